Source: an optimization exercise on an open RTL-to-GDS flow (aim: small area). Production flows keep margins and buffers that such runs may drop. At most, simulation tests tie the RTL to the original design; equivalence was not proved. Runs are listed by start time; runs that overlapped did not see each other's results, and the first one shown may already differ from the original design. Some runs may be left out. An edit can pass the tests and still lose a function that they never use. Only the layout flow was run in run 2; the RTL was not checked for function there. Power and IR drop assume default switching activity.

===== flow/constraint.sdc =====
create_clock -name core_clock -period 10.0 [get_ports {clk}]
set_input_delay 2.0000 -clock core_clock [delete_from_list [all_inputs] [get_ports {clk}]]
set_output_delay 2.0000 -clock core_clock [all_outputs]
set_load 0.01 [all_outputs]

===== flow/config.mk =====
export PLATFORM = sky130hd
export DESIGN_NAME = top
export DESIGN_NICKNAME = top
export VERILOG_FILES = /design/flow/design.v
export SDC_FILE = /design/flow/constraint.sdc
export NUM_CORES = 4
export LEC_CHECK = 0
export CAP_MARGIN = 20
export CORE_MARGIN = 2
export CORE_UTILIZATION = 40
export SLEW_MARGIN = 20

===== flow/run.sh =====
#!/bin/bash
# synth_recipe.tcl (not shown) runs the flow's synth.tcl, then flattens the netlist and writes it again
# the make line also repeats each setting of config.mk as NAME=value (left out here)
make -C /OpenROAD-flow-scripts/flow DESIGN_CONFIG=/design/flow/config.mk WORK_HOME=/design/flow/orfs CLKGATE_MAP_FILE= SYNTH_SCRIPT=/design/flow/synth_recipe.tcl finish

===== flow/design.v =====
module led8x8drv
(
    input clk,
    input rst,
    input [63:0] data,
    output [7:0] LEDrow, 
    output [7:0] LEDcol
);
reg [63:0] array;
reg [7:0] colBuff;
reg [7:0] rowBuff;
reg [13:0] clockCounter;
reg [2:0] byteCounter;
always @(posedge clk) begin
    if (rst) begin
        array <= 0;
        colBuff <= 0;
        rowBuff <= 0;
        clockCounter <= 0;
        byteCounter <= 0;
    end
    else begin
    clockCounter <= clockCounter + 1;
    if (clockCounter[13] == 1) begin
        clockCounter <= 0;
        if (byteCounter == 0) begin
            array <= data;
        end
        case (byteCounter[2:0])
            0: begin
                colBuff <= array[7:0];
                rowBuff <= 8'b00000001;
            end
            1: begin
                colBuff <= array[15:8];
                rowBuff <= 8'b00000010;
            end
            2: begin
                colBuff <= array[23:16];
                rowBuff <= 8'b00000100;
            end
            3: begin
                colBuff <= array[31:24];
                rowBuff <= 8'b00001000;
            end
            4: begin
                colBuff <= array[39:32];
                rowBuff <= 8'b00010000;
            end
            5: begin
                colBuff <= array[47:40];
                rowBuff <= 8'b00100000;
            end
            6: begin
                colBuff <= array[55:48];
                rowBuff <= 8'b01000000;
            end
            7: begin
                colBuff <= array[63:56];
                rowBuff <= 8'b10000000;
            end
        endcase
        byteCounter <= byteCounter + 1;
    end
    end
end
assign LEDcol = colBuff;
assign LEDrow = rowBuff;
endmodule
module prand64
(
    input clk,
    input rst,
    input pReset,
    input runRand,
    input [63:0] seed,
    output [63:0] randNum
);
reg [63:0] randValue;
reg r_XNOR;
always @(posedge clk) begin
    if (rst) begin
        randValue <= 64'h0123456789ABCDEF;
        r_XNOR <= 0;
    end
    else if (pReset == 1'b1) begin
        randValue <= seed;
    end
    else begin 
        if (runRand == 1'b1) begin
            r_XNOR <= randValue[63] ^~ randValue[62] ^~ randValue[60] ^~ randValue[59];
            randValue <= {randValue[62:0], r_XNOR};
        end
    end
end
assign randNum = randValue;
endmodule
module buttonDebounce
(
    input clk,
    input rst,
    input button_in, 
    output button_out,
    output button_rise
);
reg [14:0] slow_clock_counter;
reg slow_clk;
reg first_stage;
reg second_stage;
reg button_out_reg1;
reg button_out_reg2;
reg button_out_reg3;
wire slow_en = slow_clock_counter[14] & ~slow_clk;
always @(posedge clk) begin
    if (rst) begin
        slow_clock_counter <= 0;
        slow_clk <= 0;
        button_out_reg2 <= 0;
        button_out_reg3 <= 0;
    end
    else begin
        slow_clock_counter <= slow_clock_counter+1;
        slow_clk <= slow_clock_counter[14];
        button_out_reg2 <= button_out_reg1;
        button_out_reg3 <= button_out_reg2;
    end
end
always @(posedge clk) begin
    if (rst) begin
        button_out_reg1 <= 0;
        second_stage <= 0;
        first_stage <= 0;
    end
    else if (slow_en) begin
        button_out_reg1 <= second_stage && first_stage;
        second_stage <= first_stage;
        first_stage <= button_in;
    end
end
assign button_out = button_out_reg2;
assign button_rise = button_out_reg1 & ~button_out_reg2;
endmodule
module top
(
    input clk,
    input rst,
    input [7:0] switch,
    input [3:0] button,
    output [7:0] LEDrow, 
    output [7:0] LEDcol
);
reg [63:0] data_pattern;
wire [7:0] ledRow_w;
wire [7:0] ledCol_w;
wire [63:0] randNum_w;
wire [63:0] seed_w;
wire bt0_w;
wire bt1_w;
wire bt1_rise_w;
wire bt0_rise_unused;
reg [31:0] countCounter;
localparam FAST_COUNT_WAIT = 500000;
reg [1:0] count_speed;
reg [31:0] countValue_sw;
reg [31:0] countValue;
led8x8drv matrix (.clk(clk), .rst(rst), .data(data_pattern), .LEDrow(ledRow_w), .LEDcol(ledCol_w));
prand64 randomizer (.clk(clk), .rst(rst), .pReset(bt0_w), .runRand(1'b1), .seed(seed_w), .randNum(randNum_w));
buttonDebounce bt0 (.clk(clk), .rst(rst), .button_in(button[0]), .button_out(bt0_w), .button_rise(bt0_rise_unused));
buttonDebounce bt1 (.clk(clk), .rst(rst), .button_in(button[1]), .button_out(bt1_w), .button_rise(bt1_rise_w));
always @(posedge clk) begin
    if (rst) begin
        countValue <= FAST_COUNT_WAIT;
        countCounter <= 0;
        data_pattern <= 0;
    end
    else begin
        countValue <= countValue_sw;
        countCounter <= countCounter+1;
        if (countCounter > countValue) begin
            countCounter <= 0;
            data_pattern <= randNum_w;
        end
    end
end
always @(posedge clk) begin
    if (rst) begin
        count_speed <= 1;
        countValue_sw <= FAST_COUNT_WAIT;
    end
    else if (bt1_rise_w) begin
        count_speed <= count_speed+1;
        case (count_speed)
            0: countValue_sw <= FAST_COUNT_WAIT;
            1: countValue_sw <= 5*FAST_COUNT_WAIT;
            2: countValue_sw <= 25*FAST_COUNT_WAIT;
            3: countValue_sw <= 100*FAST_COUNT_WAIT;
        endcase
    end
end
assign LEDrow[7:0] = ~ledRow_w;
assign seed_w[63:0] = {8{switch[7:0]}};
genvar i;
for (i=0; i<8; i=i+1) begin : g_col
    assign LEDcol[i] = ledCol_w[7-i];
end
endmodule

==> results of run 1 <==
flip-flops by register name, indices dropped and copies added, names as in the netlist, 10 cells and up:
| name | cells |
|---|---|
| randomizer.randValue | 64 |
| data_pattern | 64 |
| countValue | 10 |
| bt1.slow_clock_counter | 15 |
| matrix.array | 64 |
| countValue_sw | 10 |
| countCounter | 32 |
| matrix.clockCounter | 14 |
| bt0.slow_clock_counter | 15 |
worst max-delay path, delay by kind of cell:
family	cells	cell delay, ps
buffers and inverters	2	1380
AO/OA/AOI/OAI	2	480
cell type report:
type	count	area share, %
clock inverter	5	0.577
clock buffer	50	7.34
inverter	64	1.76
tap	390	3.57
timing repair buffer	35	2.43
multi-input combinational	849	37.6
sequential	319	46.8
worst max-delay path by stage:
stage | from | depth (start not counted) | slack (ps) | endpoint
after floorplan | rst | 6 | 6940 | data_pattern[24]$_SDFFE_PP0N_
after global placement | rst | 4 | 5850 | countCounter[9]$_SDFF_PP0_
after detailed placement | rst | 4 | 5910 | randomizer.randValue[24]$_SDFF_PP1_
after CTS | rst | 4 | 6440 | randomizer.randValue[24]$_SDFF_PP1_
after global routing | rst | 4 | 6230 | randomizer.randValue[32]$_SDFF_PP1_
final | rst | 4 | 6390 | randomizer.randValue[24]$_SDFF_PP1_
Yosys cell counts (2+ instances only):
library cell	instances
dfxtp_1	319
nand2_1	180
a21oi_1	134
nor2_1	104
inv_1	64
a22o_1	60
clkbuf_1	46
o21ai_0	46
nand2b_1	40
ha_1	33
xor2_1	33
nand3_1	32
xnor2_1	23
nor2b_1	17
nand4_1	15
mux2_2	14
nor3_1	13
a211oi_1	10
a22oi_1	10
buf_1	10
or3_1	10
and3_1	7
mux2i_1	7
or2_2	7
a222oi_1	6
buf_6	6
and2_1	5
buf_2	5
a22o_2	4
and4_1	4
a31oi_1	3
a211o_1	2
a2bb2oi_1	2
nor4_1	2
o21bai_1	2
layer usage:
metal  wire, um  vias up  global-route usage [%]
met5          0        -                       0
met4        405        0                    3.89
met3       1150       29                    2.83
met2      10800      146                    25.3
met1      13000     3966                    24.1
li1           -     4401                       -
per-stage QoR:
| step | util, % | hold slack [ps] | instance area (sq um) |
|---|---|---|---|
| final | 46.1 | 437 | 13700 |
| after global routing | 46.1 | 464 | 13700 |
| after global placement | 42.4 | 429 | 12600 |
| after CTS | 46.1 | 443 | 13700 |
| after detailed placement | 42.4 | 434 | 12600 |
| after floorplan | - | 418 | 12100 |
cell families (layout without fill, tap and decap cells):
| logic type | after synthesis | in the layout | share of synthesized area (%) |
|---|---|---|---|
| compound gates | 288 | 288 | 15.3 |
| other cells | 1 | 5 | 0.0311 |
| xor+xnor | 56 | 56 | 4.07 |
| mux | 21 | 21 | 1.89 |
| fa+ha+maj | 33 | 33 | 3.42 |
| flops | 319 | 319 | 52.9 |
| simple gates | 446 | 446 | 17.4 |
| buf+inv | 136 | 154 | 4.97 |
power groups by stage:
stage               clock network [W]  registers [W]  logic [W]
global route                  0.00131        0.00133  0.0000720
detailed placement                  0        0.00135  0.0000645
finish                        0.00122        0.00133  0.0000641
global placement                    0        0.00135  0.0000636
floorplan                           0        0.00135  0.0000500
CTS                           0.00125        0.00132  0.0000649
==> summary.txt, run 1 <==
Syn avg cell area: 9.28 sq um
Hold_sp: matrix.clockCounter[12]$_SDFF_PP0_
Worst rel slew slack: 34.8%
Post-synth EDFFs: 0
Antenna violations before repair: 0
Final hold vios: 0
Placed cell count: 1657
DR pass1 iterations: 7
Synth Instances: 1300
Synth area leaders: dfxtp_1 53%, nand2_1 5.6%, a21oi_1 5.6%
Chip height: 178 um
R2r setup slk: 7130 ps
Detailed router's first-iteration violation count: 584
Crit path time final: 3610 ps
Comb pwr share: 2.5%
GRT Residual Overflow: 0
Int Pwr: 0.00207 W
Num CTS Buffers: 34
Flop pwr share: 50.8%
Power per cell area: 191 mW/mm^2
CTS tree: yes
Vias: 8542
Pre-CTS WS: 5910 ps
Setup TNS: 0 ps
Buffers on Ports: 27
Antenna Cells: 0
Die area: 0.0316 sq mm
CTS-repair resized insts: 0
Worst VDD drop: 100 uV
Commonest non-fill, non-tap cell in the layout: dfxtp_1
Net Switching: 0.000535 W
Sequential element share of the synthesized area: 52.9%
Worst endpoint data arrival time: 4020 ps
RSZ-0062 raised after global routing: no
Cts hold-fix bufs: 0
Clk buf depth: 3
Multi-input logic area: 0.00513 sq mm
Hold endpoint: matrix.clockCounter[13]$_SDFF_PP0_
Top achievable clock speed: 0.277 GHz
Final Wtd Congestion: 0.737
Setup ws final: 6390 ps
CTS root buf: clkbuf_16
First-pass GRT wire length: 42.2 mm
Setup crit end kind: flop
DP HPWL: 15.3 mm
CP max stage cell: buf_4
Total track usage: 16.5%
Run status: no timing/DRC/antenna violations
Final Setup Violations: 0
H-tree depth: 2
Worst r2r src: matrix.byteCounter[0]$_SDFFE_PP0P_
Layout cells sized above 1: 7.34%
Worst skew pair latency: 500 ps
Fin cells: 1712
Share of the synthesized area in the top cell type: 52.9%
R2r endpoint: matrix.colBuff[5]$_SDFFE_PP0P_
Number of global-route vias before repair: 8138
Reg area: 0.00639 sq mm
Clock network fraction of design power: 46.8%
Most frequent cells in the layout: 318 x dfxtp_1, 179 x nand2_1, 134 x a21oi_1
Type of the worst setup path: in -> reg
Hold depth: 2
Starting Density: 40.7%
Max-Cap Viols: 0
Unique cell type count in the Yosys netlist: 60
Clock transition at path regs: 60 ps
Synth Cell Area: 0.0121 sq mm
Power Total: 0.00261 W
Fillers: 2902
Postcts setup bufs: 0
Switching share of power: 20.5%
Sink Count: 319
Worst-margin pin slew: 979 ps
Width of the die: 178 um
Crit path cell chain: buf_6, buf_4, a21oi_1, o21ai_0
Max FO, Critical Path: 102
Tcrit/Tclk final: 36.1%
Hold Crit Class: reg -> reg
Fin. max-slew vios: 0
Drt drc: 0
Via/cell ratio: 4.99
Routed WL per cell: 14.8 um
FF+latch count, synth: 319
Yosys warns: 4
I/O Pins: 30
Area growth from synthesis to layout: 13.2%
Critical Path Max Stage Delay: 850 ps
Post-Route WL: 25.3 mm
Num rows: 63
Final net count: 1350
Core ar.: 0.0296 sq mm
Clock Skew: 17.0 ps
Critical Path RT: 10410 ps
Pin count of the biggest net entering global routing: 103
Largest area contributor in the netlist: dfxtp_1
Top FF cell, synth: dfxtp_1
CP Launch Type: primary input
Leakage power: 5.07 nW
Worst r2r path cells: 6
ANT nets after route: 0
FFs w/ async S/R, synth: 0%
==> inputs of run 2 (changes only) <==
==> flow/design.v (replaced) <==
module top
(
    input clk,
    input rst,
    input [7:0] switch,
    input [3:0] button,
    output [7:0] LEDrow,
    output [7:0] LEDcol
);
function automatic pol(input integer i);
    pol = (i % 2) == 0;
endfunction
function automatic pl(input integer i);
    pl = pol(i) ^ ((i / 8) % 2);
endfunction
genvar i, j;
wire rstn = ~rst;
localparam [14:0] D_RST = 15'h7f7e;
reg  [14:0] dn;
wire [14:0] dv, dn_d;
for (i = 0; i < 15; i = i + 1) begin : g_dv
    assign dv[i] = dn[i] ^ pol(i);
end
wire dlow1 = &dv[13:0];
wire tick  = dlow1 & dv[14];
wire dfb   = ~(dv[14] ^ dv[13]) ^ dlow1;
for (i = 0; i < 15; i = i + 1) begin : g_dn
    wire prev = (i == 0) ? dfb : dn[(i == 0) ? 0 : i - 1];
    if (D_RST[i] ^ pol(i)) begin : g1
        c_nand2 u (.a(rstn), .b(prev), .y(dn_d[i]));
    end else begin : g0
        c_nor2 u (.a(rst), .b(prev), .y(dn_d[i]));
    end
    always @(posedge clk) dn[i] <= dn_d[i];
end
wire t1 = tick & rstn;
wire t0 = ~tick & rstn;
reg  [1:0] bf, bs, br1, br2;
wire [1:0] bf_d, bs_d, br1_d;
for (i = 0; i < 2; i = i + 1) begin : g_btn
    c_a22o uf (.a1(t1), .a2(button[i]), .b1(t0), .b2(bf[i]), .y(bf_d[i]));
    c_a22o us (.a1(t1), .a2(bf[i]), .b1(t0), .b2(bs[i]), .y(bs_d[i]));
    c_a32o ur (.a1(t1), .a2(bs[i]), .a3(bf[i]), .b1(t0), .b2(br1[i]), .y(br1_d[i]));
    always @(posedge clk) begin
        bf[i] <= bf_d[i];
        bs[i] <= bs_d[i];
        br1[i] <= br1_d[i];
        br2[i] <= br1[i] & rstn;
    end
end
wire load = br2[0];
reg rise_d;                  
always @(posedge clk) rise_d <= br1[1] & ~br2[1] & rstn;
localparam [63:0] RV_RST = 64'h0123456789ABCDEF;
reg  [63:0] n;
wire [63:0] n_d;
reg rx;
wire [7:0] swn = ~switch;
wire [7:0] swr, swnr;        
for (i = 0; i < 8; i = i + 1) begin : g_sw
    c_nor2 ua (.a(swn[i]), .b(rst), .y(swr[i]));
    c_nor2 ub (.a(switch[i]), .b(rst), .y(swnr[i]));
end
wire ld_a = ~load | rst;
wire ld_b =  load | rst;
wire ld_c =  load & rstn;
wire ld_d = ~load & rstn;
for (i = 0; i < 64; i = i + 1) begin : g_n
    wire y = (i == 0) ? rx : n[(i == 0) ? 0 : i - 1];
    localparam integer PP = (i == 0) ? 0 : pl(i - 1);
    localparam integer R  = RV_RST[i] ^ pl(i);
    if (pl(i) != PP) begin : ginv
        if (R == 0) begin : g0
            c_o22ai u (.a1(ld_a), .a2(pl(i) ? switch[i % 8] : swn[i % 8]),
                       .b1(ld_b), .b2(y), .y(n_d[i]));
        end else begin : g1
            c_o22ai u (.a1(ld_d), .a2(pl(i) ? swr[i % 8] : swnr[i % 8]),
                       .b1(ld_b), .b2(y), .y(n_d[i]));
        end
    end else begin : gbuf
        if (R == 0) begin : g0
            c_a22o u (.a1(ld_c), .a2(pl(i) ? swn[i % 8] : switch[i % 8]),
                      .b1(ld_d), .b2(y), .y(n_d[i]));
        end else begin : g1
            c_o22a u (.a1(ld_a), .a2(pl(i) ? swn[i % 8] : switch[i % 8]),
                      .b1(ld_b), .b2(y), .y(n_d[i]));
        end
    end
    always @(posedge clk) n[i] <= n_d[i];
end
wire rfb = ~((n[63] ^ pl(63)) ^ (n[62] ^ pl(62)) ^ (n[60] ^ pl(60)) ^ (n[59] ^ pl(59)));
wire rx_d;
c_a22o u_rx (.a1(ld_d), .a2(rfb), .b1(ld_c), .b2(rx), .y(rx_d));
always @(posedge clk) rx <= rx_d;
reg [1:0] idx;
reg  [25:0] cn;
wire [25:0] cv, cn_d;
reg g;
for (i = 0; i < 26; i = i + 1) begin : g_cv
    assign cv[i] = cn[i] ^ pol(i);
end
wire cfb = ~(cv[25] ^ cv[5] ^ cv[1] ^ cv[0]);
wire eq0 = cv == 26'h3d6eac1;    
wire eq1 = cv == 26'h1e6003a;    
wire eq2 = cv == 26'h260859b;    
wire eq3 = cv == 26'h25f4042;    
wire fire = (idx == 2'd0) ? (eq0 | g) :
            (idx == 2'd1) ? eq1 :
            (idx == 2'd2) ? eq2 : eq3;
wire crl  = rst | fire;
wire crln = ~crl;
for (i = 0; i < 26; i = i + 1) begin : g_cn
    wire prev = (i == 0) ? cfb : cn[(i == 0) ? 0 : i - 1];
    if (pol(i)) begin : g1
        c_nand2 u (.a(crln), .b(prev), .y(cn_d[i]));
    end else begin : g0
        c_nor2 u (.a(crl), .b(prev), .y(cn_d[i]));
    end
    always @(posedge clk) cn[i] <= cn_d[i];
end
always @(posedge clk) begin
    if (rst) begin
        idx <= 0; g <= 0;
    end else begin
        if (rise_d) idx <= idx + 1'b1;
        g <= ~fire & (g | eq0);
    end
end
reg  [63:0] dq;
wire [63:0] dq_d;
wire f_a = ~fire | rst;
wire f_b =  fire | rst;
wire f_c =  fire & rstn;
wire f_d = ~fire & rstn;
for (i = 0; i < 64; i = i + 1) begin : g_dq
    if (pl(i)) begin : g1
        c_o22a u (.a1(f_a), .a2(n[i]), .b1(f_b), .b2(dq[i]), .y(dq_d[i]));
    end else begin : g0
        c_a22o u (.a1(f_c), .a2(n[i]), .b1(f_d), .b2(dq[i]), .y(dq_d[i]));
    end
    always @(posedge clk) dq[i] <= dq_d[i];
end
reg  [13:0] rn;
wire [13:0] rcv, rn_d;
for (i = 0; i < 14; i = i + 1) begin : g_rcv
    assign rcv[i] = rn[i] ^ pol(i);
end
wire rfb2 = ~(rcv[13] ^ rcv[4] ^ rcv[2] ^ rcv[0]);
wire step = rcv == 14'h2d25;
wire rrl  = rst | step;
wire rrln = ~rrl;
for (i = 0; i < 14; i = i + 1) begin : g_rn
    wire prev = (i == 0) ? rfb2 : rn[(i == 0) ? 0 : i - 1];
    if (pol(i)) begin : g1
        c_nand2 u (.a(rrln), .b(prev), .y(rn_d[i]));
    end else begin : g0
        c_nor2 u (.a(rrl), .b(prev), .y(rn_d[i]));
    end
    always @(posedge clk) rn[i] <= rn_d[i];
end
reg [2:0] k;
reg started;
always @(posedge clk) begin
    if (rst) begin
        k <= 0; started <= 0;
    end else if (step) begin
        k <= k + 1'b1; started <= 1;
    end
end
for (i = 0; i < 8; i = i + 1) begin : g_row
    assign LEDrow[i] = ~(started & (k == ((i + 1) % 8)));
end
reg  [63:0] aq;
wire [63:0] aq_d;
wire fl  = step & (k == 3'd0);
wire fln = ~fl;
for (i = 0; i < 64; i = i + 1) begin : g_aq
    c_o22ai u (.a1(fl), .a2(aq[(i + 56) % 64]), .b1(fln), .b2(dq[i]), .y(aq_d[i]));
    always @(posedge clk) aq[i] <= aq_d[i];
end
wire [3:0] sm;               
for (i = 0; i < 4; i = i + 1) begin : g_sm
    assign sm[i] = step & rstn & started & (k[1:0] == i);
end
wire hold = ~step & rstn;
wire cz = rstn & (started | ~step);
reg  [7:0] cq;
wire [7:0] cq_d;
for (i = 0; i < 8; i = i + 1) begin : g_col
    wire u0y, u1y;
    c_a222oi u0 (.a1(sm[1]), .a2(aq[8*1 + 7 - i]), .b1(sm[2]), .b2(aq[8*3 + 7 - i]),
                 .c1(sm[3]), .c2(aq[8*5 + 7 - i]), .y(u0y));
    c_a22o   u1 (.a1(sm[0]), .a2(aq[8*7 + 7 - i]), .b1(hold), .b2(cq[i]), .y(u1y));
    if (pol(7 - i)) begin : g1
        c_nand3b u2 (.a_n(u1y), .b(u0y), .c(cz), .y(cq_d[i]));
        assign LEDcol[i] = ~cq[i];
    end else begin : g0
        c_nand2b u2 (.a_n(u1y), .b(u0y), .y(cq_d[i]));
        assign LEDcol[i] = cq[i];
    end
    always @(posedge clk) cq[i] <= cq_d[i];
end
endmodule
module c_nor2 (input a, input b, output y);
assign y = ~(a | b);
endmodule
module c_nand2 (input a, input b, output y);
assign y = ~(a & b);
endmodule
module c_nand3 (input a, input b, input c, output y);
assign y = ~(a & b & c);
endmodule
module c_nand2b (input a_n, input b, output y);
assign y = ~(~a_n & b);
endmodule
module c_nand3b (input a_n, input b, input c, output y);
assign y = ~(~a_n & b & c);
endmodule
module c_o22ai (input a1, input a2, input b1, input b2, output y);
assign y = ~((a1 | a2) & (b1 | b2));
endmodule
module c_a22oi (input a1, input a2, input b1, input b2, output y);
assign y = ~((a1 & a2) | (b1 & b2));
endmodule
module c_a22o (input a1, input a2, input b1, input b2, output y);
assign y = (a1 & a2) | (b1 & b2);
endmodule
module c_a32o (input a1, input a2, input a3, input b1, input b2, output y);
assign y = (a1 & a2 & a3) | (b1 & b2);
endmodule
module c_o22a (input a1, input a2, input b1, input b2, output y);
assign y = (a1 | a2) & (b1 | b2);
endmodule
module c_a222oi (input a1, input a2, input b1, input b2, input c1, input c2, output y);
assign y = ~((a1 & a2) | (b1 & b2) | (c1 & c2));
endmodule
--- a/flow/config.mk
+++ b/flow/config.mk
@@ -5,7 +5,10 @@
 export SDC_FILE = /design/flow/constraint.sdc
 export NUM_CORES = 4
 export LEC_CHECK = 0
+export ABC_AREA = 0
+export ABC_CLOCK_PERIOD_IN_PS = 10000
 export CAP_MARGIN = 20
 export CORE_MARGIN = 2
 export CORE_UTILIZATION = 40
 export SLEW_MARGIN = 20
+export SYNTH_HIERARCHICAL = 1
==> summary.txt, run 2 <==
Width of the die: 147 um (was 178 um)
CP Launch Type: primary input (unchanged)
DR pass1 iterations: 5 (was 7)
Post-synth EDFFs: 0 (unchanged)
Setup TNS: 0 ps (unchanged)
Sink Count: 272 (was 319)
Power Total: 0.00218 W (was 0.00261 W)
Post-synth top cells: 272 x dfxtp_1, 123 x o22ai_1, 55 x nor2_1, 48 x a22o_1, 38 x nand2_1 (was 319 x dfxtp_1, 180 x nand2_1, 134 x a21oi_1, 104 x nor2_1, 64 x inv_1)
Reg area: 0.00545 sq mm (was 0.00639 sq mm)
Post-Route WL: 19.2 mm (was 25.3 mm)
Detailed router's first-iteration violation count: 337 (was 584)
Post-synthesis compound-gate area fraction: 20.2% (was 15.3%)
Buffers on Ports: 27 (unchanged)
CTS root buf: clkbuf_16 (unchanged)
Hold Crit Class: reg -> reg (unchanged)
Pin count of the biggest net entering global routing: 66 (was 103)
Post-Synth Simple-Gate Area: 9.06% (was 17.4%)
DP HPWL: 11.6 mm (was 15.3 mm)
Chip height: 147 um (was 178 um)
Syn avg cell area: 11.8 sq um (was 9.28 sq um)
Setup ws final: 6000 ps (was 6390 ps)
Multi-input logic area: 0.00267 sq mm (was 0.00513 sq mm)
Starting Density: 40.7% (about the same)
Pre-CTS WS: 5400 ps (was 5910 ps)
Total track usage: 17.6% (was 16.5%)
Core ar.: 0.0202 sq mm (was 0.0296 sq mm)
Most frequent cells in the layout: 272 x dfxtp_1, 123 x o22ai_1, 55 x nor2_1 (was 318 x dfxtp_1, 179 x nand2_1, 134 x a21oi_1)
Layout cells sized above 1: 7.47% (was 7.34%)
Setup crit end kind: flop (unchanged)
Final Wtd Congestion: 0.832 (was 0.737)
FFs w/ async S/R, synth: 0% (unchanged)
Largest regs: aq: 64 flops, dq: 64 flops, n: 64 flops (was data_pattern: 64 flops, matrix.array: 64 flops, randomizer.randValue: 64 flops)
Via/cell ratio: 5.49 (was 4.99)
Die area: 0.0217 sq mm (was 0.0316 sq mm)
Largest family of logic cells by synthesized area: compound AO/OA/AOI/OAI gates (was simple AND/OR/NAND/NOR gates)
FF+latch count, synth: 272 (was 319)
Unique cell type count in the Yosys netlist: 42 (was 60)
H-tree depth: 1 (was 2)
CTS tree: yes (unchanged)
Max-Cap Viols: 0 (unchanged)
Yosys warns: 7 (was 4)
Synth area leaders: dfxtp_1 66%, o22ai_1 9.4%, a22o_1 5.1% (was dfxtp_1 53%, nand2_1 5.6%, a21oi_1 5.6%)
Num rows: 52 (was 63)
Routed WL per cell: 18.4 um (was 14.8 um)
Worst Hold Slack: 382 ps (was 437 ps)
Synth Instances: 700 (was 1300)
Sequential element share of the synthesized area: 66.2% (was 52.9%)
Area growth from synthesis to layout: 18.5% (was 13.2%)
RSZ-0062 raised after global routing: no (unchanged)
Crit path time final: 4000 ps (was 3610 ps)
GRT Residual Overflow: 0 (unchanged)
Critical Path RT: 10390 ps (was 10410 ps)
Number of global-route vias before repair: 5738 (was 8138)
Cts hold-fix bufs: 0 (unchanged)
Multiplexer share of the synthesized area: 0.243% (was 1.89%)
Hold_sp: rn[3]$_DFF_P_ (was matrix.clockCounter[12]$_SDFF_PP0_)
Final cell utilization of the core: 48.2% (was 46.1%)
First-pass GRT wire length: 30.8 mm (was 42.2 mm)
Post-Synth XOR/XNOR Area: 1.28% (was 4.07%)
Max FO, Critical Path: 37 (was 102)
Drt drc: 0 (unchanged)
Vias: 5744 (was 8542)
Clk buf depth: 3 (unchanged)
ANT nets after route: 0 (unchanged)
Fillers: 1791 (was 2902)
Worst-margin pin slew: 1050 ps (was 979 ps)
Type of the worst setup path: in -> reg (unchanged)
Run status: no timing/DRC/antenna violations (unchanged)
Synth Cell Area: 0.00823 sq mm (was 0.0121 sq mm)
Leakage power: 3.75 nW (was 5.07 nW)
Worst VDD drop: 119 uV (was 100 uV)
Commonest non-fill, non-tap cell in the layout: dfxtp_1 (unchanged)
Worst r2r src: rn[9]$_DFF_P_ (was matrix.byteCounter[0]$_SDFFE_PP0P_)
CTS-repair resized insts: 0 (unchanged)
Worst rel slew slack: 30.0% (was 34.8%)
Post-Synth Adder-Cell Area: 1.37% (was 3.42%)
Final hold vios: 0 (unchanged)
Top achievable clock speed: 0.250 GHz (was 0.277 GHz)
Worst endpoint data arrival time: 4390 ps (was 4020 ps)
Antenna violations before repair: 1 (was 0)
Num CTS Buffers: 27 (was 34)
Postcts setup bufs: 0 (unchanged)
Tcrit/Tclk final: 40.0% (was 36.1%)
Clock transition at path regs: 60 ps (about the same)
Clock Skew: 20.9 ps (was 17.0 ps)
Count leader, synth: dfxtp_1 (unchanged)
I/O Pins: 30 (unchanged)
Worst skew pair latency: 530 ps (was 500 ps)
Final net count: 781 (was 1350)
Power per cell area: 224 mW/mm^2 (was 191 mW/mm^2)
Largest area contributor in the netlist: dfxtp_1 (unchanged)
Share of the synthesized area in the top cell type: 66.2% (was 52.9%)
Critical path origin: rst (unchanged)
R2r setup slk: 6950 ps (was 7130 ps)
Final Setup Violations: 0 (unchanged)
Fin. max-slew vios: 0 (unchanged)
Top FF cell, synth: dfxtp_1 (unchanged)
==> run 2: cell types whose count changed in the layout (fill, tap and decap cells not counted), moves of 14 or more <==
cell      delta
nand2_1    -141
a21oi_1    -130
o22ai_1    +123
nor2_1      -48
dfxtp_1     -46
o21ai_0     -45
inv_1       -42
o22a_1      +36
nand2b_1    -34
xor2_1      -30
nand3_1     -29
ha_1        -24
mux2_2      -14
xnor2_1     -14
==> run 2: final cells by class <==
class / count / area share [%]
Sequential cell: 272 / 55.8
Multi-Input combinational cell: 398 / 27.3
Tap cell: 270 / 3.46
Inverter: 24 / 0.924
Clock inverter: 6 / 0.642
Antenna cell: 1 / 0.0257
Clock buffer: 41 / 8.39
Timing Repair Buffer: 35 / 3.39
==> run 2: where the power goes <==
part           switching [W]  internal (W)  total [W]
Clock               0.000396      0.000587   0.000982
Combinational      0.0000366     0.0000275  0.0000641
Sequential         0.0000220       0.00111    0.00114
==> run 2: cells by family (layout without fill, tap and decap cells) <==
logic type / count (synthesis) / in the layout
multiplexers: 2 / 2
AND/OR/NAND/NOR: 148 / 148
flip-flops: 272 / 272
other: 0 / 1
XOR/XNOR: 12 / 12
adder cells (fa/ha/maj): 9 / 9
buffers and inverters: 30 / 106
AO/OA/AOI/OAI: 227 / 227
==> run 2: final timing paths <==
kind         cells after the start            end
min                              1  rn[4]$_DFF_P_
max                              7  cq[5]$_DFF_P_
min reg2reg                      1  rn[4]$_DFF_P_
max reg2reg                      7  aq[2]$_DFF_P_
==> run 2: metal layers <==
layer	routed length (um)	track usage, %	share of wire, %	vias to the layer above
met1	9230	25.0	48	2797
li1	-	-	-	2764
met4	438	5.24	2.3	0
met5	0	0	0	-
met3	860	2.56	4.5	37
met2	8710	28.0	45	146
==> run 2: modules after synthesis (local to each module, per instance) <==
module,times used,flops+latches,cells inside,area (sq um)
c_o22ai,121,0,1,6.26
c_a32o,2,0,1,10.0
c_a22o,48,0,1,8.76
c_nand3b,4,0,1,7.51
c_o22a,36,0,1,8.76
c_nand2,27,0,1,3.75
c_a222oi,8,0,1,10.0
c_nand2b,4,0,1,6.26
top,1,272,409,6330
c_nor2,41,0,1,3.75
==> run 2: per-stage QoR <==
step                area [sq um]  std cells
floorplan                   8230        700
global placement            8870        999
detailed placement          8870        999
CTS                         9750       1046
global route                9750       1047
finish                      9750       1047
==> run 2: worst max-delay path, stage by stage <==
cell             delay (ps)
clkdlybuf4s50_1         460
buf_4                   380
inv_1                   340
nand2_1                 310
inv_1                   380
a22o_1                  320
nand3b_1                150
==> inputs of run 3 (changes only) <==
--- a/flow/design.v
+++ b/flow/design.v
@@ -100,13 +100,12 @@
     assign cv[i] = cn[i] ^ pol(i);
 end
 wire cfb = ~(cv[25] ^ cv[5] ^ cv[1] ^ cv[0]);
-wire eq0 = cv == 26'h3d6eac1;    
-wire eq1 = cv == 26'h1e6003a;    
-wire eq2 = cv == 26'h260859b;    
-wire eq3 = cv == 26'h25f4042;    
-wire fire = (idx == 2'd0) ? (eq0 | g) :
-            (idx == 2'd1) ? eq1 :
-            (idx == 2'd2) ? eq2 : eq3;
+wire eq0 = (cv & 26'h3fdfaa0) == (26'h3d6eac1 & 26'h3fdfaa0);    
+wire eq1 = (cv & 26'h3f7fcb8) == (26'h1e6003a & 26'h3f7fcb8);    
+wire eq2 = (cv & 26'h3fddfea) == (26'h260859b & 26'h3fddfea);    
+wire eq3 = (cv & 26'h3fffbf7) == (26'h25f4042 & 26'h3fffbf7);    
+wire fire = (~idx[1] & ~idx[0] & (eq0 | g)) | (~idx[1] & idx[0] & eq1) |
+            ( idx[1] &  idx[0] & eq2)       | ( idx[1] & ~idx[0] & eq3);
 wire crl  = rst | fire;
 wire crln = ~crl;
 for (i = 0; i < 26; i = i + 1) begin : g_cn
@@ -122,7 +121,7 @@
     if (rst) begin
         idx <= 0; g <= 0;
     end else begin
-        if (rise_d) idx <= idx + 1'b1;
+        if (rise_d) idx <= {idx[0], ~idx[1]};
         g <= ~fire & (g | eq0);
     end
 end
@@ -146,7 +145,7 @@
     assign rcv[i] = rn[i] ^ pol(i);
 end
 wire rfb2 = ~(rcv[13] ^ rcv[4] ^ rcv[2] ^ rcv[0]);
-wire step = rcv == 14'h2d25;
+wire step = (rcv & 14'h3ff5) == (14'h2d25 & 14'h3ff5);    
 wire rrl  = rst | step;
 wire rrln = ~rrl;
 for (i = 0; i < 14; i = i + 1) begin : g_rn
@@ -161,11 +160,10 @@
 reg [2:0] k;
 reg started;
 always @(posedge clk) begin
-    if (rst) begin
-        k <= 0; started <= 0;
-    end else if (step) begin
-        k <= k + 1'b1; started <= 1;
-    end
+    k[0] <= rstn & (k[0] ^ step);
+    k[1] <= rstn & (k[1] ^ (step & k[0]));
+    k[2] <= rstn & (k[2] ^ (step & k[0] & k[1]));
+    started <= rstn & (started | step);
 end
 for (i = 0; i < 8; i = i + 1) begin : g_row
     assign LEDrow[i] = ~(started & (k == ((i + 1) % 8)));
@@ -179,8 +177,9 @@
     always @(posedge clk) aq[i] <= aq_d[i];
 end
 wire [3:0] sm;               
+wire sr = step & rstn & started;
 for (i = 0; i < 4; i = i + 1) begin : g_sm
-    assign sm[i] = step & rstn & started & (k[1:0] == i);
+    assign sm[i] = sr & (k[1:0] == i);
 end
 wire hold = ~step & rstn;
 wire cz = rstn & (started | ~step);
==> flow/flow/run.sh (new file) <==
#!/bin/bash
# The standard flow (standard.sh, unchanged synthesis), with two
# layout choices changed:
#  * ports are buffered with buf_1 instead of the default buffer cell;
#  * clock tree: clkbuf_4 buffers, sink clusters of at most 10 flops within
#    50 um, and no dummy load cells.
# standard.sh's full output (make and every tool) goes to standard.log here;
# ORFS keeps each step's own log under orfs/logs/.
set -euo pipefail
bash standard.sh \
  BUFFER_PORTS_ARGS="-buffer_cell sky130_fd_sc_hd__buf_1" \
  CTS_ARGS="-sink_clustering_enable -repair_clock_nets -dont_use_dummy_load -buf_list sky130_fd_sc_hd__clkbuf_4 -sink_clustering_size 10 -sink_clustering_max_diameter 50" \
  finish > standard.log 2>&1
==> flow/standard.sh (new file) <==
#!/bin/bash
# synth_recipe.tcl (not shown) runs the flow's synth.tcl, then flattens the netlist and writes it again
# the make line also repeats each setting of config.mk as NAME=value (left out here)
make -C /OpenROAD-flow-scripts/flow DESIGN_CONFIG=/design/flow/config.mk WORK_HOME=/design/flow/orfs CLKGATE_MAP_FILE= SYNTH_SCRIPT=/design/flow/synth_recipe.tcl "${@:-finish}"
removed: flow/run.sh
==> summary.txt, run 3 <==
CP top delay family: simple AND/OR/NAND/NOR gates (was buffers and inverters)
CTS-repair resized insts: 0 (unchanged)
Sink Count: 272 (unchanged)
Die area: 0.0215 sq mm (was 0.0217 sq mm)
GRT Residual Overflow: 0 (unchanged)
Crit path cell chain: clkbuf_2, buf_4, inv_1, nand3_1, nor2_1, a222oi_1, nand3b_1 (was clkdlybuf4s50_1, buf_4, inv_1, nand2_1, inv_1, a22o_1, nand3b_1)
Fin. max-slew vios: 0 (unchanged)
Top FF cell, synth: dfxtp_1 (unchanged)
Clk buf depth: 3 (unchanged)
Critical Path RT: 10490 ps (was 10390 ps)
Layout cells sized above 1: 7.87% (was 7.47%)
Num rows: 52 (unchanged)
Syn avg cell area: 11.8 sq um (about the same)
Synth Instances: 686 (was 700)
Final Wtd Congestion: 0.801 (was 0.832)
Setup TNS: 0 ps (unchanged)
Vias: 5773 (was 5744)
DR pass1 iterations: 7 (was 5)
Worst r2r src: rn[9]$_DFF_P_ (unchanged)
Core ar.: 0.0201 sq mm (was 0.0202 sq mm)
Pin count of the biggest net entering global routing: 66 (unchanged)
Postcts setup bufs: 0 (unchanged)
Num CTS Buffers: 34 (was 27)
CP Launch Type: primary input (unchanged)
Worst endpoint data arrival time: 4310 ps (was 4390 ps)
Share of the synthesized area in the top cell type: 67.0% (was 66.2%)
Post-synth top cells: 272 x dfxtp_1, 121 x o22ai_1, 53 x nor2_1, 48 x a22o_1 (was 272 x dfxtp_1, 123 x o22ai_1, 55 x nor2_1, 48 x a22o_1, 38 x nand2_1)
Hold Crit Class: reg -> reg (unchanged)
Final hold vios: 0 (unchanged)
H-tree depth: 2 (was 1)
Routing usage on met3: 4.13% (was 2.56%)
FF+latch count, synth: 272 (unchanged)
Run status: no timing/DRC/antenna violations (unchanged)
Synth area leaders: dfxtp_1 67%, o22ai_1 9.3%, a22o_1 5.2% (was dfxtp_1 66%, o22ai_1 9.4%, a22o_1 5.1%)
Max-Cap Viols: 0 (unchanged)
Chip height: 147 um (about the same)
Met1 Track Usage GR: 24.4% (was 25.0%)
Cts hold-fix bufs: 0 (unchanged)
Hold depth: 1 (unchanged)
Unique cell type count in the Yosys netlist: 42 (unchanged)
Critical Path Max Stage Delay: 930 ps (was 460 ps)
Fillers: 1874 (was 1791)
Post-Route WL: 18.9 mm (was 19.2 mm)
Clock Skew: 85.3 ps (was 20.9 ps)
Worst-margin pin slew: 1140 ps (was 1050 ps)
Post-synth EDFFs: 0 (unchanged)
Clock transition at path regs: 100 ps (was 60 ps)
Count leader, synth: dfxtp_1 (unchanged)
Leakage power: 3.37 nW (was 3.75 nW)
Antenna violations before repair: 1 (unchanged)
Crit path time final: 3820 ps (was 4000 ps)
CTS root buf: clkbuf_4 (was clkbuf_16)
CP max stage cell: nor2_1 (was clkdlybuf4s50_1)
Worst r2r path cells: 7 (unchanged)
Sequential element share of the synthesized area: 67.0% (was 66.2%)
Width of the die: 147 um (about the same)
Top achievable clock speed: 0.262 GHz (was 0.250 GHz)
FFs w/ async S/R, synth: 0% (unchanged)
Commonest non-fill, non-tap cell in the layout: dfxtp_1 (unchanged)
Final net count: 768 (was 781)
Hold endpoint: rn[12]$_DFF_P_ (was rn[4]$_DFF_P_)
ANT nets after route: 0 (unchanged)
Worst Hold Slack: 352 ps (was 382 ps)
Largest regs: aq: 64 flops, dq: 64 flops, n: 64 flops (unchanged)
I/O Pins: 30 (unchanged)
Largest area contributor in the netlist: dfxtp_1 (unchanged)
R2r setup slk: 6980 ps (was 6950 ps)
Most frequent cells in the layout: 272 x dfxtp_1, 121 x o22ai_1, 52 x nor2_1 (was 272 x dfxtp_1, 123 x o22ai_1, 55 x nor2_1)
R2r endpoint: aq[58]$_DFF_P_ (was aq[2]$_DFF_P_)
Worst skew pair latency: 620 ps (was 530 ps)
Yosys warns: 7 (unchanged)
Worst rel slew slack: 23.6% (was 30.0%)
CTS tree: yes (unchanged)
Area growth from synthesis to layout: 9.13% (was 18.5%)
Power per cell area: 188 mW/mm^2 (was 224 mW/mm^2)
RSZ-0062 raised after global routing: no (unchanged)
First-pass GRT wire length: 30.5 mm (was 30.8 mm)
Worst VDD drop: 68.1 uV (was 119 uV)
Crit path buf inv count: 3 (was 4)
Starting Density: 40.4% (was 40.7%)
Number of global-route vias before repair: 5717 (was 5738)
DP HPWL: 11.5 mm (was 11.6 mm)
Setup crit end kind: flop (unchanged)
Routed WL per cell: 18.5 um (was 18.4 um)
Type of the worst setup path: in -> reg (unchanged)
Buffers on Ports: 27 (unchanged)
Most Crowded Layer GR: met2 (unchanged)
Via/cell ratio: 5.65 (was 5.49)
Synth Cell Area: 0.00813 sq mm (was 0.00823 sq mm)
Total track usage: 17.7% (was 17.6%)
Detailed router's first-iteration violation count: 408 (was 337)
Hold_sp: rn[11]$_DFF_P_ (was rn[3]$_DFF_P_)
Met2 usage: 27.8% (was 28.0%)
Tcrit/Tclk final: 38.2% (was 40.0%)
Final Setup Violations: 0 (unchanged)
Max FO, Critical Path: 34 (was 37)
Drt drc: 0 (unchanged)
-- run 3: changes by cell type in the layout (fill, tap and decap cells not counted), moves of 3 or more --
cell and change:
inv_1 -3, ha_1 -7, clkbuf_4 +34, nor3_1 +3
nand3_1 +3, nand2_1 -3, buf_1 +26, nor2_1 -3
clkdlybuf4s50_1 -27, clkbuf_8 -9, clkbuf_1 -5, clkbuf_16 -27
-- run 3: worst reg2reg max path: cells and delay by family (launching register included) --
family          cells  cell delay, ps
simple gates        4             520
buf+inv             2            1510
compound gates      1             540
flops               1             340
-- run 3: logic make-up after synthesis --
| group | Yosys count | synth area share [%] |
|---|---|---|
| flops | 272 | 67.0 |
| fa+ha+maj | 2 | 0.308 |
| compound gates | 223 | 20.4 |
| mux | 2 | 0.246 |
| simple gates | 150 | 9.44 |
| xor+xnor | 11 | 1.19 |
| buf+inv | 26 | 1.39 |
-- run 3: worst max-delay path by stage --
stage | startpoint | end | slack, ps | cells after the start
after floorplan | rst | rx$_DFF_P_ | 6320 | 3
after global placement | rst | cq[5]$_DFF_P_ | 5590 | 7
after detailed placement | rst | cq[7]$_DFF_P_ | 5550 | 7
after CTS | rst | cq[5]$_DFF_P_ | 6170 | 7
after global routing | rst | n[10]$_DFF_P_ | 6110 | 7
final | rst | cq[3]$_DFF_P_ | 6180 | 7
-- run 3: where the power goes --
group / switching (W) / internal, W / total [W] / leakage, nW
logic: 0.0000371 / 0.0000229 / 0.0000600 / 0.971
registers: 0.0000209 / 0.00111 / 0.00113 / 2.24
clock network: 0.000320 / 0.000158 / 0.000478 / 0.156
-- run 3: Yosys stat by module (local to each module, per instance) --
module    cells inside  times used  area [sq um]  flops+latches
c_nor2               1          41          3.75              0
top                395           1          6220            272
c_nand3b             1           4          7.51              0
c_a22o               1          48          8.76              0
c_a32o               1           2          10.0              0
c_nand2              1          27          3.75              0
c_o22ai              1         121          6.26              0
c_nand2b             1           4          6.26              0
c_a222oi             1           8          10.0              0
c_o22a               1          36          8.76              0
-- run 3: per-stage QoR --
stage	instances	worst slack (ps)	power (W)	util, %	area (sq um)
finish	1021	6180	0.00167	44.1	8870
global route	1021	6110	0.00174	44.1	8870
CTS	1020	6170	0.00169	44.1	8860
detailed placement	986	5550	0.00122	42.8	8610
global placement	986	5590	0.00122	42.8	8610
floorplan	686	6320	0.00119	-	8130
-- run 3: layout make-up --
cell class / instances / area [sq um] / share of cell area (%)
Timing Repair Buffer: 36 / 170 / 1.92
Multi-Input combinational cell: 388 / 2580 / 29.1
Inverter: 20 / 76.3 / 0.861
Sequential cell: 272 / 5450 / 61.4
Clock buffer: 34 / 255 / 2.88
Antenna cell: 1 / 2.50 / 0.0282
Tap cell: 270 / 338 / 3.81
-- run 3: metal layers --
layer | routed length (um) | vias to the layer above
met3 | 1230 | 37
met5 | 0 | -
met2 | 8430 | 164
li1 | - | 2735
met4 | 387 | 0
met1 | 8820 | 2837
==> inputs of run 4 (changes only) <==
==> flow/run.sh (new file) <==
#!/bin/bash
# synth_recipe.tcl (not shown) runs the flow's synth.tcl, then flattens the netlist and writes it again
# the make line also repeats each setting of config.mk as NAME=value (left out here)
make -C /OpenROAD-flow-scripts/flow DESIGN_CONFIG=/design/flow/config.mk WORK_HOME=/design/flow/orfs CLKGATE_MAP_FILE= SYNTH_SCRIPT=/design/flow/synth_recipe.tcl finish
--- a/flow/config.mk
+++ b/flow/config.mk
@@ -10,5 +10,8 @@
 export CAP_MARGIN = 20
 export CORE_MARGIN = 2
 export CORE_UTILIZATION = 40
+export CTS_BUF_LIST = sky130_fd_sc_hd__clkbuf_4
+export CTS_CLUSTER_DIAMETER = 50
+export CTS_CLUSTER_SIZE = 10
 export SLEW_MARGIN = 20
 export SYNTH_HIERARCHICAL = 1
removed: flow/flow/run.sh
removed: flow/standard.sh
==> summary.txt, run 4 <==
Chip height: 147 um (unchanged)
Largest regs: aq: 64 flops, dq: 64 flops, n: 64 flops (unchanged)
Die area: 0.0215 sq mm (unchanged)
Pin count of the biggest net entering global routing: 66 (unchanged)
Commonest non-fill, non-tap cell in the layout: dfxtp_1 (unchanged)
Final Wtd Congestion: 0.818 (was 0.801)
Width of the die: 147 um (unchanged)
Routing usage on met3: 2.91% (was 4.13%)
R2r setup slk: 6920 ps (was 6980 ps)
Top achievable clock speed: 0.245 GHz (was 0.262 GHz)
Area growth from synthesis to layout: 11.2% (was 9.13%)
CTS tree: yes (unchanged)
Via/cell ratio: 5.65 (about the same)
Clock network fraction of design power: 28.2% (was 28.6%)
GRT Residual Overflow: 0 (unchanged)
Crit path time final: 4090 ps (was 3820 ps)
Post-Route WL: 18.5 mm (was 18.9 mm)
Final Setup Violations: 0 (unchanged)
Post-synth EDFFs: 0 (unchanged)
Worst-margin pin slew: 1220 ps (was 1140 ps)
FF+latch count, synth: 272 (unchanged)
FFs w/ async S/R, synth: 0% (unchanged)
Antenna violations before repair: 1 (unchanged)
Synth Cell Area: 0.00813 sq mm (unchanged)
Most frequent cells in the layout: 272 x dfxtp_1, 121 x o22ai_1, 52 x nor2_1 (unchanged)
CP Launch Type: primary input (unchanged)
Switching share of power: 22.8% (was 22.6%)
Starting Density: 40.4% (unchanged)
Number of global-route vias before repair: 5736 (was 5717)
Largest area contributor in the netlist: dfxtp_1 (unchanged)
Run status: no timing/DRC/antenna violations (unchanged)
Met1 Track Usage GR: 23.6% (was 24.4%)
Clock transition at path regs: 110 ps (was 100 ps)
CTS root buf: clkbuf_4 (unchanged)
Hold Crit Class: reg -> reg (unchanged)
Vias: 5775 (was 5773)
Net Switching: 0.000381 W (was 0.000378 W)
Worst VDD drop: 72.4 uV (was 68.1 uV)
Comb pwr share: 3.8% (was 3.6%)
Unique cell type count in the Yosys netlist: 42 (unchanged)
Cts hold-fix bufs: 0 (unchanged)
Max-Cap Viols: 0 (unchanged)
Synth Instances: 686 (unchanged)
Worst skew pair latency: 700 ps (was 620 ps)
Clock Skew: 66.4 ps (was 85.3 ps)
Core ar.: 0.0201 sq mm (unchanged)
H-tree depth: 1 (was 2)
Final net count: 765 (was 768)
Type of the worst setup path: in -> reg (unchanged)
Num rows: 52 (unchanged)
CTS-repair resized insts: 0 (unchanged)
Top FF cell, synth: dfxtp_1 (unchanged)
Yosys warns: 7 (unchanged)
Critical Path RT: 10560 ps (was 10490 ps)
Fillers: 1863 (was 1874)
Syn avg cell area: 11.8 sq um (unchanged)
Int Pwr: 0.00129 W (about the same)
Leakage power: 3.44 nW (was 3.37 nW)
DR pass1 iterations: 6 (was 7)
Total track usage: 17.3% (was 17.7%)
DP HPWL: 11.2 mm (was 11.5 mm)
Fin. max-slew vios: 0 (unchanged)
I/O Pins: 30 (unchanged)
Routed WL per cell: 18.1 um (was 18.5 um)
Power per cell area: 185 mW/mm^2 (was 188 mW/mm^2)
Tcrit/Tclk final: 40.9% (was 38.2%)
Post-synth top cells: 272 x dfxtp_1, 121 x o22ai_1, 53 x nor2_1, 48 x a22o_1 (unchanged)
Sequential element share of the synthesized area: 67.0% (unchanged)
Worst rel slew slack: 18.4% (was 23.6%)
Detailed router's first-iteration violation count: 400 (was 408)
Setup crit end kind: flop (unchanged)
Count leader, synth: dfxtp_1 (unchanged)
Post-route cell area: 0.00904 sq mm (was 0.00887 sq mm)
Clk buf depth: 3 (unchanged)
Final hold vios: 0 (unchanged)
Flop pwr share: 67.9% (was 67.8%)
Most Crowded Layer GR: met2 (unchanged)
Layout cells sized above 1: 7.71% (was 7.87%)
Sink Count: 272 (unchanged)
Share of the synthesized area in the top cell type: 67.0% (unchanged)
Worst endpoint data arrival time: 4650 ps (was 4310 ps)
Drt drc: 0 (unchanged)
Setup TNS: 0 ps (unchanged)
ANT nets after route: 0 (unchanged)
First-pass GRT wire length: 30.1 mm (was 30.5 mm)
RSZ-0062 raised after global routing: no (unchanged)
Postcts setup bufs: 0 (unchanged)
Met2 usage: 28.2% (was 27.8%)
Synth area leaders: dfxtp_1 67%, o22ai_1 9.3%, a22o_1 5.2% (unchanged)
Max FO, Critical Path: 34 (unchanged)
Num CTS Buffers: 31 (was 34)
Placed Area: 0.00877 sq mm (was 0.00861 sq mm)
Buffers on Ports: 27 (unchanged)
run 4: cell counts after synthesis:
No cell type changed its count.
run 4: cell type report:
cell class / count / area (sq um) / area share (%)
flip-flops and latches: 272 / 5450 / 60.2
well taps: 270 / 338 / 3.74
clock buffers: 32 / 240 / 2.66
inverters: 20 / 76.3 / 0.844
repair buffers: 36 / 338 / 3.74
multi-input cells: 388 / 2580 / 28.5
clock inverters: 4 / 20.0 / 0.221
diodes: 1 / 2.50 / 0.0277
run 4: path summary, 6_finish.rpt:
kind | start | end | cells past startpoint
setup / recovery | rst | cq[5]$_DFF_P_ | 7
hold / removal | rn[1]$_DFF_P_ | rn[2]$_DFF_P_ | 1
setup reg to reg | rn[9]$_DFF_P_ | aq[50]$_DFF_P_ | 7
hold reg to reg | rn[1]$_DFF_P_ | rn[2]$_DFF_P_ | 1
run 4: cells by family after synthesis:
family	after synthesis	share of synthesized area, %
and+or+nand+nor	150	9.44
AOI/OAI and AO/OA	223	20.4
buffers and inverters	26	1.39
adders and majority gates	2	0.308
muxes	2	0.246
DFF	272	67.0
xor gates and xnor gates	11	1.19
run 4: critical path: stages:
cell and delay (ps):
clkdlybuf4s50_1 390, buf_4 260, inv_1 390, nand3_1 230, nor2_1 980, a222oi_1 220, nand3b_1 160
run 4: routing by layer:
layer  routed length [um]  vias up  part of all wire, %
met5                    0        -                    0
met3                 1270       31                  6.9
met4                  417        0                  2.2
met2                 8390      160                   45
met1                 8460     2852                   46
li1                     -     2732                    -
run 4: metrics by stage:
step	setup WS [ps]	total power, W	std cells	hold slack (ps)	utilization [%]
after floorplan	6320	0.00119	686	343	-
after global placement	5200	0.00122	986	348	43.6
after detailed placement	5100	0.00122	986	357	43.6
after CTS	5820	0.00169	1022	386	44.9
after global routing	5820	0.00174	1023	387	45.0
final	5910	0.00167	1023	373	45.0
run 4: power groups by stage:
stage | Combinational [W] | Clock, W | Sequential, W
after detailed placement | 0.0000633 | 0 | 0.00116
after global routing | 0.0000703 | 0.000533 | 0.00114
after global placement | 0.0000619 | 0 | 0.00116
after CTS | 0.0000638 | 0.000498 | 0.00113
final | 0.0000641 | 0.000471 | 0.00113
after floorplan | 0.0000399 | 0 | 0.00115
run 4: Yosys stat by module, one instance, submodules excluded:
module    times used  flip-flops and latches  area, sq um  cells
c_a222oi           8                       0         10.0      1
c_nand3b           4                       0         7.51      1
c_a22o            48                       0         8.76      1
c_o22a            36                       0         8.76      1
top                1                     272         6220    395
c_nand2           27                       0         3.75      1
c_nand2b           4                       0         6.26      1
c_a32o             2                       0         10.0      1
c_nor2            41                       0         3.75      1
c_o22ai          121                       0         6.26      1
==> inputs of run 5 (changes only) <==
--- a/flow/design.v
+++ b/flow/design.v
@@ -173,28 +173,21 @@
 wire fl  = step & (k == 3'd0);
 wire fln = ~fl;
 for (i = 0; i < 64; i = i + 1) begin : g_aq
-    c_o22ai u (.a1(fl), .a2(aq[(i + 56) % 64]), .b1(fln), .b2(dq[i]), .y(aq_d[i]));
+    c_o22ai u (.a1(fl), .a2(aq[(i + 8) % 64]), .b1(fln), .b2(dq[i]), .y(aq_d[i]));
     always @(posedge clk) aq[i] <= aq_d[i];
 end
-wire [3:0] sm;               
-wire sr = step & rstn & started;
-for (i = 0; i < 4; i = i + 1) begin : g_sm
-    assign sm[i] = sr & (k[1:0] == i);
-end
-wire hold = ~step & rstn;
-wire cz = rstn & (started | ~step);
+wire cs  = step & started & rstn;    
+wire csn = ~cs;
+wire ch  = ~step & rstn;             
+wire chn = step | rst;
 reg  [7:0] cq;
 wire [7:0] cq_d;
 for (i = 0; i < 8; i = i + 1) begin : g_col
-    wire u0y, u1y;
-    c_a222oi u0 (.a1(sm[1]), .a2(aq[8*1 + 7 - i]), .b1(sm[2]), .b2(aq[8*3 + 7 - i]),
-                 .c1(sm[3]), .c2(aq[8*5 + 7 - i]), .y(u0y));
-    c_a22o   u1 (.a1(sm[0]), .a2(aq[8*7 + 7 - i]), .b1(hold), .b2(cq[i]), .y(u1y));
     if (pol(7 - i)) begin : g1
-        c_nand3b u2 (.a_n(u1y), .b(u0y), .c(cz), .y(cq_d[i]));
+        c_o22a u (.a1(csn), .a2(aq[8 + 7 - i]), .b1(chn), .b2(cq[i]), .y(cq_d[i]));
         assign LEDcol[i] = ~cq[i];
     end else begin : g0
-        c_nand2b u2 (.a_n(u1y), .b(u0y), .y(cq_d[i]));
+        c_a22o u (.a1(cs), .a2(aq[8 + 7 - i]), .b1(ch), .b2(cq[i]), .y(cq_d[i]));
         assign LEDcol[i] = cq[i];
     end
     always @(posedge clk) cq[i] <= cq_d[i];
==> summary.txt, run 5 <==
I/O Pins: 30 (unchanged)
Starting Density: 40.7% (was 40.4%)
Largest area contributor in the netlist: dfxtp_1 (unchanged)
Worst skew pair latency: 690 ps (was 700 ps)
Routed WL per cell: 17.1 um (was 18.1 um)
Area growth from synthesis to layout: 11.5% (was 11.2%)
Detailed router's first-iteration violation count: 303 (was 400)
Worst endpoint data arrival time: 1980 ps (was 4650 ps)
Most frequent cells in the layout: 272 x dfxtp_1, 121 x o22ai_1, 54 x nor2_1 (was 272 x dfxtp_1, 121 x o22ai_1, 52 x nor2_1)
Total track usage: 16.7% (was 17.3%)
Post-synth EDFFs: 0 (unchanged)
Final Wtd Congestion: 0.791 (was 0.818)
Yosys warns: 7 (unchanged)
Synth area leaders: dfxtp_1 69%, o22ai_1 9.6%, a22o_1 4.9% (was dfxtp_1 67%, o22ai_1 9.3%, a22o_1 5.2%)
Worst rel slew slack: 27.3% (was 18.4%)
Crit path time final: 3980 ps (was 4090 ps)
Setup TNS: 0 ps (unchanged)
Crit path cell chain: nor2b_1, nand3_1, clkdlybuf4s50_1 (was clkdlybuf4s50_1, buf_4, inv_1, nand3_1, nor2_1, a222oi_1, nand3b_1)
CP max stage cell: clkdlybuf4s50_1 (was nor2_1)
CP Launch Type: flop (was primary input)
Type of the worst setup path: reg -> out (was in -> reg)
Fillers: 1801 (was 1863)
Final hold vios: 0 (unchanged)
Sink Count: 272 (unchanged)
Layout cells sized above 1: 7.27% (was 7.71%)
Final net count: 743 (was 765)
Die area: 0.0209 sq mm (was 0.0215 sq mm)
Share of the synthesized area in the top cell type: 68.7% (was 67.0%)
Vias: 5461 (was 5775)
DP HPWL: 10.4 mm (was 11.2 mm)
GRT Residual Overflow: 0 (unchanged)
ANT nets after route: 0 (unchanged)
Max FO, Critical Path: 7 (was 34)
Leakage power: 3.33 nW (was 3.44 nW)
Fin. max-slew vios: 0 (unchanged)
Final Setup Violations: 0 (unchanged)
Worst-margin pin slew: 1090 ps (was 1220 ps)
Clock transition at path regs: 100 ps (was 110 ps)
Post-synth top cells: 272 x dfxtp_1, 121 x o22ai_1, 55 x nor2_1, 44 x a22o_1, 40 x o22a_1 (was 272 x dfxtp_1, 121 x o22ai_1, 53 x nor2_1, 48 x a22o_1)
Critical Path RT: 8000 ps (was 10560 ps)
Width of the die: 145 um (was 147 um)
RSZ-0062 raised after global routing: no (unchanged)
Pin count of the biggest net entering global routing: 66 (unchanged)
Max-Cap Viols: 0 (unchanged)
CP top delay family: buffers and inverters (was simple AND/OR/NAND/NOR gates)
Commonest non-fill, non-tap cell in the layout: dfxtp_1 (unchanged)
Power per cell area: 188 mW/mm^2 (was 185 mW/mm^2)
Buffers on Ports: 27 (unchanged)
Syn avg cell area: 11.9 sq um (was 11.8 sq um)
Clk buf depth: 3 (unchanged)
Synth Cell Area: 0.00792 sq mm (was 0.00813 sq mm)
Power Total: 0.00166 W (was 0.00167 W)
Core ar.: 0.0195 sq mm (was 0.0201 sq mm)
Cts hold-fix bufs: 0 (unchanged)
Top achievable clock speed: 0.251 GHz (was 0.245 GHz)
Clock Skew: 64.8 ps (was 66.4 ps)
Drt drc: 0 (unchanged)
CTS tree: yes (unchanged)
Critical Path Max Stage Delay: 490 ps (was 980 ps)
Num rows: 51 (was 52)
Largest regs: aq: 64 flops, dq: 64 flops, n: 64 flops (unchanged)
Post-Route WL: 17.0 mm (was 18.5 mm)
FF+latch count, synth: 272 (unchanged)
Fin cells: 995 (was 1023)
Unique cell type count in the Yosys netlist: 36 (was 42)
Sequential element share of the synthesized area: 68.7% (was 67.0%)
H-tree depth: 1 (unchanged)
Num CTS Buffers: 31 (unchanged)
Crit path buf inv count: 1 (was 3)
Postcts setup bufs: 0 (unchanged)
Top FF cell, synth: dfxtp_1 (unchanged)
Number of global-route vias before repair: 5426 (was 5736)
Chip height: 145 um (was 147 um)
Count leader, synth: dfxtp_1 (unchanged)
Worst VDD drop: 77.4 uV (was 72.4 uV)
Antenna violations before repair: 1 (unchanged)
FFs w/ async S/R, synth: 0% (unchanged)
Synth Instances: 665 (was 686)
CTS-repair resized insts: 0 (unchanged)
Tcrit/Tclk final: 39.8% (was 40.9%)
CTS root buf: clkbuf_4 (unchanged)
Run status: no timing/DRC/antenna violations (unchanged)
Final cell utilization of the core: 45.4% (was 45.0%)
Via/cell ratio: 5.49 (was 5.65)
DR pass1 iterations: 4 (was 6)
Placed cell count: 959 (was 986)
First-pass GRT wire length: 28.0 mm (was 30.1 mm)
Hold Crit Class: reg -> reg (unchanged)
Setup crit end kind: primary output (was flop)
[run 5: cell count changes after synthesis, moves of 3 or more]
cell and change:
nor4_1 +3, a222oi_1 -8, nand2b_1 -3, a22o_1 -4
nor3b_1 -3, o22a_1 +4, nand3b_1 -3
[run 5: per-layer routing]
layer / global-route usage (%) / share of wire (%)
met1: 23.1 / 48
met2: 27.3 / 46
met4: 4.50 / 1.6
met5: 0 / 0
met3: 2.86 / 5.1
[run 5: where the power goes]
| part | switching (W) | internal (W) |
|---|---|---|
| Clock | 0.000320 | 0.000149 |
| Combinational | 0.0000339 | 0.0000238 |
| Sequential | 0.0000209 | 0.00111 |
| Total | 0.000375 | 0.00128 |
[run 5: cells by family after synthesis]
family	after synthesis	synth area share, %
flip-flops	272	68.7
AO/OA/AOI/OAI	215	19.9
AND/OR/NAND/NOR	139	8.37
buffers and inverters	25	1.37
XOR/XNOR	11	1.22
adder cells (fa/ha/maj)	2	0.316
multiplexers	1	0.126
[run 5: through the flow]
step	hold WS [ps]	setup slack [ps]	cell area, sq um
floorplan	343	6070	7920
global placement	350	5210	8540
detailed placement	364	5180	8580
CTS	373	5920	8830
global route	398	5760	8830
finish	376	6020	8830
[run 5: per-module statistics from Yosys, one instance, submodules excluded]
module | cells | copies in the design
c_o22ai | 1 | 121
top | 390 | 1
c_nor2 | 1 | 41
c_a32o | 1 | 2
c_a22o | 1 | 44
c_nand2 | 1 | 27
c_o22a | 1 | 40
[run 5: final cells by class]
cell class | instances | area, sq um | area share [%]
clock inverter | 3 | 15.0 | 0.170
multi-input combinational | 368 | 2380 | 26.9
antenna | 1 | 2.50 | 0.0283
inverter | 20 | 75.1 | 0.850
clock buffer | 32 | 240 | 2.72
tap | 265 | 332 | 3.75
sequential | 272 | 5450 | 61.6
timing repair buffer | 34 | 348 | 3.94
[run 5: worst paths after layout]
check	start	endpoint	slack [ps]	cells after the start
worst max-delay path	started$_DFF_P_	LEDrow[2]	6020	3
worst min-delay path	rn[8]$_DFF_P_	rn[9]$_DFF_P_	380	1
worst max register to register	rn[9]$_DFF_P_	aq[58]$_DFF_P_	7010	8
worst min register to register	rn[8]$_DFF_P_	rn[9]$_DFF_P_	380	1
[run 5: worst reg2reg max path: stages (launching register included)]
cell,delay (ps)
dfxtp_1,330
and4bb_2,280
nand4_1,100
nor4_1,670
nand2_2,80
buf_4,380
inv_2,520
buf_12,280
o22ai_1,140
==> inputs of run 6 (changes only) <==
==> flow/flow/run.sh (new file) <==
#!/bin/bash
# The standard flow (standard.sh, unchanged synthesis), with two
# layout choices changed:
#  * ports are buffered with buf_1 instead of the default buffer cell;
#  * clock tree: clkbuf_4 buffers, sink clusters of at most 10 flops within
#    50 um, and no dummy load cells.
# standard.sh's full output (make and every tool) goes to standard.log here;
# ORFS keeps each step's own log under orfs/logs/.
set -euo pipefail
bash standard.sh \
  BUFFER_PORTS_ARGS="-buffer_cell sky130_fd_sc_hd__buf_1" \
  CTS_ARGS="-sink_clustering_enable -repair_clock_nets -dont_use_dummy_load -buf_list sky130_fd_sc_hd__clkbuf_4 -sink_clustering_size 10 -sink_clustering_max_diameter 50" \
  finish > standard.log 2>&1
==> flow/standard.sh (new file) <==
#!/bin/bash
# synth_recipe.tcl (not shown) runs the flow's synth.tcl, then flattens the netlist and writes it again
# the make line also repeats each setting of config.mk as NAME=value (left out here)
make -C /OpenROAD-flow-scripts/flow DESIGN_CONFIG=/design/flow/config.mk WORK_HOME=/design/flow/orfs CLKGATE_MAP_FILE= SYNTH_SCRIPT=/design/flow/synth_recipe.tcl "${@:-finish}"
==> flow/config.mk (replaced) <==
export PLATFORM = sky130hd
export DESIGN_NAME = top
export DESIGN_NICKNAME = top
export VERILOG_FILES = /design/flow/design.v
export SDC_FILE = /design/flow/constraint.sdc
export NUM_CORES = 4
export LEC_CHECK = 0
export ABC_AREA = 0
export ABC_CLOCK_PERIOD_IN_PS = 10000
export CAP_MARGIN = 0
export CORE_MARGIN = 2
export CORE_UTILIZATION = 40
export SLEW_MARGIN = 0
export SYNTH_HIERARCHICAL = 1
removed: flow/run.sh
==> summary.txt, run 6 <==
CP dominant cell by count: buf_4
Die area: 0.0209 sq mm (unchanged)
Max FO, Critical Path: 62 (was 7)
Syn avg cell area: 11.9 sq um (unchanged)
Buffers on Ports: 27 (unchanged)
Top FF cell, synth: dfxtp_1 (unchanged)
Fillers: 1819 (was 1801)
DR pass1 iterations: 5 (was 4)
CP max stage cell: inv_1 (was clkdlybuf4s50_1)
Sink Count: 272 (unchanged)
Chip height: 145 um (unchanged)
Max layer used: met4 (unchanged)
Final net count: 742 (was 743)
Worst endpoint data arrival time: 4310 ps (was 1980 ps)
Num CTS Buffers: 31 (unchanged)
Count leader, synth: dfxtp_1 (unchanged)
Setup TNS: 0 ps (unchanged)
Top achievable clock speed: 0.263 GHz (was 0.251 GHz)
Worst rel slew slack: 20.0% (was 27.3%)
Wl on met1: 8.39 mm (was 8.13 mm)
Critical Path Max Stage Delay: 700 ps (was 490 ps)
Unique cell type count in the Yosys netlist: 36 (unchanged)
Commonest non-fill, non-tap cell in the layout: dfxtp_1 (unchanged)
Number of global-route vias before repair: 5321 (was 5426)
Final Wtd Congestion: 0.805 (was 0.791)
Synth Instances: 665 (unchanged)
Cts hold-fix bufs: 0 (unchanged)
FF+latch count, synth: 272 (unchanged)
Largest area contributor in the netlist: dfxtp_1 (unchanged)
Via/cell ratio: 5.45 (was 5.49)
Final Setup Violations: 0 (unchanged)
Clock transition at path regs: 100 ps (about the same)
Starting Density: 40.7% (unchanged)
Most frequent cells in the layout: 272 x dfxtp_1, 121 x o22ai_1, 54 x nor2_1 (unchanged)
Clock Skew: 107 ps (was 64.8 ps)
Power per cell area: 191 mW/mm^2 (was 188 mW/mm^2)
GRT Residual Overflow: 0 (unchanged)
Area growth from synthesis to layout: 8.69% (was 11.5%)
Worst-margin pin slew: 1200 ps (was 1090 ps)
Max-Cap Viols: 0 (unchanged)
Total track usage: 16.4% (was 16.7%)
Worst VDD drop: 72.6 uV (was 77.4 uV)
CTS tree: yes (unchanged)
Worst skew pair latency: 670 ps (was 690 ps)
Sequential element share of the synthesized area: 68.7% (unchanged)
First-pass GRT wire length: 27.4 mm (was 28.0 mm)
Drt drc: 0 (unchanged)
CP Launch Type: primary input (was flop)
Power Total: 0.00164 W (was 0.00166 W)
Post-Route WL: 17.0 mm (about the same)
Tcrit/Tclk final: 38.0% (was 39.8%)
Largest regs: aq: 64 flops, dq: 64 flops, n: 64 flops (unchanged)
Post-synth top cells: 272 x dfxtp_1, 121 x o22ai_1, 55 x nor2_1, 44 x a22o_1, 40 x o22a_1 (unchanged)
Run status: no timing/DRC/antenna violations (unchanged)
Width of the die: 145 um (unchanged)
ANT nets after route: 0 (unchanged)
Hold Crit Class: reg -> reg (unchanged)
Met3 routed WL: 721 um (was 865 um)
Routed WL per cell: 17.2 um (was 17.1 um)
Final hold vios: 0 (unchanged)
Post-synth EDFFs: 0 (unchanged)
Type of the worst setup path: in -> reg (was reg -> out)
Share of the synthesized area in the top cell type: 68.7% (unchanged)
Antenna violations before repair: 0 (was 1)
Core ar.: 0.0195 sq mm (unchanged)
DP HPWL: 10.1 mm (was 10.4 mm)
Final cell utilization of the core: 44.2% (was 45.4%)
Crit path cell chain: clkbuf_2, buf_4, or2_2, buf_4, inv_1, o22ai_1 (was nor2b_1, nand3_1, clkdlybuf4s50_1)
Clk buf depth: 3 (unchanged)
CTS root buf: clkbuf_4 (unchanged)
FFs w/ async S/R, synth: 0% (unchanged)
Detailed router's first-iteration violation count: 305 (was 303)
Yosys warns: 7 (unchanged)
Fin. max-slew vios: 0 (unchanged)
Crit path time final: 3800 ps (was 3980 ps)
Reg area: 0.00545 sq mm (unchanged)
Critical Path RT: 10510 ps (was 8000 ps)
Num rows: 51 (unchanged)
Layout cells sized above 1: 6.77% (was 7.27%)
Metal2 WL: 7.71 mm (was 7.74 mm)
Synth area leaders: dfxtp_1 69%, o22ai_1 9.6%, a22o_1 4.9% (unchanged)
Leakage power: 3.24 nW (was 3.33 nW)
Multi-input logic area: 0.00238 sq mm (unchanged)
Vias: 5391 (was 5461)
H-tree depth: 1 (unchanged)
CTS-repair resized insts: 0 (unchanged)
Setup crit end kind: flop (was primary output)
I/O Pins: 30 (unchanged)
Pin count of the biggest net entering global routing: 66 (unchanged)
RSZ-0062 raised after global routing: no (unchanged)
Antenna Cells: 0 (was 1)
Synth Cell Area: 0.00792 sq mm (unchanged)
Postcts setup bufs: 0 (unchanged)
run 6: cell counts after synthesis:
No cell type changed its count.
run 6: cells by family after synthesis:
logic type	Yosys count	synth area share [%]
buffers and inverters	25	1.37
xor gates and xnor gates	11	1.22
DFF	272	68.7
AOI/OAI and AO/OA	215	19.9
and+or+nand+nor	139	8.37
adders and majority gates	2	0.316
muxes	1	0.126
run 6: area by class of cell:
| class | count | area share [%] |
|---|---|---|
| repair buffers | 33 | 1.71 |
| clock buffers | 31 | 2.70 |
| flip-flops and latches | 272 | 63.2 |
| well taps | 265 | 3.85 |
| inverters | 20 | 0.872 |
| multi-input cells | 368 | 27.6 |
run 6: path summary, 6_finish.rpt:
check	slack, ps	depth (start not counted)	end	from
worst max register to register	6660	7	aq[2]$_DFF_P_	rn[7]$_DFF_P_
worst min register to register	370	1	rn[2]$_DFF_P_	rn[1]$_DFF_P_
worst min-delay path	370	1	rn[2]$_DFF_P_	rn[1]$_DFF_P_
worst max-delay path	6200	6	n[52]$_DFF_P_	rst
run 6: power breakdown:
part,internal [W],leakage [nW],switching [W]
clock network,0.000142,0.143,0.000314
logic,0.0000203,0.851,0.0000334
registers,0.00111,2.24,0.0000210
total,0.00127,3.24,0.000368
run 6: per-stage QoR:
| stage | cell area (sq um) | setup slack [ps] | hold slack (ps) | std cells |
|---|---|---|---|---|
| floorplan | 7920 | 6070 | 343 | 665 |
| global placement | 8380 | 5600 | 351 | 958 |
| detailed placement | 8380 | 5570 | 350 | 958 |
| CTS | 8610 | 6310 | 380 | 989 |
| global route | 8610 | 6040 | 402 | 989 |
| finish | 8610 | 6200 | 375 | 989 |
run 6: layer usage:
metal,global-route usage [%],up-vias
li1,-,2611
met5,0,-
met4,4.04,0
met3,2.73,20
met2,27.0,126
met1,22.6,2634
run 6: modules after synthesis (local to each module, per instance):
module / cells / area, sq um / copies in the design
c_a22o: 1 / 8.76 / 44
c_a32o: 1 / 10.0 / 2
c_nand2: 1 / 3.75 / 27
c_nor2: 1 / 3.75 / 41
c_o22a: 1 / 8.76 / 40
c_o22ai: 1 / 6.26 / 121
top: 390 / 6150 / 1
run 6: critical path: cells and delay by family:
| family | cells | cell delay (ps) |
|---|---|---|
| AND/OR/NAND/NOR | 1 | 190 |
| buffers and inverters | 4 | 1640 |
| AO/OA/AOI/OAI | 1 | 400 |
==> inputs of run 7 (changes only) <==
--- a/flow/design.v
+++ b/flow/design.v
@@ -99,11 +99,11 @@
 for (i = 0; i < 26; i = i + 1) begin : g_cv
     assign cv[i] = cn[i] ^ pol(i);
 end
-wire cfb = ~(cv[25] ^ cv[5] ^ cv[1] ^ cv[0]);
-wire eq0 = (cv & 26'h3fdfaa0) == (26'h3d6eac1 & 26'h3fdfaa0);    
-wire eq1 = (cv & 26'h3f7fcb8) == (26'h1e6003a & 26'h3f7fcb8);    
-wire eq2 = (cv & 26'h3fddfea) == (26'h260859b & 26'h3fddfea);    
-wire eq3 = (cv & 26'h3fffbf7) == (26'h25f4042 & 26'h3fffbf7);    
+wire cfb = ~(cv[25] ^ cv[4]);
+wire eq0 = (cv & 26'h3ff7a81) == (26'h260ca75 & 26'h3ff7a81);    
+wire eq1 = (cv & 26'h3bffc59) == (26'h0133cb7 & 26'h3bffc59);    
+wire eq2 = (cv & 26'h3fffbf8) == (26'h0f6b563 & 26'h3fffbf8);    
+wire eq3 = (cv & 26'h3f7f7ff) == (26'h13cab14 & 26'h3f7f7ff);    
 wire fire = (~idx[1] & ~idx[0] & (eq0 | g)) | (~idx[1] & idx[0] & eq1) |
             ( idx[1] &  idx[0] & eq2)       | ( idx[1] & ~idx[0] & eq3);
 wire crl  = rst | fire;
@@ -144,8 +144,8 @@
 for (i = 0; i < 14; i = i + 1) begin : g_rcv
     assign rcv[i] = rn[i] ^ pol(i);
 end
-wire rfb2 = ~(rcv[13] ^ rcv[4] ^ rcv[2] ^ rcv[0]);
-wire step = (rcv & 14'h3ff5) == (14'h2d25 & 14'h3ff5);    
+wire rfb2 = ~(rcv[13] ^ rcv[0]);
+wire step = (rcv & 14'h3ff8) == (14'h0999 & 14'h3ff8);    
 wire rrl  = rst | step;
 wire rrln = ~rrl;
 for (i = 0; i < 14; i = i + 1) begin : g_rn
==> flow/flow/run.sh (replaced) <==
#!/bin/bash
# The standard flow (standard.sh, unchanged synthesis), with these
# layout choices changed:
#  * ports are buffered with buf_1 instead of the default buffer cell;
#  * clock tree: clkbuf_4 buffers, sink clusters of at most 11 flops within
#    50 um, and no dummy load cells;
#  * after global routing, gates off the critical paths are downsized
#    (ORFS's RECOVER_POWER step).
# standard.sh's full output (make and every tool) goes to standard.log here;
# ORFS keeps each step's own log under orfs/logs/.
set -euo pipefail
bash standard.sh \
  BUFFER_PORTS_ARGS="-buffer_cell sky130_fd_sc_hd__buf_1" \
  CTS_ARGS="-sink_clustering_enable -repair_clock_nets -dont_use_dummy_load -buf_list sky130_fd_sc_hd__clkbuf_4 -sink_clustering_size 11 -sink_clustering_max_diameter 50" \
  RECOVER_POWER=100 \
  finish > standard.log 2>&1
--- a/flow/config.mk
+++ b/flow/config.mk
@@ -9,6 +9,6 @@
 export ABC_CLOCK_PERIOD_IN_PS = 10000
 export CAP_MARGIN = 0
 export CORE_MARGIN = 2
-export CORE_UTILIZATION = 40
+export CORE_UTILIZATION = 65
 export SLEW_MARGIN = 0
 export SYNTH_HIERARCHICAL = 1
==> summary.txt, run 7 <==
Run status: failed layout checks (was no timing/DRC/antenna violations)
Layout check failures: max-capacitance violations, max-slew violations
Max FO, Critical Path: 65 (was 62)
Most frequent cells in the layout: 272 x dfxtp_1, 122 x o22ai_1, 53 x nor2_1 (was 272 x dfxtp_1, 121 x o22ai_1, 54 x nor2_1)
Chip height: 114 um (was 145 um)
Yosys warns: 7 (unchanged)
Num CTS Buffers: 28 (was 31)
Largest regs: aq: 64 flops, dq: 64 flops, n: 64 flops (unchanged)
RSZ-0062 raised after global routing: no (unchanged)
CTS tree: yes (unchanged)
FFs w/ async S/R, synth: 0% (unchanged)
Hold depth: 1 (unchanged)
Largest area contributor in the netlist: dfxtp_1 (unchanged)
Tcrit/Tclk final: 59.2% (was 38.0%)
Synth Instances: 658 (was 665)
R2r endpoint: aq[58]$_DFF_P_ (was aq[2]$_DFF_P_)
Fin. max-slew vios: 165 (was 0)
Sequential element share of the synthesized area: 68.9% (was 68.7%)
Die area: 0.0131 sq mm (was 0.0209 sq mm)
Worst VDD drop: 130 uV (was 72.6 uV)
Synth area leaders: dfxtp_1 69%, o22ai_1 9.7%, a22o_1 4.9% (was dfxtp_1 69%, o22ai_1 9.6%, a22o_1 4.9%)
Final Wtd Congestion: 0.844 (was 0.805)
Max-Cap Viols: 3 (was 0)
Vias: 5337 (was 5391)
Leakage power: 3.24 nW (about the same)
Power per cell area: 192 mW/mm^2 (was 191 mW/mm^2)
Clk buf depth: 3 (unchanged)
Via/cell ratio: 6.21 (was 5.45)
GRT Residual Overflow: 0 (unchanged)
Synth Cell Area: 0.00790 sq mm (was 0.00792 sq mm)
Post-synth EDFFs: 0 (unchanged)
ANT nets after route: 0 (unchanged)
Buffers on Ports: 27 (unchanged)
Hold endpoint: rn[2]$_DFF_P_ (unchanged)
Worst skew pair latency: 650 ps (was 670 ps)
Routed WL per cell: 18.6 um (was 17.2 um)
Antenna Cells: 0 (unchanged)
Final hold vios: 0 (unchanged)
Pin count of the biggest net entering global routing: 66 (unchanged)
Area growth from synthesis to layout: 6.24% (was 8.69%)
Drt drc: 0 (unchanged)
Top FF cell, synth: dfxtp_1 (unchanged)
Setup TNS: 0 ps (unchanged)
Number of global-route vias before repair: 5198 (was 5321)
Setup crit end kind: flop (unchanged)
Reg area: 0.00545 sq mm (unchanged)
Multi-input logic area: 0.00235 sq mm (was 0.00238 sq mm)
Final cell utilization of the core: 70.2% (was 44.2%)
Final Setup Violations: 0 (unchanged)
CTS root buf: clkbuf_4 (unchanged)
Starting Density: 66.1% (was 40.7%)
Sink Count: 272 (unchanged)
Antenna violations before repair: 0 (unchanged)
Cts hold-fix bufs: 0 (unchanged)
Unique cell type count in the Yosys netlist: 38 (was 36)
Total track usage: 24.8% (was 16.4%)
Type of the worst setup path: reg -> reg (was in -> reg)
Final net count: 731 (was 742)
Count leader, synth: dfxtp_1 (unchanged)
I/O Pins: 30 (unchanged)
DR pass1 iterations: 5 (unchanged)
Clock Skew: 51.9 ps (was 107 ps)
Worst-margin pin slew: 2910 ps (was 1200 ps)
R2r setup slk: 4080 ps (was 6660 ps)
Layout cells sized above 1: 5.05% (was 6.77%)
Hold Crit Class: reg -> reg (unchanged)
CP Launch Type: flop (was primary input)
Syn avg cell area: 12.0 sq um (was 11.9 sq um)
Commonest non-fill, non-tap cell in the layout: dfxtp_1 (unchanged)
Width of the die: 114 um (was 145 um)
DP HPWL: 9.95 mm (was 10.1 mm)
Core ar.: 0.0120 sq mm (was 0.0195 sq mm)
Postcts setup bufs: 0 (unchanged)
CTS-repair resized insts: 0 (unchanged)
Worst rel slew slack: -94.1% (was 20.0%)
Fillers: 929 (was 1819)
Num rows: 40 (was 51)
Hold_sp: rn[1]$_DFF_P_ (unchanged)
Worst r2r src: rn[3]$_DFF_P_ (was rn[7]$_DFF_P_)
First-pass GRT wire length: 26.1 mm (was 27.4 mm)
Post-Route WL: 16.0 mm (was 17.0 mm)
Share of the synthesized area in the top cell type: 68.9% (was 68.7%)
Critical Path RT: 10490 ps (was 10510 ps)
H-tree depth: 1 (unchanged)
Clock transition at path regs: 110 ps (was 100 ps)
Detailed router's first-iteration violation count: 353 (was 305)
Worst endpoint data arrival time: 6420 ps (was 4310 ps)
FF+latch count, synth: 272 (unchanged)
Post-synth top cells: 272 x dfxtp_1, 122 x o22ai_1, 54 x nor2_1, 44 x a22o_1, 40 x o22a_1 (was 272 x dfxtp_1, 121 x o22ai_1, 55 x nor2_1, 44 x a22o_1, 40 x o22a_1)
Worst r2r path cells: 8 (was 7)
Top achievable clock speed: 0.169 GHz (was 0.263 GHz)
Crit path time final: 5920 ps (was 3800 ps)
run 7: changes by cell type after synthesis, moves of 3 or more:
cell,previous run,this run
xnor2_1,8,4
nor3_1,3,0
nor4bb_1,0,4
or2_2,4,0
nor4_1,7,3
nand4_1,5,8
inv_2,0,4
and4b_1,0,4
inv_1,20,17
nand2_1,37,34
run 7: routing by layer:
layer  up-vias  part of all wire, %  GRT usage [%]
met5         -                    0              0
met4         0                  1.6           6.10
met3        27                  4.7           3.60
met2       145                   46           41.2
met1      2572                   47           34.6
li1       2593                    -              -
run 7: worst max path at each step:
stage                                 to  cells past startpoint          start  slack [ps]
after floorplan               rx$_DFF_P_                      4            rst        5360
after global placement        rx$_DFF_P_                      5            rst        5210
after detailed placement      rx$_DFF_P_                      5            rst        5170
after CTS                     rx$_DFF_P_                      5            rst        5840
after global routing      aq[57]$_DFF_P_                      8  rn[3]$_DFF_P_        3570
final                     aq[58]$_DFF_P_                      8  rn[3]$_DFF_P_        4080
run 7: cells by family after synthesis:
| group | count (synthesis) | synth area share, % |
|---|---|---|
| fa+ha+maj | 2 | 0.317 |
| flops | 272 | 68.9 |
| mux | 1 | 0.127 |
| simple gates | 135 | 8.68 |
| xor+xnor | 7 | 0.776 |
| buf+inv | 26 | 1.43 |
| compound gates | 215 | 19.8 |
run 7: per-module statistics from Yosys (local to each module, per instance):
| module | flip-flops and latches | times used |
|---|---|---|
| c_a22o | 0 | 44 |
| c_a32o | 0 | 2 |
| c_nand2 | 0 | 27 |
| c_nor2 | 0 | 41 |
| c_o22a | 0 | 40 |
| c_o22ai | 0 | 121 |
| top | 272 | 1 |
run 7: worst max-delay path: stages, from the launching register on:
cell	delay (ps)
dfxtp_1	330
or4b_1	160
nor4_1	50
nand4_1	130
inv_1	120
nand3b_2	90
clkbuf_1	2060
inv_1	2110
o22ai_1	700
run 7: stage by stage:
stage	total power [W]	worst slack [ps]	std cells	cell area, sq um	hold WS, ps
6_report	0.00161	4080	860	8390	381
4_1_cts	0.00162	5840	860	8410	385
3_3_place_gp	0.00120	5210	832	8200	350
5_1_grt	0.00167	3570	860	8390	394
3_5_place_dp	0.00120	5170	832	8200	357
2_1_floorplan	0.00118	5360	658	7900	343
run 7: power breakdown:
group / internal (W) / switching (W)
Clock: 0.000129 / 0.000305
Combinational: 0.0000179 / 0.0000323
Sequential: 0.00111 / 0.0000189
Total: 0.00126 / 0.000356
run 7: cell type report:
type,count,area share (%)
sequential,272,64.9
multi-input combinational,360,28.0
clock buffer,28,2.50
tap,147,2.19
timing repair buffer,32,1.49
inverter,21,0.939
==> inputs of run 8 (changes only) <==
--- a/flow/design.v
+++ b/flow/design.v
@@ -93,36 +93,50 @@
 c_a22o u_rx (.a1(ld_d), .a2(rfb), .b1(ld_c), .b2(rx), .y(rx_d));
 always @(posedge clk) rx <= rx_d;
 reg [1:0] idx;
-reg  [25:0] cn;
-wire [25:0] cv, cn_d;
-reg g;
-for (i = 0; i < 26; i = i + 1) begin : g_cv
-    assign cv[i] = cn[i] ^ pol(i);
-end
-wire cfb = ~(cv[25] ^ cv[4]);
-wire eq0 = (cv & 26'h3ff7a81) == (26'h260ca75 & 26'h3ff7a81);    
-wire eq1 = (cv & 26'h3bffc59) == (26'h0133cb7 & 26'h3bffc59);    
-wire eq2 = (cv & 26'h3fffbf8) == (26'h0f6b563 & 26'h3fffbf8);    
-wire eq3 = (cv & 26'h3f7f7ff) == (26'h13cab14 & 26'h3f7f7ff);    
-wire fire = (~idx[1] & ~idx[0] & (eq0 | g)) | (~idx[1] & idx[0] & eq1) |
-            ( idx[1] &  idx[0] & eq2)       | ( idx[1] & ~idx[0] & eq3);
-wire crl  = rst | fire;
-wire crln = ~crl;
-for (i = 0; i < 26; i = i + 1) begin : g_cn
-    wire prev = (i == 0) ? cfb : cn[(i == 0) ? 0 : i - 1];
+reg  [18:0] bn;              
+wire [18:0] bv, bn_d;
+reg  [6:0]  aq7;             
+wire [6:0]  aq7_d;
+reg bw, g;
+for (i = 0; i < 19; i = i + 1) begin : g_bv
+    assign bv[i] = bn[i] ^ pol(i);
+end
+wire bfb  = ~(bv[18] ^ bv[5]);
+wire bend = (bv & 19'h7dfff) == (19'h594b8 & 19'h7dfff);      
+wire afb  = ~(aq7[6] ^ aq7[3]);
+wire am1   = aq7[0];                                           
+wire am5   = aq7[4];                                           
+wire am25  = (aq7 & 7'h64) == (7'h6d & 7'h64);                 
+wire am100 = (aq7 & 7'h4f) == (7'h50 & 7'h4f);                 
+wire fire = (~bw & ((~idx[1] & idx[0] & am5) | (idx[1] & idx[0] & am25) |
+                    (idx[1] & ~idx[0] & am100))) |
+            (~idx[1] & ~idx[0] & g);
+wire arl  = rst | fire;      
+wire brl  = arl | bend;      
+wire brln = ~brl;
+for (i = 0; i < 19; i = i + 1) begin : g_bn
+    wire prev = (i == 0) ? bfb : bn[(i == 0) ? 0 : i - 1];
     if (pol(i)) begin : g1
-        c_nand2 u (.a(crln), .b(prev), .y(cn_d[i]));
-    end else begin : g0
-        c_nor2 u (.a(crl), .b(prev), .y(cn_d[i]));
-    end
-    always @(posedge clk) cn[i] <= cn_d[i];
+        c_nand2 u (.a(brln), .b(prev), .y(bn_d[i]));
+    end else begin : g0
+        c_nor2 u (.a(brl), .b(prev), .y(bn_d[i]));
+    end
+    always @(posedge clk) bn[i] <= bn_d[i];
+end
+wire a_s = bend & ~arl;      
+wire a_h = ~bend & ~arl;     
+for (i = 0; i < 7; i = i + 1) begin : g_a
+    c_a22o u (.a1(a_s), .a2((i == 0) ? afb : aq7[(i == 0) ? 0 : i - 1]),
+              .b1(a_h), .b2(aq7[i]), .y(aq7_d[i]));
+    always @(posedge clk) aq7[i] <= aq7_d[i];
 end
 always @(posedge clk) begin
+    bw <= brl;
     if (rst) begin
         idx <= 0; g <= 0;
     end else begin
         if (rise_d) idx <= {idx[0], ~idx[1]};
-        g <= ~fire & (g | eq0);
+        g <= ~fire & (g | (am1 & bw));
     end
 end
 reg  [63:0] dq;
==> flow/flow/run.sh (replaced) <==
#!/bin/bash
# The standard flow (standard.sh, unchanged synthesis), with these
# layout choices changed:
#  * ports are buffered with buf_1 instead of the default buffer cell;
#  * clock tree: clkbuf_4 buffers, sink clusters of at most 11 flops within
#    50 um, and no dummy load cells.
# standard.sh's full output (make and every tool) goes to standard.log here;
# ORFS keeps each step's own log under orfs/logs/.
set -euo pipefail
bash standard.sh \
  BUFFER_PORTS_ARGS="-buffer_cell sky130_fd_sc_hd__buf_1" \
  CTS_ARGS="-sink_clustering_enable -repair_clock_nets -dont_use_dummy_load -buf_list sky130_fd_sc_hd__clkbuf_4 -sink_clustering_size 11 -sink_clustering_max_diameter 50" \
  finish > standard.log 2>&1
--- a/flow/config.mk
+++ b/flow/config.mk
@@ -9,6 +9,6 @@
 export ABC_CLOCK_PERIOD_IN_PS = 10000
 export CAP_MARGIN = 0
 export CORE_MARGIN = 2
-export CORE_UTILIZATION = 65
+export CORE_UTILIZATION = 75
 export SLEW_MARGIN = 0
 export SYNTH_HIERARCHICAL = 1
==> summary.txt, run 8 <==
Run status: no timing/DRC/antenna violations (was failed layout checks)
H-tree depth: 1 (unchanged)
Worst Hold Slack: 389 ps (was 381 ps)
Crit path cell chain: clkbuf_2, buf_4, or2_2, buf_4, inv_1, a22o_1 (was or4b_1, nor4_1, nand4_1, inv_1, nand3b_2, clkbuf_1, inv_1, o22ai_1)
Type of the worst setup path: in -> reg (was reg -> reg)
Final net count: 722 (was 731)
Routed WL per cell: 19.0 um (was 18.6 um)
Sequential element share of the synthesized area: 69.4% (was 68.9%)
Post-route cell area: 0.00839 sq mm (about the same)
Number of global-route vias before repair: 5171 (was 5198)
Yosys warns: 7 (unchanged)
Tcrit/Tclk final: 38.7% (was 59.2%)
Power per cell area: 192 mW/mm^2 (about the same)
Syn avg cell area: 12.1 sq um (was 12.0 sq um)
Width of the die: 106 um (was 114 um)
Placed cell count: 812 (was 832)
CP dominant cell by count: buf_4 (was inv_1)
Most frequent cells in the layout: 273 x dfxtp_1, 121 x o22ai_1, 51 x a22o_1 (was 272 x dfxtp_1, 122 x o22ai_1, 53 x nor2_1)
Leakage power: 3.22 nW (was 3.24 nW)
DP HPWL: 9.66 mm (was 9.95 mm)
Setup TNS: 0 ps (unchanged)
Drt drc: 0 (unchanged)
Buffers on Ports: 27 (unchanged)
Fillers: 650 (was 929)
Largest area contributor in the netlist: dfxtp_1 (unchanged)
Max layer used: met4 (unchanged)
CTS root buf: clkbuf_4 (unchanged)
Largest regs: aq: 64 flops, dq: 64 flops, n: 64 flops (unchanged)
Critical Path RT: 10520 ps (was 10490 ps)
Vias: 5440 (was 5337)
Synth area leaders: dfxtp_1 69%, o22ai_1 9.6%, a22o_1 5.7% (was dfxtp_1 69%, o22ai_1 9.7%, a22o_1 4.9%)
Clock Skew: 25.2 ps (was 51.9 ps)
Top FF cell, synth: dfxtp_1 (unchanged)
Unique cell type count in the Yosys netlist: 37 (was 38)
Postcts setup bufs: 0 (unchanged)
CP Launch Type: primary input (was flop)
Via/cell ratio: 6.48 (was 6.21)
Post-synth EDFFs: 0 (unchanged)
Metal2 WL: 7.58 mm (was 7.41 mm)
Hold Crit Class: reg -> reg (unchanged)
Share of the synthesized area in the top cell type: 69.4% (was 68.9%)
Final hold vios: 0 (unchanged)
Antenna Cells: 0 (unchanged)
FFs w/ async S/R, synth: 0% (unchanged)
Count leader, synth: dfxtp_1 (unchanged)
FF+latch count, synth: 273 (was 272)
Fin cells: 840 (was 860)
Clock transition at path regs: 100 ps (was 110 ps)
Top achievable clock speed: 0.258 GHz (was 0.169 GHz)
ANT nets after route: 0 (unchanged)
Area growth from synthesis to layout: 6.51% (was 6.24%)
First-pass GRT wire length: 25.7 mm (was 26.1 mm)
Starting Density: 76.7% (was 66.1%)
Pin count of the biggest net entering global routing: 65 (was 66)
Placed Area: 0.00818 sq mm (was 0.00820 sq mm)
Max FO, Critical Path: 62 (was 65)
Num rows: 37 (was 40)
Final Setup Violations: 0 (unchanged)
Worst rel slew slack: 15.3% (was -94.1%)
GRT Residual Overflow: 0 (unchanged)
Clk buf depth: 3 (unchanged)
Met3 routed WL: 941 um (was 753 um)
Synth Cell Area: 0.00788 sq mm (was 0.00790 sq mm)
Post-Route WL: 15.9 mm (was 16.0 mm)
Antenna violations before repair: 0 (unchanged)
Post-synth top cells: 273 x dfxtp_1, 121 x o22ai_1, 51 x a22o_1, 44 x nor2_1, 40 x o22a_1 (was 272 x dfxtp_1, 122 x o22ai_1, 54 x nor2_1, 44 x a22o_1, 40 x o22a_1)
Final Wtd Congestion: 0.792 (was 0.844)
Cts hold-fix bufs: 0 (unchanged)
CP max stage cell: inv_1 (unchanged)
DR pass1 iterations: 5 (unchanged)
Worst endpoint data arrival time: 4390 ps (was 6420 ps)
Crit path time final: 3870 ps (was 5920 ps)
Core ar.: 0.0103 sq mm (was 0.0120 sq mm)
Sink Count: 273 (was 272)
Worst-margin pin slew: 1270 ps (was 2910 ps)
I/O Pins: 30 (unchanged)
Layout cells sized above 1: 6.25% (was 5.05%)
RSZ-0062 raised after global routing: no (unchanged)
Commonest non-fill, non-tap cell in the layout: dfxtp_1 (unchanged)
Worst skew pair latency: 630 ps (was 650 ps)
Num CTS Buffers: 28 (unchanged)
Die area: 0.0113 sq mm (was 0.0131 sq mm)
Power Total: 0.00161 W (about the same)
Synth Instances: 649 (was 658)
CTS tree: yes (unchanged)
Total track usage: 28.4% (was 24.8%)
Max-Cap Viols: 0 (was 3)
CTS-repair resized insts: 0 (unchanged)
Wl on met1: 7.07 mm (was 7.60 mm)
Worst VDD drop: 152 uV (was 130 uV)
Detailed router's first-iteration violation count: 413 (was 353)
Fin. max-slew vios: 0 (was 165)
Setup crit end kind: flop (unchanged)
Critical Path Max Stage Delay: 720 ps (was 2110 ps)
Chip height: 106 um (was 114 um)
run 8: cell count changes after synthesis, sizes merged, moves of 3 or more:
cell,before,now
nand4,8,5
nor4bb,4,1
nor2,54,44
a22o,44,51
nand2,34,31
xnor2,4,7
and4b,4,1
run 8: power breakdown:
part           internal [W]  switching, W  total (W)
clock              0.000129      0.000300   0.000429
sequential          0.00111     0.0000186    0.00113
combinational     0.0000184     0.0000324  0.0000508
run 8: modules after synthesis, one instance, submodules excluded:
module,area [sq um],cells inside
top,6080,374
c_a32o,10.0,1
c_a22o,8.76,1
c_o22a,8.76,1
c_o22ai,6.26,1
c_nand2,3.75,1
c_nor2,3.75,1
run 8: area by class of cell:
| class | instances | area (sq um) | area share, % |
|---|---|---|---|
| inverter | 21 | 78.8 | 0.939 |
| sequential | 273 | 5470 | 65.1 |
| multi-input combinational | 349 | 2320 | 27.6 |
| tap | 136 | 170 | 2.03 |
| timing repair buffer | 33 | 148 | 1.76 |
| clock buffer | 28 | 210 | 2.50 |
run 8: per-stage QoR:
stage          util, %  setup WS, ps
2_1_floorplan        -          3780
3_3_place_gp      79.6          5660
3_5_place_dp      79.6          5570
4_1_cts           81.7          6220
5_1_grt           81.7          6030
6_report          81.7          6130
run 8: cell families after synthesis:
logic type      share of synthesized area [%]
fa+ha+maj                               0.318
flops                                    69.4
buf+inv                                  1.48
compound gates                           20.7
mux                                     0.127
simple gates                             6.97
xor+xnor                                 1.00
run 8: per-layer routing:
metal | vias up | global-route usage, %
met5 | - | 0
met1 | 2657 | 40.0
met3 | 31 | 4.41
met2 | 193 | 45.6
met4 | 0 | 9.28
li1 | 2559 | -
run 8: final timing paths:
check                                endpoint  slack, ps  cells after the start     startpoint
worst max-delay path               rx$_DFF_P_       6130                      6            rst
worst min-delay path            bn[4]$_DFF_P_        390                      1  bn[3]$_DFF_P_
worst max register to register  aq[0]$_DFF_P_       6910                      5  rn[4]$_DFF_P_
worst min register to register  bn[4]$_DFF_P_        390                      1  bn[3]$_DFF_P_
run 8: worst max-delay path: cells and delay by family:
family,cells,cell delay [ps]
buffers and inverters,4,1690
AOI/OAI and AO/OA,1,440
and+or+nand+nor,1,200
==> inputs of run 9 (changes only) <==
--- a/flow/design.v
+++ b/flow/design.v
@@ -13,7 +13,7 @@
 function automatic pl(input integer i);
     pl = pol(i) ^ ((i / 8) % 2);
 endfunction
-genvar i, j;
+genvar i;
 wire rstn = ~rst;
 localparam [14:0] D_RST = 15'h7f7e;
 reg  [14:0] dn;
@@ -213,21 +213,9 @@
 module c_nand2 (input a, input b, output y);
 assign y = ~(a & b);
 endmodule
-module c_nand3 (input a, input b, input c, output y);
-assign y = ~(a & b & c);
-endmodule
-module c_nand2b (input a_n, input b, output y);
-assign y = ~(~a_n & b);
-endmodule
-module c_nand3b (input a_n, input b, input c, output y);
-assign y = ~(~a_n & b & c);
-endmodule
 module c_o22ai (input a1, input a2, input b1, input b2, output y);
 assign y = ~((a1 | a2) & (b1 | b2));
 endmodule
-module c_a22oi (input a1, input a2, input b1, input b2, output y);
-assign y = ~((a1 & a2) | (b1 & b2));
-endmodule
 module c_a22o (input a1, input a2, input b1, input b2, output y);
 assign y = (a1 & a2) | (b1 & b2);
 endmodule
@@ -237,6 +225,3 @@
 module c_o22a (input a1, input a2, input b1, input b2, output y);
 assign y = (a1 | a2) & (b1 | b2);
 endmodule
-module c_a222oi (input a1, input a2, input b1, input b2, input c1, input c2, output y);
-assign y = ~((a1 & a2) | (b1 & b2) | (c1 & c2));
-endmodule
==> summary.txt, run 9 <==
Worst rel slew slack: 15.3% (unchanged)
Critical Path RT: 10520 ps (about the same)
Setup crit end kind: flop (unchanged)
Crit path time final: 3870 ps (unchanged)
Hold Crit Class: reg -> reg (unchanged)
Net Switching: 0.000351 W (unchanged)
Clock transition at path regs: 100 ps (about the same)
R2r endpoint: aq[0]$_DFF_P_ (unchanged)
Largest regs: aq: 64 flops, dq: 64 flops, n: 64 flops (unchanged)
Final Setup Violations: 0 (unchanged)
Buffers on Ports: 27 (unchanged)
Most frequent cells in the layout: 273 x dfxtp_1, 121 x o22ai_1, 51 x a22o_1 (unchanged)
Antenna Cells: 0 (unchanged)
I/O Pins: 30 (unchanged)
Count leader, synth: dfxtp_1 (unchanged)
FF+latch count, synth: 273 (unchanged)
Area growth from synthesis to layout: 6.51% (unchanged)
DP HPWL: 9.66 mm (unchanged)
Comb pwr share: 3.2% (about the same)
Switching share of power: 21.8% (unchanged)
Sink Count: 273 (unchanged)
Hold depth: 1 (unchanged)
CTS tree: yes (unchanged)
Type of the worst setup path: in -> reg (unchanged)
H-tree depth: 1 (unchanged)
Top achievable clock speed: 0.258 GHz (unchanged)
Leakage power: 3.22 nW (unchanged)
Final net count: 722 (unchanged)
Share of the synthesized area in the top cell type: 69.4% (unchanged)
CP dominant cell by count: buf_4 (unchanged)
Worst VDD drop: 152 uV (unchanged)
Crit path cell chain: clkbuf_2, buf_4, or2_2, buf_4, inv_1, a22o_1 (unchanged)
Total track usage: 28.4% (unchanged)
Tcrit/Tclk final: 38.7% (unchanged)
Number of global-route vias before repair: 5171 (unchanged)
Run status: no timing/DRC/antenna violations (unchanged)
Clock network fraction of design power: 26.6% (about the same)
ANT nets after route: 0 (unchanged)
CTS root buf: clkbuf_4 (unchanged)
Worst skew pair latency: 630 ps (about the same)
Yosys warns: 7 (unchanged)
Num CTS Buffers: 28 (unchanged)
Worst r2r path cells: 5 (unchanged)
CTS-repair resized insts: 0 (unchanged)
Final cell utilization of the core: 81.7% (unchanged)
Antenna violations before repair: 0 (unchanged)
Unique cell type count in the Yosys netlist: 37 (unchanged)
Worst r2r src: rn[4]$_DFF_P_ (unchanged)
RSZ-0062 raised after global routing: no (unchanged)
Synth Instances: 649 (unchanged)
Hold_sp: bn[3]$_DFF_P_ (unchanged)
R2r setup slk: 6910 ps (about the same)
Worst endpoint data arrival time: 4390 ps (about the same)
Worst-margin pin slew: 1270 ps (unchanged)
Power Total: 0.00161 W (unchanged)
Commonest non-fill, non-tap cell in the layout: dfxtp_1 (unchanged)
Largest area contributor in the netlist: dfxtp_1 (unchanged)
Drt drc: 0 (unchanged)
Layout cells sized above 1: 6.25% (unchanged)
Die area: 0.0113 sq mm (unchanged)
Max-Cap Viols: 0 (unchanged)
Pre-CTS WS: 5570 ps (unchanged)
Fin. max-slew vios: 0 (unchanged)
Post-Route WL: 15.9 mm (unchanged)
Power per cell area: 192 mW/mm^2 (unchanged)
Hold endpoint: bn[4]$_DFF_P_ (unchanged)
Via/cell ratio: 6.48 (unchanged)
CP Launch Type: primary input (unchanged)
Final Wtd Congestion: 0.792 (unchanged)
Critical Path Max Stage Delay: 720 ps (about the same)
Clk buf depth: 3 (unchanged)
Vias: 5440 (unchanged)
CP max stage cell: inv_1 (unchanged)
Int Pwr: 0.00126 W (unchanged)
Setup TNS: 0 ps (unchanged)
Flop pwr share: 70.2% (about the same)
Postcts setup bufs: 0 (unchanged)
Cts hold-fix bufs: 0 (unchanged)
Starting Density: 76.7% (unchanged)
GRT Residual Overflow: 0 (unchanged)
Clock Skew: 25.2 ps (unchanged)
FFs w/ async S/R, synth: 0% (unchanged)
Top FF cell, synth: dfxtp_1 (unchanged)
Post-synth EDFFs: 0 (unchanged)
Pin count of the biggest net entering global routing: 65 (unchanged)
Post-synth top cells: 273 x dfxtp_1, 121 x o22ai_1, 51 x a22o_1, 44 x nor2_1, 40 x o22a_1 (unchanged)
Width of the die: 106 um (unchanged)
Num rows: 37 (unchanged)
Sequential element share of the synthesized area: 69.4% (unchanged)
Chip height: 106 um (unchanged)
First-pass GRT wire length: 25.7 mm (unchanged)
Core ar.: 0.0103 sq mm (unchanged)
Setup ws final: 6130 ps (unchanged)
Detailed router's first-iteration violation count: 413 (unchanged)
Routed WL per cell: 19.0 um (unchanged)
Final hold vios: 0 (unchanged)
Synth area leaders: dfxtp_1 69%, o22ai_1 9.6%, a22o_1 5.7% (unchanged)
Syn avg cell area: 12.1 sq um (unchanged)
DR pass1 iterations: 5 (unchanged)
Synth Cell Area: 0.00788 sq mm (unchanged)
Max FO, Critical Path: 62 (unchanged)
run 9: power groups by stage:
| stage | Combinational [W] | Clock [W] | Sequential, W |
|---|---|---|---|
| finish | 0.0000508 | 0.000429 | 0.00113 |
| global route | 0.0000552 | 0.000476 | 0.00114 |
| CTS | 0.0000500 | 0.000438 | 0.00113 |
| detailed placement | 0.0000494 | 0 | 0.00116 |
| global placement | 0.0000478 | 0 | 0.00116 |
| floorplan | 0.0000336 | 0 | 0.00115 |
run 9: logic make-up after synthesis:
kind of cell | after synthesis | synth area share (%)
flops | 273 | 69.4
compound gates | 224 | 20.7
simple gates | 113 | 6.97
buf+inv | 27 | 1.48
xor+xnor | 9 | 1.00
fa+ha+maj | 2 | 0.318
mux | 1 | 0.127
run 9: per-layer routing:
| layer | track usage [%] | routed length, um | vias to the layer above |
|---|---|---|---|
| met5 | 0 | 0 | - |
| met4 | 9.28 | 343 | 0 |
| met3 | 4.41 | 941 | 31 |
| met2 | 45.6 | 7580 | 193 |
| met1 | 40.0 | 7070 | 2657 |
| li1 | - | - | 2559 |
run 9: per-stage QoR:
| step | hold slack (ps) | std cells | area [sq um] |
|---|---|---|---|
| 3_5_place_dp | 365 | 812 | 8180 |
| 6_report | 389 | 840 | 8390 |
| 3_3_place_gp | 357 | 812 | 8180 |
| 4_1_cts | 390 | 840 | 8390 |
| 5_1_grt | 404 | 840 | 8390 |
| 2_1_floorplan | 343 | 649 | 7880 |
run 9: critical path: cells and delay by family:
family	cells	cell delay (ps)
AO/OA/AOI/OAI	1	440
buffers and inverters	4	1690
AND/OR/NAND/NOR	1	200
run 9: area by class of cell:
class | instances | area (sq um)
Tap cell | 136 | 170
Sequential cell | 273 | 5470
Timing Repair Buffer | 33 | 148
Multi-Input combinational cell | 349 | 2320
Clock buffer | 28 | 210
Inverter | 21 | 78.8
Fill cell | 650 | 1890
run 9: modules after synthesis (local to each module, per instance):
module / flops+latches / cell area, sq um / cells / copies in the design
c_a22o: 0 / 8.76 / 1 / 51
c_nand2: 0 / 3.75 / 1 / 24
c_o22a: 0 / 8.76 / 1 / 40
top: 273 / 6080 / 374 / 1
c_o22ai: 0 / 6.26 / 1 / 121
c_a32o: 0 / 10.0 / 1 / 2
c_nor2: 0 / 3.75 / 1 / 37
run 9: worst max-delay path by stage:
stage                   from            end  slack, ps
6_report                 rst     rx$_DFF_P_       6130
5_1_grt                  rst     rx$_DFF_P_       6030
3_3_place_gp             rst     rx$_DFF_P_       5660
3_5_place_dp             rst     rx$_DFF_P_       5570
2_1_floorplan  rn[4]$_DFF_P_  aq[0]$_DFF_P_       3780
4_1_cts                  rst     rx$_DFF_P_       6220
==> inputs of run 10 (changes only) <==
--- a/flow/config.mk
+++ b/flow/config.mk
@@ -10,5 +10,6 @@
 export CAP_MARGIN = 0
 export CORE_MARGIN = 2
 export CORE_UTILIZATION = 75
+export PLACE_DENSITY = 0.85
 export SLEW_MARGIN = 0
 export SYNTH_HIERARCHICAL = 1
==> summary.txt, run 10 <==
Post-Synth XOR/XNOR Area: 1.00% (unchanged)
Tcrit/Tclk final: 41.2% (was 38.7%)
Met1 Track Usage GR: 38.7% (was 40.0%)
Layout cells sized above 1: 5.98% (was 6.25%)
Switching share of power: 21.7% (was 21.8%)
Post-Synth Simple-Gate Area: 6.97% (unchanged)
Detailed router's first-iteration violation count: 406 (was 413)
Critical Path Max Stage Delay: 980 ps (was 720 ps)
Run status: no timing/DRC/antenna violations (unchanged)
CTS-repair resized insts: 0 (unchanged)
Final Setup Violations: 0 (unchanged)
Via/cell ratio: 6.40 (was 6.48)
Clock transition at path regs: 100 ps (about the same)
Post-Route WL: 16.1 mm (was 15.9 mm)
Hold Crit Class: reg -> reg (unchanged)
Most frequent cells in the layout: 273 x dfxtp_1, 121 x o22ai_1, 51 x a22o_1 (unchanged)
ANT nets after route: 0 (unchanged)
Synth Cell Area: 0.00788 sq mm (unchanged)
GRT Residual Overflow: 0 (unchanged)
Flop pwr share: 70.3% (was 70.2%)
Largest regs: aq: 64 flops, dq: 64 flops, n: 64 flops (unchanged)
Max FO, Critical Path: 62 (unchanged)
Die area: 0.0113 sq mm (unchanged)
H-tree depth: 1 (unchanged)
Buffers on Ports: 27 (unchanged)
Largest family of logic cells by synthesized area: compound AO/OA/AOI/OAI gates (unchanged)
Core ar.: 0.0103 sq mm (unchanged)
FFs w/ async S/R, synth: 0% (unchanged)
Final cell utilization of the core: 81.5% (was 81.7%)
CTS tree: yes (unchanged)
Routed WL per cell: 19.2 um (was 19.0 um)
Setup TNS: 0 ps (unchanged)
Top achievable clock speed: 0.243 GHz (was 0.258 GHz)
CTS root buf: clkbuf_4 (unchanged)
Postcts setup bufs: 0 (unchanged)
Worst-margin pin slew: 1260 ps (was 1270 ps)
DR pass1 iterations: 5 (unchanged)
Met2 usage: 48.3% (was 45.6%)
Syn avg cell area: 12.1 sq um (unchanged)
Worst VDD drop: 122 uV (was 152 uV)
CP Launch Type: primary input (unchanged)
Antenna violations before repair: 0 (unchanged)
Pin count of the biggest net entering global routing: 65 (unchanged)
FF+latch count, synth: 273 (unchanged)
Area growth from synthesis to layout: 6.32% (was 6.51%)
Final net count: 720 (was 722)
Vias: 5367 (was 5440)
Drt drc: 0 (unchanged)
CP max stage cell: inv_1 (unchanged)
Share of the synthesized area in the top cell type: 69.4% (unchanged)
Antenna Cells: 0 (unchanged)
Sequential element share of the synthesized area: 69.4% (unchanged)
Most Crowded Layer GR: met2 (unchanged)
Cts hold-fix bufs: 0 (unchanged)
Net Switching: 0.000350 W (was 0.000351 W)
Chip height: 106 um (unchanged)
Setup crit end kind: flop (unchanged)
Clock Skew: 39.6 ps (was 25.2 ps)
Leakage power: 3.22 nW (about the same)
First-pass GRT wire length: 26.0 mm (was 25.7 mm)
Unique cell type count in the Yosys netlist: 37 (unchanged)
Max-Cap Viols: 0 (unchanged)
Num rows: 37 (unchanged)
Fin. max-slew vios: 0 (unchanged)
Worst skew pair latency: 620 ps (was 630 ps)
DP HPWL: 9.85 mm (was 9.66 mm)
Critical Path RT: 10420 ps (was 10520 ps)
Crit path cell chain: clkbuf_2, or2_2, buf_4, inv_1, o22ai_1 (was clkbuf_2, buf_4, or2_2, buf_4, inv_1, a22o_1)
Worst endpoint data arrival time: 4540 ps (was 4390 ps)
Number of global-route vias before repair: 5328 (was 5171)
Synth area leaders: dfxtp_1 69%, o22ai_1 9.6%, a22o_1 5.7% (unchanged)
Worst rel slew slack: 16.3% (was 15.3%)
Synth Instances: 649 (unchanged)
Post-synthesis compound-gate area fraction: 20.7% (unchanged)
Comb pwr share: 3.1% (was 3.2%)
Num CTS Buffers: 28 (unchanged)
RSZ-0062 raised after global routing: no (unchanged)
Post-synth top cells: 273 x dfxtp_1, 121 x o22ai_1, 51 x a22o_1, 44 x nor2_1, 40 x o22a_1 (unchanged)
Count leader, synth: dfxtp_1 (unchanged)
Top FF cell, synth: dfxtp_1 (unchanged)
Routing usage on met3: 3.99% (was 4.41%)
Int Pwr: 0.00126 W (about the same)
Commonest non-fill, non-tap cell in the layout: dfxtp_1 (unchanged)
Crit path time final: 4120 ps (was 3870 ps)
Width of the die: 106 um (unchanged)
Yosys warns: 7 (unchanged)
I/O Pins: 30 (unchanged)
Total track usage: 28.5% (was 28.4%)
Sink Count: 273 (unchanged)
Post-Synth Adder-Cell Area: 0.318% (unchanged)
Final Wtd Congestion: 0.824 (was 0.792)
Largest area contributor in the netlist: dfxtp_1 (unchanged)
Power per cell area: 192 mW/mm^2 (about the same)
Post-synth EDFFs: 0 (unchanged)
Final hold vios: 0 (unchanged)
Starting Density: 76.7% (unchanged)
Multiplexer share of the synthesized area: 0.127% (unchanged)
Clk buf depth: 3 (unchanged)
Clock network fraction of design power: 26.6% (about the same)
Type of the worst setup path: in -> reg (unchanged)
==> run 10: cell counts after synthesis <==
No cell type changed its count.
==> run 10: power by group through the flow <==
stage	Clock (W)	Combinational (W)	Sequential, W
detailed placement	0	0.0000489	0.00116
global route	0.000478	0.0000547	0.00114
finish	0.000428	0.0000503	0.00113
CTS	0.000436	0.0000494	0.00113
global placement	0	0.0000473	0.00116
floorplan	0	0.0000336	0.00115
==> run 10: metal layers <==
layer | part of all wire (%) | up-vias
met5 | 0 | -
met4 | 1.7 | 0
met3 | 6.0 | 28
met2 | 48 | 185
met1 | 44 | 2604
li1 | - | 2550
==> run 10: logic make-up after synthesis <==
kind of cell	count (synthesis)
buffers and inverters	27
flip-flops	273
AO/OA/AOI/OAI	224
AND/OR/NAND/NOR	113
adder cells (fa/ha/maj)	2
XOR/XNOR	9
multiplexers	1
==> run 10: path summary, 6_finish.rpt <==
path | start | to | slack [ps] | depth (start not counted)
worst max-delay path | rst | n[10]$_DFF_P_ | 5880 | 5
worst min-delay path | bn[13]$_DFF_P_ | bn[14]$_DFF_P_ | 370 | 1
worst max register to register | rn[4]$_DFF_P_ | aq[58]$_DFF_P_ | 6890 | 5
worst min register to register | bn[13]$_DFF_P_ | bn[14]$_DFF_P_ | 370 | 1
==> run 10: critical path: cells and delay by family <==
kind / cells / cell delay [ps]
compound gates: 1 / 220
buf+inv: 3 / 1770
simple gates: 1 / 500
==> run 10: metrics by stage <==
step / hold WS (ps) / instances / total power [W] / cell area, sq um / setup slack [ps]
floorplan: 343 / 649 / 0.00118 / 7880 / 3780
global placement: 350 / 810 / 0.00120 / 8170 / 5410
detailed placement: 353 / 810 / 0.00121 / 8170 / 5340
CTS: 380 / 838 / 0.00162 / 8380 / 5990
global route: 392 / 838 / 0.00167 / 8380 / 5750
finish: 374 / 838 / 0.00161 / 8380 / 5880
==> run 10: final cells by class <==
class,count,area [sq um]
Inverter,21,78.8
Sequential cell,273,5470
Clock buffer,28,210
Multi-Input combinational cell,349,2320
Tap cell,136,170
Fill cell,589,1900
Timing Repair Buffer,31,133
==> run 10: modules after synthesis (local to each module, per instance) <==
module | cells inside | times used
top | 374 | 1
c_o22a | 1 | 40
c_nand2 | 1 | 24
c_a22o | 1 | 51
c_o22ai | 1 | 121
c_nor2 | 1 | 37
c_a32o | 1 | 2

-- what the ideal ports hide --
No port has a modelled driver above. Below, the same layouts with a new extraction and two added sets of constraints.
Step 1 assumes that a clkbuf_16 drives the clock port and a buf_2 every other input.
Step 2, shift: input delay + t, output delay - t, t = (earliest + latest rising clock arrival at the registers) / 2. This alone moves slack from input paths to output paths.
Slacks: ideal / step 1 / step 2; pairs: ideal / step 1.
run	t, ns	setup WS [ns]	hold slack, ns	pins driven straight from the clock port
run 1	0.538	6.388 / 6.395 / 5.856	0.437 / 0.437 / 0.437	1
run 2	0.566	5.998 / 6.022 / 5.456	0.382 / 0.382 / 0.382	1
run 3	0.614	6.182 / 6.199 / 5.585	0.352 / 0.352 / 0.352	1
run 4	0.707	5.911 / 5.930 / 5.224	0.373 / 0.373 / 0.373	1
run 5	0.698	6.018 / 5.977 / 5.360	0.376 / 0.376 / 0.376	1
run 6	0.656	6.202 / 6.215 / 5.559	0.375 / 0.375 / 0.375	1
run 7	0.657	4.077 / 4.077 / 3.671	0.381 / 0.381 / 0.381	1
run 8	0.647	6.131 / 6.144 / 5.496	0.389 / 0.389 / 0.389	1
run 9	0.647	6.131 / 6.144 / 5.496	0.389 / 0.389 / 0.389	1
run 10	0.628	5.884 / 5.894 / 5.266	0.374 / 0.374 / 0.374	1
The setup slack of run 4, which loses most, moves by +0.019 ns with the drivers and by -0.687 ns with both steps.
